This is an optimization exercise on Yosys and OpenROAD, whose aim is small area, not a production implementation. At most, simulation tests tie the RTL to the original design; equivalence was not proved. Order is by start time. A run may have started before the one above it ended, and the first run may already hold edits. Some runs may be left out. An edit can pass the tests and still lose a function that they never use. Function not checked in run 2: the RTL went through the layout flow alone. Power and IR drop assume default switching activity.

--- design/flow/design.v ---
module immediate_gen_optimized #(
    parameter DATA_WIDTH = 32
) (
    input  wire [DATA_WIDTH-1:0] instruction,
    output wire [DATA_WIDTH-1:0] immediate
);
    wire [6:0] opcode = instruction[6:0];
    wire [31:0] i_imm, s_imm, b_imm, u_imm, j_imm;
    assign i_imm = {{20{instruction[31]}}, instruction[31:20]};
    wire [11:0] s_imm_parts = {instruction[31:25], instruction[11:7]};
    assign s_imm = {{20{instruction[31]}}, s_imm_parts};
    wire [11:0] b_imm_parts = {instruction[31], instruction[7], instruction[30:25], instruction[11:8]};
    assign b_imm = {{19{instruction[31]}}, b_imm_parts, 1'b0};
    assign u_imm = {instruction[31:12], 12'h000};
    wire [19:0] j_imm_parts = {instruction[31], instruction[19:12], instruction[20], instruction[30:21]};
    assign j_imm = {{11{instruction[31]}}, j_imm_parts, 1'b0};
    wire sel_i = (opcode[6:2] == 5'b00000) ||   
                 (opcode[6:2] == 5'b00100) ||   
                 (opcode[6:2] == 5'b11001) ||   
                 (opcode[6:2] == 5'b11100);     
    wire sel_s = (opcode[6:2] == 5'b01000);     
    wire sel_b = (opcode[6:2] == 5'b11000);     
    wire sel_u = (opcode[6:2] == 5'b01101) ||   
                 (opcode[6:2] == 5'b00101);     
    wire sel_j = (opcode[6:2] == 5'b11011);     
    wire [31:0] mux_a = sel_i ? i_imm : s_imm;   
    wire [31:0] mux_b = sel_b ? b_imm : j_imm;   
    wire [31:0] mux_c = sel_u ? u_imm : 32'h0;   
    wire sel_ab = sel_i | sel_s;
    wire sel_cd = sel_b | sel_j;
    wire [31:0] result_ab = sel_ab ? mux_a : mux_b;
    wire [31:0] result_cd = sel_cd ? mux_b : mux_c;
    assign immediate = (sel_i | sel_s | sel_b | sel_j) ? result_ab : result_cd;
endmodule 
module control_unit (
    input  wire [6:0] opcode,
    input  wire [2:0] funct3,
    input  wire [6:0] funct7,
    output reg        reg_write,
    output reg        mem_read,
    output reg        mem_write,
    output reg        branch,
    output reg        jump,
    output reg        alu_src,
    output reg [3:0]  alu_op,
    output reg [1:0]  wb_sel,
    output reg [1:0]  pc_sel
);
    localparam OP_LUI     = 7'b0110111;
    localparam OP_AUIPC   = 7'b0010111;
    localparam OP_JAL     = 7'b1101111;
    localparam OP_JALR    = 7'b1100111;
    localparam OP_BRANCH  = 7'b1100011;
    localparam OP_LOAD    = 7'b0000011;
    localparam OP_STORE   = 7'b0100011;
    localparam OP_IMM     = 7'b0010011;
    localparam OP_REG     = 7'b0110011;
    localparam OP_FENCE   = 7'b0001111;
    localparam OP_SYSTEM  = 7'b1110011;
    localparam ALU_ADD    = 4'b0000;
    localparam ALU_SUB    = 4'b0001;
    localparam ALU_AND    = 4'b0010;
    localparam ALU_OR     = 4'b0011;
    localparam ALU_XOR    = 4'b0100;
    localparam ALU_SLL    = 4'b0101;
    localparam ALU_SRL    = 4'b0110;
    localparam ALU_SRA    = 4'b0111;
    localparam ALU_SLT    = 4'b1000;
    localparam ALU_SLTU   = 4'b1001;
    localparam ALU_PASS_A = 4'b1010;
    localparam ALU_PASS_B = 4'b1011;
    localparam WB_ALU     = 2'b00;
    localparam WB_MEM     = 2'b01;
    localparam WB_PC4     = 2'b10;
    localparam WB_IMM     = 2'b11;
    localparam PC_PLUS4   = 2'b00;
    localparam PC_ALU     = 2'b01;
    localparam PC_IMM     = 2'b10;
    always @(*) begin
        reg_write = 1'b0;
        mem_read  = 1'b0;
        mem_write = 1'b0;
        branch    = 1'b0;
        jump      = 1'b0;
        alu_src   = 1'b0;
        alu_op    = ALU_ADD;
        wb_sel    = WB_ALU;
        pc_sel    = PC_PLUS4;
        case (opcode)
            OP_LUI: begin
                reg_write = 1'b1;
                alu_src   = 1'b1;
                alu_op    = ALU_PASS_B;
                wb_sel    = WB_ALU;
            end
            OP_AUIPC: begin
                reg_write = 1'b1;
                alu_src   = 1'b1;
                alu_op    = ALU_ADD;
                wb_sel    = WB_ALU;
            end
            OP_JAL: begin
                reg_write = 1'b1;
                jump      = 1'b1;
                wb_sel    = WB_PC4;
                pc_sel    = PC_IMM;
            end
            OP_JALR: begin
                reg_write = 1'b1;
                jump      = 1'b1;
                alu_src   = 1'b1;
                alu_op    = ALU_ADD;
                wb_sel    = WB_PC4;
                pc_sel    = PC_ALU;
            end
            OP_BRANCH: begin
                branch = 1'b1;
                alu_src = 1'b0;
                case (funct3)
                    3'b000: alu_op = ALU_SUB;   
                    3'b001: alu_op = ALU_SUB;   
                    3'b100: alu_op = ALU_SLT;   
                    3'b101: alu_op = ALU_SLT;   
                    3'b110: alu_op = ALU_SLTU;  
                    3'b111: alu_op = ALU_SLTU;  
                    default: alu_op = ALU_SUB;
                endcase
            end
            OP_LOAD: begin
                reg_write = 1'b1;
                mem_read  = 1'b1;
                alu_src   = 1'b1;
                alu_op    = ALU_ADD;
                wb_sel    = WB_MEM;
            end
            OP_STORE: begin
                mem_write = 1'b1;
                alu_src   = 1'b1;
                alu_op    = ALU_ADD;
            end
            OP_IMM: begin
                reg_write = 1'b1;
                alu_src   = 1'b1;
                case (funct3)
                    3'b000: alu_op = ALU_ADD;    
                    3'b010: alu_op = ALU_SLT;    
                    3'b011: alu_op = ALU_SLTU;   
                    3'b100: alu_op = ALU_XOR;    
                    3'b110: alu_op = ALU_OR;     
                    3'b111: alu_op = ALU_AND;    
                    3'b001: alu_op = ALU_SLL;    
                    3'b101: begin
                        if (funct7[5])
                            alu_op = ALU_SRA;    
                        else
                            alu_op = ALU_SRL;    
                    end
                    default: alu_op = ALU_ADD;
                endcase
                wb_sel = WB_ALU;
            end
            OP_REG: begin
                reg_write = 1'b1;
                alu_src   = 1'b0;
                case (funct3)
                    3'b000: begin
                        if (funct7[5])
                            alu_op = ALU_SUB;    
                        else
                            alu_op = ALU_ADD;    
                    end
                    3'b001: alu_op = ALU_SLL;    
                    3'b010: alu_op = ALU_SLT;    
                    3'b011: alu_op = ALU_SLTU;   
                    3'b100: alu_op = ALU_XOR;    
                    3'b101: begin
                        if (funct7[5])
                            alu_op = ALU_SRA;    
                        else
                            alu_op = ALU_SRL;    
                    end
                    3'b110: alu_op = ALU_OR;     
                    3'b111: alu_op = ALU_AND;    
                    default: alu_op = ALU_ADD;
                endcase
                wb_sel = WB_ALU;
            end
            OP_FENCE: begin
                reg_write = 1'b0;
            end
            OP_SYSTEM: begin
                case (funct3)
                    3'b000: begin
                        reg_write = 1'b0;
                    end
                    default: begin
                        reg_write = 1'b1;
                        alu_src   = 1'b1;
                        alu_op    = ALU_PASS_B;
                        wb_sel    = WB_ALU;
                    end
                endcase
            end
            default: begin
                reg_write = 1'b0;
                mem_read  = 1'b0;
                mem_write = 1'b0;
                branch    = 1'b0;
                jump      = 1'b0;
            end
        endcase
    end
endmodule 
module register_file #(
    parameter DATA_WIDTH = 32,
    parameter ADDR_WIDTH = 5
) (
    input  wire                  clk,
    input  wire                  rst_n,
    input  wire [ADDR_WIDTH-1:0] rs1_addr,
    input  wire [ADDR_WIDTH-1:0] rs2_addr,
    output wire [DATA_WIDTH-1:0] rs1_data,
    output wire [DATA_WIDTH-1:0] rs2_data,
    input  wire [ADDR_WIDTH-1:0] rd_addr,
    input  wire [DATA_WIDTH-1:0] rd_data,
    input  wire                  reg_we
);
    reg [DATA_WIDTH-1:0] registers [31:1];  
    integer i;
    always @(posedge clk or negedge rst_n) begin
        if (!rst_n) begin
            for (i = 1; i < 32; i = i + 1) begin
                registers[i] <= 32'h00000000;
            end
        end else if (reg_we && rd_addr != 5'b00000) begin
            registers[rd_addr] <= rd_data;
        end
    end
    assign rs1_data = (rs1_addr == 5'b00000) ? 32'h00000000 : registers[rs1_addr];
    assign rs2_data = (rs2_addr == 5'b00000) ? 32'h00000000 : registers[rs2_addr];
endmodule 
module alu_optimized #(
    parameter DATA_WIDTH = 32
) (
    input  wire [DATA_WIDTH-1:0] src1,
    input  wire [DATA_WIDTH-1:0] src2,
    input  wire [3:0]            alu_op,
    output wire [DATA_WIDTH-1:0] result,
    output wire                  zero,
    output wire                  fast_ready,
    output wire                  slow_ready
);
    localparam ALU_ADD    = 4'b0000;
    localparam ALU_SUB    = 4'b0001;
    localparam ALU_AND    = 4'b0010;
    localparam ALU_OR     = 4'b0011;
    localparam ALU_XOR    = 4'b0100;
    localparam ALU_SLL    = 4'b0101;
    localparam ALU_SRL    = 4'b0110;
    localparam ALU_SRA    = 4'b0111;
    localparam ALU_SLT    = 4'b1000;
    localparam ALU_SLTU   = 4'b1001;
    localparam ALU_PASS_A = 4'b1010;
    localparam ALU_PASS_B = 4'b1011;
    wire is_fast_op = (alu_op == ALU_ADD) || (alu_op == ALU_SUB) || 
                      (alu_op == ALU_PASS_A) || (alu_op == ALU_PASS_B);
    wire is_logic_op = (alu_op == ALU_AND) || (alu_op == ALU_OR) || 
                       (alu_op == ALU_XOR);
    wire is_shift_op = (alu_op == ALU_SLL) || (alu_op == ALU_SRL) || 
                       (alu_op == ALU_SRA);
    wire is_compare_op = (alu_op == ALU_SLT) || (alu_op == ALU_SLTU);
    wire [31:0] add_result;
    wire [31:0] sub_result;
    assign add_result = src1 + src2;
    assign sub_result = src1 - src2;
    wire [31:0] and_result = src1 & src2;
    wire [31:0] or_result  = src1 | src2;
    wire [31:0] xor_result = src1 ^ src2;
    wire [31:0] pass_a_result = src1;
    wire [31:0] pass_b_result = src2;
    wire [4:0] shamt = src2[4:0];
    wire signed [31:0] signed_src1 = $signed(src1);
    wire signed [31:0] signed_src2 = $signed(src2);
    wire [31:0] sll_result = src1 << shamt;
    wire [31:0] srl_result = src1 >> shamt;
    wire [31:0] sra_result = $unsigned(signed_src1 >>> shamt);
    wire slt_result  = (signed_src1 < signed_src2);
    wire sltu_result = (src1 < src2);
    wire [31:0] fast_arith_result = (alu_op[0]) ? sub_result : add_result;
    wire [31:0] fast_logic_result = (alu_op[1:0] == 2'b10) ? and_result :
                                   (alu_op[1:0] == 2'b11) ? or_result :
                                                           xor_result;
    wire [31:0] fast_pass_result = (alu_op[0]) ? pass_b_result : pass_a_result;
    wire [31:0] fast_result = (alu_op[3:2] == 2'b00) ? 
                             ((alu_op[1]) ? fast_logic_result : fast_arith_result) :
                             fast_pass_result;
    wire [31:0] shift_result = (alu_op[1:0] == 2'b01) ? sll_result :
                              (alu_op[1:0] == 2'b10) ? srl_result :
                                                      sra_result;
    wire [31:0] compare_result = {31'b0, (alu_op[0]) ? sltu_result : slt_result};
    wire [31:0] slow_result = (alu_op[3]) ? compare_result : shift_result;
    assign result = is_fast_op ? fast_result :
                   is_logic_op ? fast_logic_result :
                   slow_result;
    assign fast_ready = is_fast_op | is_logic_op;
    assign slow_ready = 1'b1;   
    assign zero = (result == 32'h00000000);
endmodule 
module branch_unit_optimized (
    input  wire [31:0] rs1_data,
    input  wire [31:0] rs2_data,
    input  wire [2:0]  funct3,
    output wire        branch_taken,
    output wire        predict_taken
);
    localparam BEQ  = 3'b000;
    localparam BNE  = 3'b001;
    localparam BLT  = 3'b100;
    localparam BGE  = 3'b101;
    localparam BLTU = 3'b110;
    localparam BGEU = 3'b111;
    wire eq_result  = (rs1_data == rs2_data);
    wire ne_result  = ~eq_result;
    wire signed [31:0] signed_rs1 = $signed(rs1_data);
    wire signed [31:0] signed_rs2 = $signed(rs2_data);
    wire slt_result = (signed_rs1 < signed_rs2);
    wire sge_result = ~slt_result;
    wire ult_result = (rs1_data < rs2_data);
    wire uge_result = ~ult_result;
    wire [5:0] comparison_results = {uge_result, ult_result, sge_result, 
                                   slt_result, ne_result, eq_result};
    reg taken_sel;
    always @(*) begin
        case (funct3)
            BEQ:     taken_sel = comparison_results[0];
            BNE:     taken_sel = comparison_results[1];
            BLT:     taken_sel = comparison_results[2];
            BGE:     taken_sel = comparison_results[3];
            BLTU:    taken_sel = comparison_results[4];
            BGEU:    taken_sel = comparison_results[5];
            default: taken_sel = 1'b0;
        endcase
    end
    assign branch_taken = taken_sel;
    assign predict_taken = 1'b1;   
endmodule 
module risc_v_cpu_optimized #(
    parameter DATA_WIDTH = 32,
    parameter ADDR_WIDTH = 32,
    parameter REG_FILE_ADDR_WIDTH = 5
) (
    input  wire                      clk,
    input  wire                      rst_n,
    output wire [ADDR_WIDTH-1:0]     imem_addr,
    output wire                      imem_req,
    input  wire [DATA_WIDTH-1:0]     imem_data,
    input  wire                      imem_ready,
    output wire [ADDR_WIDTH-1:0]     dmem_addr,
    output wire [DATA_WIDTH-1:0]     dmem_wdata,
    output wire [3:0]                dmem_wstrb,
    output wire                      dmem_req,
    output wire                      dmem_we,
    input  wire [DATA_WIDTH-1:0]     dmem_rdata,
    input  wire                      dmem_ready,
    output wire [31:0]               cycle_count,
    output wire [31:0]               instr_count,
    output wire [31:0]               stall_count,
    output wire [31:0]               branch_count,
    output wire [31:0]               branch_taken_count
);
    reg [DATA_WIDTH-1:0] if_pc, id_pc;
    reg [DATA_WIDTH-1:0] if_instruction, id_instruction;
    reg                  if_valid, id_valid;
    wire stall_if, stall_id, flush_if, flush_id;
    wire pipeline_ready;
    wire [6:0]  opcode;
    wire [4:0]  rd, rs1, rs2;
    wire [2:0]  funct3;
    wire [6:0]  funct7;
    wire [31:0] immediate;
    wire        reg_write;
    wire [1:0]  reg_write_src;
    wire        alu_src;
    wire [3:0]  alu_op;
    wire        mem_read, mem_write;
    wire [2:0]  mem_size;
    wire        branch, jump;
    wire        branch_condition;
    wire        fast_ready, slow_ready;
    wire [DATA_WIDTH-1:0] rs1_data, rs2_data, rd_data;
    wire [DATA_WIDTH-1:0] alu_src1, alu_src2, alu_result;
    wire                  alu_zero;
    wire                  branch_taken, predict_taken;
    wire [DATA_WIDTH-1:0] branch_target, jump_target;
    wire [DATA_WIDTH-1:0] next_pc;
    wire [DATA_WIDTH-1:0] mem_result;
    wire [3:0]            mem_strobe;
    reg [31:0] cycle_counter;
    reg [31:0] instr_counter; 
    reg [31:0] stall_counter;
    reg [31:0] branch_counter;
    reg [31:0] branch_taken_counter;
    assign cycle_count = cycle_counter;
    assign instr_count = instr_counter;
    assign stall_count = stall_counter;
    assign branch_count = branch_counter;
    assign branch_taken_count = branch_taken_counter;
    reg [DATA_WIDTH-1:0] pc_reg;
    wire pc_enable = pipeline_ready && imem_ready && !stall_if;
    wire [DATA_WIDTH-1:0] pc_plus_4 = pc_reg + 4;
    assign branch_target = id_pc + immediate;
    assign jump_target = (opcode == 7'b1101111) ? id_pc + immediate :   
                        (opcode == 7'b1100111) ? alu_result :            
                        pc_plus_4;
    assign next_pc = (flush_id) ? branch_target :
                    (jump && id_valid) ? jump_target :
                    pc_plus_4;
    always @(posedge clk or negedge rst_n) begin
        if (!rst_n) begin
            pc_reg <= 32'h00001000;  
        end else if (pc_enable || flush_id) begin
            pc_reg <= next_pc;
        end
    end
    assign imem_addr = pc_reg;
    assign imem_req = !stall_if && rst_n;
    always @(posedge clk or negedge rst_n) begin
        if (!rst_n) begin
            if_pc <= 32'h00001000;
            if_instruction <= 32'h00000013;  
            if_valid <= 1'b0;
        end else if (flush_if) begin
            if_pc <= 32'h00001000;
            if_instruction <= 32'h00000013;
            if_valid <= 1'b0;
        end else if (pc_enable) begin
            if_pc <= pc_reg;
            if_instruction <= imem_data;
            if_valid <= imem_ready;
        end else if (!stall_id) begin
            if_valid <= 1'b0;
        end
    end
    always @(posedge clk or negedge rst_n) begin
        if (!rst_n) begin
            id_pc <= 32'h00001000;
            id_instruction <= 32'h00000013;
            id_valid <= 1'b0;
        end else if (flush_id) begin
            id_pc <= 32'h00001000;
            id_instruction <= 32'h00000013;
            id_valid <= 1'b0;
        end else if (!stall_id) begin
            id_pc <= if_pc;
            id_instruction <= if_instruction;
            id_valid <= if_valid;
        end
    end
    assign mem_size = funct3;
    assign opcode = id_instruction[6:0];
    assign rd     = id_instruction[11:7];
    assign funct3 = id_instruction[14:12];
    assign rs1    = id_instruction[19:15];
    assign rs2    = id_instruction[24:20];
    assign funct7 = id_instruction[31:25];
    immediate_gen_optimized imm_gen (
        .instruction(id_instruction),
        .immediate(immediate)
    );
    control_unit ctrl_unit (
        .opcode(opcode),
        .funct3(funct3),
        .funct7(funct7),
        .reg_write(reg_write),
        .wb_sel(reg_write_src),
        .pc_sel(),
        .alu_src(alu_src),
        .alu_op(alu_op),
        .mem_read(mem_read),
        .mem_write(mem_write),
        .branch(branch),
        .jump(jump)
    );
    register_file reg_file (
        .clk(clk),
        .rst_n(rst_n),
        .rs1_addr(rs1),
        .rs2_addr(rs2),
        .rd_addr(rd),
        .rd_data(rd_data),
        .reg_we(reg_write && id_valid && !stall_id),
        .rs1_data(rs1_data),
        .rs2_data(rs2_data)
    );
    assign alu_src1 = (opcode == 7'b0010111) ? id_pc : rs1_data;   
    assign alu_src2 = alu_src ? immediate : rs2_data;
    alu_optimized alu (
        .src1(alu_src1),
        .src2(alu_src2),
        .alu_op(alu_op),
        .result(alu_result),
        .zero(alu_zero),
        .fast_ready(fast_ready),
        .slow_ready(slow_ready)
    );
    branch_unit_optimized branch_unit (
        .rs1_data(rs1_data),
        .rs2_data(rs2_data), 
        .funct3(funct3),
        .branch_taken(branch_taken),
        .predict_taken(predict_taken)
    );
    assign branch_condition = branch && branch_taken && id_valid;
    assign dmem_addr = alu_result;
    assign dmem_wdata = rs2_data;
    assign dmem_req = (mem_read || mem_write) && id_valid;
    assign dmem_we = mem_write;
    memory_byte_enable mem_be_gen (
        .addr(alu_result[1:0]),
        .mem_size(mem_size),
        .byte_enable(mem_strobe)
    );
    assign dmem_wstrb = mem_strobe;
    memory_load_unit mem_load (
        .addr(alu_result[1:0]),
        .mem_size(mem_size),
        .mem_data(dmem_rdata),
        .load_result(mem_result)
    );
    wire [DATA_WIDTH-1:0] pc_plus_4_wb = id_pc + 4;
    assign rd_data = (reg_write_src == 2'b00) ? alu_result :
                    (reg_write_src == 2'b01) ? mem_result :
                    (reg_write_src == 2'b10) ? pc_plus_4_wb :
                    32'h00000000;
    assign stall_if = !imem_ready || stall_id;
    assign stall_id = (mem_read || mem_write) && !dmem_ready;
    assign flush_if = branch_condition || (jump && id_valid);
    assign flush_id = branch_condition || (jump && id_valid);
    assign pipeline_ready = 1'b1;
    always @(posedge clk or negedge rst_n) begin
        if (!rst_n) begin
            cycle_counter <= 32'h0;
            instr_counter <= 32'h0;
            stall_counter <= 32'h0;
            branch_counter <= 32'h0;
            branch_taken_counter <= 32'h0;
        end else begin
            cycle_counter <= cycle_counter + 1;
            if (id_valid && !stall_id) begin
                instr_counter <= instr_counter + 1;
            end
            if (stall_if || stall_id) begin
                stall_counter <= stall_counter + 1;
            end
            if (branch && id_valid) begin
                branch_counter <= branch_counter + 1;
                if (branch_taken) begin
                    branch_taken_counter <= branch_taken_counter + 1;
                end
            end
        end
    end
endmodule
module memory_byte_enable (
    input  wire [1:0] addr,
    input  wire [2:0] mem_size,
    output reg  [3:0] byte_enable
);
    always @(*) begin
        case (mem_size)
            3'b000:  
                case (addr)
                    2'b00: byte_enable = 4'b0001;
                    2'b01: byte_enable = 4'b0010; 
                    2'b10: byte_enable = 4'b0100;
                    2'b11: byte_enable = 4'b1000;
                endcase
            3'b001:  
                case (addr[1])
                    1'b0: byte_enable = 4'b0011;
                    1'b1: byte_enable = 4'b1100;
                endcase
            3'b010:  
                byte_enable = 4'b1111;
            default:
                byte_enable = 4'b1111;
        endcase
    end
endmodule
module memory_load_unit (
    input  wire [1:0]  addr,
    input  wire [2:0]  mem_size,
    input  wire [31:0] mem_data,
    output reg  [31:0] load_result
);
    always @(*) begin
        case (mem_size)
            3'b000:  
                case (addr)
                    2'b00: load_result = {{24{mem_data[7]}}, mem_data[7:0]};
                    2'b01: load_result = {{24{mem_data[15]}}, mem_data[15:8]};
                    2'b10: load_result = {{24{mem_data[23]}}, mem_data[23:16]};
                    2'b11: load_result = {{24{mem_data[31]}}, mem_data[31:24]};
                endcase
            3'b001:  
                case (addr[1])
                    1'b0: load_result = {{16{mem_data[15]}}, mem_data[15:0]};
                    1'b1: load_result = {{16{mem_data[31]}}, mem_data[31:16]};
                endcase
            3'b010:  
                load_result = mem_data;
            3'b100:  
                case (addr)
                    2'b00: load_result = {24'h0, mem_data[7:0]};
                    2'b01: load_result = {24'h0, mem_data[15:8]};
                    2'b10: load_result = {24'h0, mem_data[23:16]};
                    2'b11: load_result = {24'h0, mem_data[31:24]};
                endcase
            3'b101:  
                case (addr[1])
                    1'b0: load_result = {16'h0, mem_data[15:0]};
                    1'b1: load_result = {16'h0, mem_data[31:16]};
                endcase
            default:
                load_result = mem_data;
        endcase
    end
endmodule 
--- design/flow/config.mk ---
export PLATFORM = sky130hd
export DESIGN_NAME = risc_v_cpu_optimized
export DESIGN_NICKNAME = risc_v_cpu_optimized
export VERILOG_FILES = /design/flow/design.v
export SDC_FILE = /design/flow/constraint.sdc
export NUM_CORES = 8
export LEC_CHECK = 0
export CAP_MARGIN = 20
export CORE_MARGIN = 2
export CORE_UTILIZATION = 40
export SETUP_SLACK_MARGIN = 0.3
export SLEW_MARGIN = 20
--- design/flow/run.sh ---
#!/bin/bash
# synth_recipe.tcl (not shown) runs the flow's synth.tcl, then flattens the netlist and writes it again
# the make line also repeats each setting of config.mk as NAME=value (left out here)
make -C /OpenROAD-flow-scripts/flow DESIGN_CONFIG=/design/flow/config.mk WORK_HOME=/design/flow/orfs CLKGATE_MAP_FILE= SYNTH_SCRIPT=/design/flow/synth_recipe.tcl finish
--- design/flow/constraint.sdc ---
create_clock -name core_clock -period 13.0 [get_ports {clk}]
set_input_delay 2.6000 -clock core_clock [delete_from_list [all_inputs] [get_ports {clk}]]
set_output_delay 2.6000 -clock core_clock [all_outputs]
set_load 0.01 [all_outputs]
==> metrics.log, run 1 <==
[metrics] result of the run: finished clean
[metrics] actual slew at the worst max-slew pin: 1.32 ns
[metrics] Most flops, register: reg_file.registers
[metrics] number of synthesis warnings: 7
[metrics] FF/Latch Area: 32,900 um^2
[metrics] Die Ht: 449 um
[metrics] cell type with the largest total area after synthesis: dfrtp_1
[metrics] wire length per cell: 39.5 um
[metrics] worst setup path category: register to output port
[metrics] #FFs+latches synth: 1,314
[metrics] pin count of the biggest net entering global routing: 161
[metrics] DRC violations left: 0
[metrics] worst hold slack across all endpoints: 0.461 ns
[metrics] area of the multi-input gates: 43,300 um^2
[metrics] number of flops mapped to enable cells by yosys: 0
[metrics] vias in the first global route: 78.3k
[metrics] routed via count: 85.1k
[metrics] initial core utilization: 40.2%
[metrics] number of post-CTS setup repair buffers: 0
[metrics] final count of hold timing violations: 0
[metrics] slowest cell on the critical path: a21oi_1
[metrics] DP Wirelength: 337,000 um
[metrics] share of flip-flops with an asynchronous set or reset: 100%
[metrics] DRC violation total after the first TritonRoute iteration: 15.0k
[metrics] final global-route overflow total: 0
[metrics] CTS Root Cell: clkbuf_16
[metrics] Highest Clock Rate: 0.0804 GHz
[metrics] Worst Setup Slack, final: 0.563 ns
[metrics] count of port buffers added during placement: 330
[metrics] CTS clk-pin slew, worst paths: 0.06 ns
[metrics] cell count after synthesis: 9,311
[metrics] post-synth cell types: 124
[metrics] routed wire length: 480,000 um
[metrics] critical path's most frequent cell: buf_4
[metrics] Mapped Area: 79,300 um^2
[metrics] biggest area contributors in the synthesized netlist: dfrtp_1 41%, nand2_1 6.2%, o21ai_0 4.8%
[metrics] leading register cell type out of synthesis: dfrtp_1
[metrics] area fraction of the dominant cell type after synthesis: 41.2%
[metrics] family of cells with the greatest summed delay on the critical path: compound AO/OA/AOI/OAI gates
[metrics] initial antenna violation count: 37
[metrics] Arr. time, crit path: 9.84 ns
[metrics] kind of start point of the critical path: register
[metrics] post-place setup slack: 2.00 ns
[metrics] number of flip-flops in the largest register: 992
[metrics] MaxCap Viol Count: 0
[metrics] antenna violation net count after detailed routing: 0
[metrics] Crit Path Max Fanout: 18
[metrics] total die area: 202,000 um^2
[metrics] LEAKAGE: 40.4 nW
[metrics] detailed-router iteration count before antenna repair: 11
[metrics] worst-case clock buffer depth: 3
[metrics] largest voltage drop on the vdd net: 130 uV
[metrics] width of the die: 449 um
[metrics] wire length of the first global-routing pass: 654,000 um
[metrics] I/O Pins: 331
[metrics] register area share after synthesis: 41.5%
[metrics] most instantiated cells after synthesis: 1,314 x nand2_1, 1,305 x dfrtp_1, 753 x o21ai_0
[metrics] number of resized instances in the post-cts repair step: 0
[metrics] # H-tree levels: 4
[metrics] period utilization: 95.7%
[metrics] required arrival time at the worst endpoint: 10.40 ns
[metrics] area of the placeable core: 197,000 um^2
[metrics] clk_skew: 0.0644 ns
[metrics] count leader, synth: nand2_1
[metrics] buffers plus inverters on the worst setup path: 4
[metrics] Sinks on Clock Net: 1,314
[metrics] unrepaired setup endpoints after global routing: no
[metrics] number of cells in the finished layout apart from fillers: 12.2k
[metrics] Layout Area Growth over Synthesis: 15.9%
[metrics] class of the tightest hold or removal check: register to register
[metrics] TritonCTS clock tree: yes
[metrics] number of rows in the core area: 163
[metrics] number of buffers added by the clock tree synthesis step: 150
[metrics] max incr delay on CP: 0.90 ns
[metrics] worst slew margin relative to its limit: 11.0%
[metrics] ratio of cells with drive above 1 in the final layout: 11.5%
[metrics] endpoint type of the worst setup path: output port
[metrics] number of cells in the design after placement: 11.9k
[metrics] max-slew violation count: 0
[metrics] gr usage total: 45.9%
[metrics] Final GP Congestion: 1.07
[metrics] Layout Nets: 9,608
[metrics] Post-CTS Hold Buffers: 0
[metrics] Filler Cell Count: 19.3k
[metrics] Post-Syn Area per Cell: 8.51 um^2
[metrics] worst-skew pair later-pin latency: 0.87 ns
[metrics] Vias/cell: 7.00
[metrics] Total Neg Setup Slack: 0 ns
[metrics] Period minus WS final: 12.44 ns
[metrics] pwr dens: 144 nW/um^2
[metrics] number of setup violations in the final report: 0
## layout by cell type, fill, tap and decap left out, types with 145 or more instances in the layout
cell	count
dfrtp_1	1297
nand2_1	1295
o21ai_0	750
a21oi_1	692
nor2_1	613
a22oi_1	409
nand3_1	399
and3_1	397
buf_4	355
clkdlybuf4s50_1	329
xnor2_1	189
nand4_1	178
ha_1	167
mux2_2	160
inv_1	158
clkbuf_16	152
mux2i_1	145
## worst reg2reg max path, cell delays in order (launching register included)
cell and delay [ns]:
dfrtp_1 0.75, nand2b_1 0.63, nor2_4 0.81, buf_4 0.45, buf_4 0.33, a22oi_1 0.13
nand4_1 0.10, nor2_1 0.07, a21oi_1 0.90, buf_4 0.32, mux2i_1 0.15, ha_1 0.53
nand3_1 0.17, or2_2 0.32, o41ai_1 0.55, o211ai_1 0.20, a21oi_1 0.27, a31o_2 0.23
a2111oi_0 0.10, nor3_1 0.34, o211ai_1 0.19, a311oi_2 0.41, o31a_1 0.26, mux2_4 0.38
or2_2 0.64, a311oi_4 0.48, buf_4 0.46, mux2_2 0.32
## layout make-up
type,instances,area share (%)
diodes,26,0.0708
clock buffers,205,4.64
clock inverters,62,1.12
inverters,166,0.681
multi-input cells,7031,47.2
flip-flops and latches,1314,35.8
well taps,2640,3.59
repair buffers,707,6.92
## logic make-up (layout without fill, tap and decap cells)
group           count (synthesis)  count (layout)  synth area share, %
compound gates               2758            2758                 22.4
mux                           321             321                 4.37
buf+inv                       966            1140                 4.96
other cells                     0              26                    0
simple gates                 3516            3516                 21.2
fa+ha+maj                     171             171                 2.72
flops                        1314            1314                 41.5
xor+xnor                      265             265                 2.93
## stage by stage
| step | power (mW) | area, um^2 | utilization, % |
|---|---|---|---|
| after detailed placement | 8.48 | 86500 | 43.8 |
| final | 13.3 | 91900 | 46.6 |
| after global routing | 13.5 | 91800 | 46.6 |
| after global placement | 8.46 | 86500 | 43.8 |
| after floorplan | 6.55 | 79300 | - |
| after CTS | 13.1 | 91800 | 46.5 |
## power breakdown
| part | internal, mW | switching [mW] | leakage, nW |
|---|---|---|---|
| logic | 1.10 | 2.68 | 19.8 |
| clock network | 2.75 | 1.90 | 2.59 |
| registers | 4.36 | 0.474 | 18.0 |
## layer usage
metal	GRT usage, %	part of all wire (%)	wire, um
met1	60.2	39	186000
met2	63.1	39	189000
met3	16.3	13	63400
met4	30.9	8.6	41400
met5	0	0.022	104
## worst paths after layout
kind / startpoint / end / slack (ns) / cells past startpoint
max in group asynchronous: rst_n / cycle_counter[6] / 7.78 / 5
hold reg to reg: instr_counter[31] / instr_counter[31] / 0.46 / 1
min in group asynchronous: rst_n / reg_file.registers[14][1] / 1.65 / 1
setup reg to reg: id_instruction[21] / reg_file.registers[14][21] / 2.43 / 27
setup / recovery: id_instruction[21] / dmem_wstrb[2] / 0.56 / 25
hold / removal: instr_counter[31] / instr_counter[31] / 0.46 / 1
==> run 2: changes to the inputs <==
==> design/flow/design.v (replaced) <==
module immediate_gen_optimized (
    input  wire [31:7] i,
    input  wire        m,
    input  wire [2:0]  k,
    output wire [31:0] imm
);
    wire fs = m & k[0];                      
    wire fb = !m & (k == 3'd5);              
    wire fu = !m & (k == 3'd2 || k == 3'd4); 
    wire fj = !m & (k == 3'd6);              
    wire s = i[31];
    assign imm[0]     = (fs | fb | fu | fj) ? (fs & i[7]) : i[20];
    assign imm[4:1]   = fu ? 4'b0 : (fs | fb) ? i[11:8] : i[24:21];
    assign imm[10:5]  = fu ? 6'b0 : i[30:25];
    assign imm[11]    = fu ? 1'b0 : fb ? i[7] : fj ? i[20] : s;
    assign imm[19:12] = (fu | fj) ? i[19:12] : {8{s}};
    assign imm[30:20] = fu ? i[30:20] : {11{s}};
    assign imm[31]    = s;
endmodule
module control_unit (
    input  wire [31:0] instr,
    output wire        m,
    output reg  [2:0]  k,
    output wire [4:0]  rd
);
    wire [6:0] op = instr[6:0];
    wire is_load  = (op == 7'b0000011);
    wire is_store = (op == 7'b0100011);
    wire is_csr   = (op == 7'b1110011) && (instr[14:12] != 3'b000);
    reg  known;
    always @(*) begin
        known = 1'b1;
        k     = 3'd0;
        case (op)
            7'b0010011: k = 3'd0;
            7'b0110011: k = 3'd1;
            7'b0110111: k = 3'd2;
            7'b0010111: k = 3'd4;
            7'b1100011: k = 3'd5;
            7'b1101111: k = 3'd6;
            7'b1100111: k = 3'd7;
            7'b0000011: k = 3'd0;
            7'b0100011: k = 3'd1;
            default: begin
                k     = is_csr ? 3'd3 : 3'd0;
                known = is_csr;
            end
        endcase
    end
    assign m  = is_load | is_store;
    assign rd = known ? instr[11:7] : 5'd0;
endmodule
module rf_aoi222 (
    input  wire a1, a2, b1, b2, c1, c2,
    output wire y
);
    assign y = ~((a1 & a2) | (b1 & b2) | (c1 & c2));
endmodule
module rf_read_port (
    input  wire [31:1]     sel,
    input  wire [32*32-1:0] q,       
    output wire [31:0]     data
);
    genvar b, g;
    generate for (b = 0; b < 32; b = b + 1) begin : bt
        wire [10:0] n;
        for (g = 0; g < 10; g = g + 1) begin : grp
            rf_aoi222 u (
                .a1(sel[3*g+1]), .a2(q[32*(3*g+1)+b]),
                .b1(sel[3*g+2]), .b2(q[32*(3*g+2)+b]),
                .c1(sel[3*g+3]), .c2(q[32*(3*g+3)+b]),
                .y(n[g])
            );
        end
        assign n[10] = ~(sel[31] & q[32*31+b]);
        assign data[b] = ~&n;
    end endgenerate
endmodule
module alu_optimized (
    input  wire [31:0] a,
    input  wire [31:0] b,
    input  wire [2:0]  f3,
    input  wire        sub,      
    input  wire        alt,      
    input  wire        passb,    
    output wire [31:0] sum,
    output wire [31:0] result,
    output wire        eq,
    output wire        lt,
    output wire        ltu
);
    assign sum = a + (b ^ {32{sub}}) + {31'b0, sub};
    wire diff_neg = sum[31];
    wire sgn_ne   = a[31] ^ b[31];
    assign lt  = sgn_ne ? a[31] : diff_neg;
    assign ltu = sgn_ne ? b[31] : diff_neg;
    wire [31:0] x = a ^ b;
    assign eq = ~|x;
    wire left = !f3[2];
    wire [31:0] ar;
    genvar g;
    generate for (g = 0; g < 32; g = g + 1) begin : rev
        assign ar[g] = left ? a[31-g] : a[g];
    end endgenerate
    wire fill = alt & a[31];
    wire [31:0] sh = $signed({fill, ar}) >>> b[4:0];
    wire [31:0] shr;
    generate for (g = 0; g < 32; g = g + 1) begin : rev2
        assign shr[g] = left ? sh[31-g] : sh[g];
    end endgenerate
    reg [31:0] r;
    always @(*) begin
        case (f3)
            3'b000: r = sum;
            3'b001: r = shr;
            3'b010: r = {31'b0, lt};
            3'b011: r = {31'b0, ltu};
            3'b100: r = x;
            3'b101: r = shr;
            3'b110: r = a | b;
            default: r = a & b;
        endcase
    end
    assign result = passb ? b : r;
endmodule
module branch_unit_optimized (
    input  wire [2:0] funct3,
    input  wire       eq,
    input  wire       lt,
    input  wire       ltu,
    output wire       taken
);
    assign taken = funct3[2] ? ((funct3[1] ? ltu : lt) ^ funct3[0])
                             : (!funct3[1] & (eq ^ funct3[0]));
endmodule
module risc_v_cpu_optimized #(
    parameter DATA_WIDTH = 32,
    parameter ADDR_WIDTH = 32,
    parameter REG_FILE_ADDR_WIDTH = 5
) (
    input  wire                      clk,
    input  wire                      rst_n,
    output wire [ADDR_WIDTH-1:0]     imem_addr,
    output wire                      imem_req,
    input  wire [DATA_WIDTH-1:0]     imem_data,
    input  wire                      imem_ready,
    output wire [ADDR_WIDTH-1:0]     dmem_addr,
    output wire [DATA_WIDTH-1:0]     dmem_wdata,
    output wire [3:0]                dmem_wstrb,
    output wire                      dmem_req,
    output wire                      dmem_we,
    input  wire [DATA_WIDTH-1:0]     dmem_rdata,
    input  wire                      dmem_ready,
    output wire [31:0]               cycle_count,
    output wire [31:0]               instr_count,
    output wire [31:0]               stall_count,
    output wire [31:0]               branch_count,
    output wire [31:0]               branch_taken_count
);
    reg [31:0] pc;
    reg        if_v, id_v;
    reg        if_m, id_m;
    reg [2:0]  if_k, id_k;
    reg [31:7] if_i, id_i;
    reg [31:0] cyc_q, ins_q, stl_q, brc_q, brt_q;
    wire       f_m;
    wire [2:0] f_k;
    wire [4:0] f_rd;
    control_unit pre (
        .instr(imem_data),
        .m(f_m),
        .k(f_k),
        .rd(f_rd)
    );
    wire [2:0] f3  = id_i[14:12];
    wire [4:0] rd  = id_i[11:7];
    wire [4:0] rs1 = id_i[19:15];
    wire [4:0] rs2 = id_i[24:20];
    wire c_store  = id_m & id_k[0];
    wire c_opimm  = !id_m & (id_k == 3'd0);
    wire c_op     = !id_m & (id_k == 3'd1);
    wire c_lui_sys= !id_m & (id_k[2:1] == 2'b01);
    wire c_auipc  = !id_m & (id_k == 3'd4);
    wire c_branch = !id_m & (id_k == 3'd5);
    wire c_jump   = !id_m & (id_k[2:1] == 2'b11);
    wire stall_id = id_m & !dmem_ready;
    wire fetch    = imem_ready & !stall_id;
    wire [31:0] imm;
    immediate_gen_optimized immgen (
        .i(id_i),
        .m(id_m),
        .k(id_k),
        .imm(imm)
    );
    wire [31:0] rs1_data, rs2_data, rd_data;
    wire        wr = id_v & !stall_id & !c_store & !c_branch & (rd != 5'd0);
    reg  [31:1]      vld;
    wire [31:1]      rf_we, sel1, sel2;
    wire [32*32-1:0] rf_q;
    assign rf_q[31:0] = 32'b0;
    genvar gr;
    generate for (gr = 1; gr < 32; gr = gr + 1) begin : R
        reg [31:0] q;
        assign rf_we[gr] = wr && (rd == gr);
        always @(posedge clk)
            if (rf_we[gr]) q <= rd_data;
        always @(posedge clk or negedge rst_n)
            if (!rst_n) vld[gr] <= 1'b0;
            else if (rf_we[gr]) vld[gr] <= 1'b1;
        assign rf_q[32*gr +: 32] = q;
        assign sel1[gr] = vld[gr] && (rs1 == gr);
        assign sel2[gr] = vld[gr] && (rs2 == gr);
    end endgenerate
    rf_read_port rp1 (.sel(sel1), .q(rf_q), .data(rs1_data));
    rf_read_port rp2 (.sel(sel2), .q(rf_q), .data(rs2_data));
    wire use_imm = id_m | c_opimm | c_lui_sys;
    wire [31:0] src2 = use_imm ? imm : rs2_data;
    wire alu_f3_on = c_op | c_opimm;
    wire [2:0] alu_f3 = alu_f3_on ? f3 : 3'b000;
    wire sub = c_branch | (alu_f3_on & (f3[2:1] == 2'b01)) |
               (c_op & (f3 == 3'b000) & id_i[30]);
    wire [31:0] sum, alu_result;
    wire eq, lt, ltu;
    alu_optimized alu (
        .a(rs1_data),
        .b(src2),
        .f3(alu_f3),
        .sub(sub),
        .alt(id_i[30]),
        .passb(c_lui_sys),
        .sum(sum),
        .result(alu_result),
        .eq(eq),
        .lt(lt),
        .ltu(ltu)
    );
    wire taken;
    branch_unit_optimized bru (
        .funct3(f3),
        .eq(eq),
        .lt(lt),
        .ltu(ltu),
        .taken(taken)
    );
    wire [29:0] id_pc_w = pc[31:2] - {if_v, !if_v};
    wire [31:0] id_pc   = {id_pc_w, pc[1:0]};
    wire [31:0] target  = id_pc + imm;
    wire [29:0] link_w  = pc[31:2] - {29'b0, if_v};
    wire [31:0] link    = {link_w, pc[1:0]};
    wire flush = id_v & (c_jump | (c_branch & taken));
    assign dmem_addr  = sum;
    assign dmem_wdata = rs2_data;
    assign dmem_req   = id_m & id_v;
    assign dmem_we    = id_k[0];
    wire [1:0] ba = sum[1:0];
    reg  [3:0] wstrb;
    always @(*) begin
        case (f3)
            3'b000:  wstrb = 4'b0001 << ba;
            3'b001:  wstrb = ba[1] ? 4'b1100 : 4'b0011;
            default: wstrb = 4'b1111;
        endcase
    end
    assign dmem_wstrb = wstrb;
    wire [15:0] half  = ba[1] ? dmem_rdata[31:16] : dmem_rdata[15:0];
    wire [7:0]  byte_ = ba[0] ? half[15:8] : half[7:0];
    wire        ld_word = f3[1];
    wire        ld_half = f3[0];
    wire        ld_fill = !f3[2] & (ld_half ? half[15] : byte_[7]);
    wire [31:0] ld_data;
    assign ld_data[7:0]   = ld_word ? dmem_rdata[7:0]  : ld_half ? half[7:0] : byte_;
    assign ld_data[15:8]  = ld_word ? dmem_rdata[15:8] : ld_half ? half[15:8] : {8{ld_fill}};
    assign ld_data[31:16] = ld_word ? dmem_rdata[31:16] : {16{ld_fill}};
    assign rd_data = id_m    ? ld_data :
                     c_jump  ? link :
                     c_auipc ? target :
                               alu_result;
    always @(posedge clk or negedge rst_n) begin
        if (!rst_n) begin
            pc <= 32'h00001000;
        end else if (flush) begin
            pc <= target;
        end else if (fetch) begin
            pc <= pc + 32'd4;
        end
    end
    always @(posedge clk or negedge rst_n) begin
        if (!rst_n) begin
            if_v <= 1'b0;
            if_m <= 1'b0;
            id_v <= 1'b0;
            id_m <= 1'b0;
        end else if (!stall_id) begin
            if_v <= fetch & !flush;
            if_m <= flush ? 1'b0 : fetch ? f_m : if_m;
            id_v <= if_v & !flush;
            id_m <= if_m & !flush;
        end
    end
    always @(posedge clk) begin
        if (!stall_id) begin
            if_k <= f_k;
            if_i <= {imem_data[31:12], f_rd};
            id_k <= if_k;
            id_i <= if_i;
        end
    end
    assign imem_addr = pc;
    assign imem_req  = fetch & rst_n;
    always @(posedge clk or negedge rst_n) begin
        if (!rst_n) begin
            cyc_q <= 32'h0;
            ins_q <= 32'h0;
            stl_q <= 32'h0;
            brc_q <= 32'h0;
            brt_q <= 32'h0;
        end else begin
            cyc_q <= cyc_q + 32'd1;
            ins_q <= ins_q + {31'b0, id_v & !stall_id};
            stl_q <= stl_q + {31'b0, !imem_ready | stall_id};
            brc_q <= brc_q + {31'b0, id_v & c_branch};
            brt_q <= brt_q + {31'b0, id_v & c_branch & taken};
        end
    end
    assign cycle_count        = cyc_q;
    assign instr_count        = ins_q;
    assign stall_count        = stl_q;
    assign branch_count       = brc_q;
    assign branch_taken_count = brt_q;
endmodule
--- a/design/flow/config.mk
+++ b/design/flow/config.mk
@@ -12 +12,2 @@
 export SLEW_MARGIN = 20
+export SYNTH_HIERARCHICAL = 1
==> metrics.log, run 2 <==
[metrics] result of the run: finished clean
[metrics] ratio of cells with drive above 1 in the final layout: 11.9% (+0.40 points)
[metrics] largest voltage drop on the vdd net: 145 uV (+11%)
[metrics] DRC violations left: 0 (unchanged)
[metrics] clk_skew: 0.0423 ns (-0.0221 ns)
[metrics] unrepaired setup endpoints after global routing: no
[metrics] area of the placeable core: 156,000 um^2 (-21%)
[metrics] routed via count: 52.4k (-38%)
[metrics] MaxCap Viol Count: 0 (unchanged)
[metrics] worst slew margin relative to its limit: 19.6% (+8.6 points)
[metrics] number of setup violations in the final report: 0 (unchanged)
[metrics] Post-CTS Hold Buffers: 0 (unchanged)
[metrics] Die Ht: 401 um (-11%)
[metrics] Final GP Congestion: 1.05 (-1.7%)
[metrics] class of the tightest hold or removal check: register to register
[metrics] wire length of the first global-routing pass: 373,000 um (-43%)
[metrics] number of flip-flops in the largest register: 992 (unchanged)
[metrics] commonest non-fill, non-tap cell in the layout: edfxtp_1
[metrics] required arrival time at the worst endpoint: 10.40 ns (about the same)
[metrics] Design Area, Final: 74,300 um^2 (-19%)
[metrics] switching power: 4.11 mW (-19%)
[metrics] max-slew violation count: 0 (unchanged)
[metrics] routed wire length: 269,000 um (-44%)
[metrics] Crit Path Max Fanout: 36 (+18)
[metrics] number of rows in the core area: 145 (-11%)
[metrics] period utilization: 79.8% (-16 points)
[metrics] clock share of power: 31.7% (-3.3 points)
[metrics] Highest Clock Rate: 0.0964 GHz (+20%)
[metrics] wire length per cell: 36.2 um (-8.4%)
[metrics] Post-Syn Area per Cell: 13.1 um^2 (+54%)
[metrics] Layout Nets: 5,495 (-43%)
[metrics] combinational share of power: 26.5% (-2.0 points)
[metrics] pwr dens: 164 nW/um^2 (+13%)
[metrics] Sinks on Clock Net: 1,275 (-3.0%)
[metrics] DRC violation total after the first TritonRoute iteration: 12.0k (-20%)
[metrics] number of synthesis warnings: 9 (+2)
[metrics] internal portion of total power: 8.05 mW (-1.9%)
[metrics] Sw Share: 33.8% (-4.3 points)
[metrics] Filler Cell Count: 13.8k (-28%)
[metrics] Reg power frac: 41.8% (+5.3 points)
[metrics] width of the die: 401 um (-11%)
[metrics] worst-case clock buffer depth: 3 (unchanged)
[metrics] DP Wirelength: 180,000 um (-47%)
[metrics] pin count of the biggest net entering global routing: 132 (-18%)
[metrics] Most flops, register: R.q
[metrics] instance area at placement: 69,900 um^2 (-19%)
[metrics] CTS clk-pin slew, worst paths: 0.06 ns (about the same)
[metrics] worst hold slack across all endpoints: 0.417 ns (-0.0434 ns)
[metrics] Total Neg Setup Slack: 0 ns (unchanged)
[metrics] number of resized instances in the post-cts repair step: 0 (unchanged)
[metrics] number of buffers added by the clock tree synthesis step: 137 (-8.7%)
[metrics] vias in the first global route: 48.6k (-38%)
[metrics] cell count after synthesis: 4,812 (-48%)
[metrics] number of post-CTS setup repair buffers: 0 (unchanged)
[metrics] initial core utilization: 40.4% (+0.16 points)
[metrics] detailed-router iteration count before antenna repair: 15 (+4)
[metrics] endpoint type of the worst setup path: output port
[metrics] final count of hold timing violations: 0 (unchanged)
[metrics] Vias/cell: 7.04 (+0.48%)
[metrics] # H-tree levels: 4 (unchanged)
[metrics] Arr. time, crit path: 7.77 ns (-2.07 ns)
[metrics] CTS Root Cell: clkbuf_16
[metrics] TritonCTS clock tree: yes
[metrics] antenna violation net count after detailed routing: 0 (unchanged)
[metrics] I/O Pins: 331 (unchanged)
[metrics] total die area: 161,000 um^2 (-20%)
[metrics] Period minus WS final: 10.37 ns (-2.06 ns)
[metrics] worst setup path category: register to output port
[metrics] kind of start point of the critical path: register
[metrics] worst-skew pair later-pin latency: 0.80 ns (-0.07 ns)
[metrics] final global-route overflow total: 0 (unchanged)
[metrics] gr usage total: 32.2% (-14 points)
[metrics] Layout Area Growth over Synthesis: 17.7%
[metrics] most frequent cells in the layout: 1,048 x edfxtp_1, 641 x a222oi_1, 332 x nand2_1
[metrics] LEAKAGE: 26.9 nW (-33%)
[metrics] Mapped Area: 63,100 um^2 (-20%)
[metrics] count of port buffers added during placement: 330 (unchanged)
[metrics] initial antenna violation count: 14 (-62%)
[metrics] actual slew at the worst max-slew pin: 1.20 ns (-0.116 ns)
run 2: power by group through the flow:
| stage | registers (mW) | clock network (mW) | logic (mW) |
|---|---|---|---|
| CTS | 5.07 | 3.89 | 3.11 |
| finish | 5.08 | 3.86 | 3.23 |
| global placement | 5.15 | 0 | 3.09 |
| global route | 5.09 | 4.06 | 3.35 |
| detailed placement | 5.16 | 0 | 3.09 |
| floorplan | 5.06 | 0 | 1.69 |
run 2: worst paths after layout:
path                            startpoint            end  slack (ns)  cells after the start
worst max-delay path              id_i[20]  dmem_addr[31]        2.63                     18
min in group asynchronous            rst_n      cyc_q[26]        1.72                      1
worst min-delay path              if_i[25]       id_i[25]        0.42                      0
max in group asynchronous            rst_n           id_m        9.35                      3
worst min register to register    if_i[25]       id_i[25]        0.42                      0
worst max register to register    id_i[20]      brt_q[30]        3.79                     28
run 2: area by class of cell:
type	instances	area [um^2]	share of cell area (%)
flip-flops and latches	1275	37200	50.0
multi-input cells	3252	25200	33.9
repair buffers	493	4560	6.14
clock buffers	172	3640	4.90
well taps	2058	2570	3.46
clock inverters	74	726	0.976
inverters	125	469	0.631
diodes	2	5.00	0.00673
run 2: through the flow:
step           setup slack [ns]  std cells  power, mW  utilization (%)
3_5_place_dp               3.77       7203       8.25             44.7
4_1_cts                    2.91       7449       12.1             47.5
5_1_grt                    2.58       7449       12.5             47.5
6_report                   2.63       7451       12.2             47.5
3_3_place_gp               3.89       7202       8.24             44.7
2_1_floorplan              5.09       4812       6.76                -
run 2: layer usage:
| metal | global-route usage (%) | wire, um | vias up |
|---|---|---|---|
| li1 | - | - | 21330 |
| met1 | 43.7 | 102000 | 26041 |
| met2 | 46.1 | 112000 | 4391 |
| met3 | 11.8 | 41300 | 655 |
| met4 | 13.7 | 13700 | 8 |
| met5 | 0 | 86 | - |
run 2: worst max-delay path: stages (launching register included):
cell	delay, ns
edfxtp_1	0.56
nor2b_1	0.39
nor2b_1	0.39
and3_2	0.95
a222oi_1	0.27
nand4_1	0.20
a2111o_1	0.19
mux2_2	0.76
xor2_1	0.15
ha_1	0.41
nand4_1	0.11
o221ai_1	0.44
o2111a_1	0.30
o21ai_1	0.11
a211oi_1	0.59
nor2_1	0.12
xnor2_1	0.38
inv_1	0.09
clkdlybuf4s50_1	0.50
==> run 3: changes to the inputs <==
--- a/design/flow/design.v
+++ b/design/flow/design.v
@@ -52,8 +52,2 @@
 endmodule
-module rf_aoi222 (
-    input  wire a1, a2, b1, b2, c1, c2,
-    output wire y
-);
-    assign y = ~((a1 & a2) | (b1 & b2) | (c1 & c2));
-endmodule
 module rf_read_port (
@@ -67,3 +61,3 @@
         for (g = 0; g < 10; g = g + 1) begin : grp
-            rf_aoi222 u (
+            c_a222oi u (
                 .a1(sel[3*g+1]), .a2(q[32*(3*g+1)+b]),
@@ -74,4 +68,91 @@
         end
-        assign n[10] = ~(sel[31] & q[32*31+b]);
-        assign data[b] = ~&n;
+        c_nand2 u31 (.a(sel[31]), .b(q[32*31+b]), .y(n[10]));
+        wire h0, h1, h2;
+        c_nand4 o0 (.a(n[0]), .b(n[1]), .c(n[2]), .d(n[3]), .y(h0));
+        c_nand4 o1 (.a(n[4]), .b(n[5]), .c(n[6]), .d(n[7]), .y(h1));
+        c_nand3 o2 (.a(n[8]), .b(n[9]), .c(n[10]), .y(h2));
+        c_or3   o3 (.a(h0), .b(h1), .c(h2), .y(data[b]));
+    end endgenerate
+endmodule
+module c_xor2  (input wire a, b, output wire y); assign y = a ^ b;  endmodule
+module c_xnor2 (input wire a, b, output wire y); assign y = ~(a ^ b); endmodule
+module c_and2  (input wire a, b, output wire y); assign y = a & b;  endmodule
+module c_or2   (input wire a, b, output wire y); assign y = a | b;  endmodule
+module c_nand2 (input wire a, b, output wire y); assign y = ~(a & b); endmodule
+module c_a21o  (input wire a1, a2, b1, output wire y); assign y = (a1 & a2) | b1; endmodule
+module c_a21oi (input wire a1, a2, b1, output wire y); assign y = ~((a1 & a2) | b1); endmodule
+module c_a22oi (input wire a1, a2, b1, b2, output wire y); assign y = ~((a1 & a2) | (b1 & b2)); endmodule
+module c_a222oi (input wire a1, a2, b1, b2, c1, c2, output wire y);
+    assign y = ~((a1 & a2) | (b1 & b2) | (c1 & c2));
+endmodule
+module c_and4  (input wire a, b, c, d, output wire y); assign y = a & b & c & d; endmodule
+module c_nand3 (input wire a, b, c, output wire y); assign y = ~(a & b & c); endmodule
+module c_nand4 (input wire a, b, c, d, output wire y); assign y = ~(a & b & c & d); endmodule
+module c_or3   (input wire a, b, c, output wire y); assign y = a | b | c; endmodule
+module c_mux2i (input wire a0, a1, s, output wire y); assign y = ~(s ? a1 : a0); endmodule
+module c_ha (input wire a, b, output wire s, co); assign s = a ^ b; assign co = a & b; endmodule
+module add_ripple #(parameter N = 32) (
+    input  wire [N-1:0] x,
+    input  wire [N-1:0] y,
+    input  wire         cin,
+    output wire [N-1:0] s,
+    output wire [N-1:0] p,
+    output wire [N-1:0] g
+);
+    wire [N:0] c;
+    assign c[0] = cin;
+    genvar i;
+    generate for (i = 0; i < N; i = i + 1) begin : b
+        c_xor2 up (.a(x[i]), .b(y[i]), .y(p[i]));
+        c_and2 ug (.a(x[i]), .b(y[i]), .y(g[i]));
+        c_a21o uc (.a1(p[i]), .a2(c[i]), .b1(g[i]), .y(c[i+1]));
+        c_xor2 us (.a(p[i]), .b(c[i]), .y(s[i]));
+    end endgenerate
+endmodule
+module add_cla32 (
+    input  wire [31:0] x,
+    input  wire [31:0] y,
+    input  wire        cin,
+    output wire [31:0] s,
+    output wire [31:0] p,
+    output wire [31:0] g
+);
+    wire [32:0] c;
+    wire [8:0]  bc;           
+    assign bc[0] = cin;
+    genvar i, k;
+    generate for (i = 0; i < 32; i = i + 1) begin : pg
+        c_xor2 up (.a(x[i]), .b(y[i]), .y(p[i]));
+        c_and2 ug (.a(x[i]), .b(y[i]), .y(g[i]));
+        c_xor2 us (.a(p[i]), .b(c[i]), .y(s[i]));
+    end endgenerate
+    generate for (k = 0; k < 8; k = k + 1) begin : blk
+        assign c[4*k] = bc[k];
+        c_a21o c1 (.a1(p[4*k]),   .a2(c[4*k]),   .b1(g[4*k]),   .y(c[4*k+1]));
+        c_a21o c2 (.a1(p[4*k+1]), .a2(c[4*k+1]), .b1(g[4*k+1]), .y(c[4*k+2]));
+        c_a21o c3 (.a1(p[4*k+2]), .a2(c[4*k+2]), .b1(g[4*k+2]), .y(c[4*k+3]));
+        if (k < 7) begin : la
+            wire bp, t1, t2, bg;
+            c_and4 ubp (.a(p[4*k]), .b(p[4*k+1]), .c(p[4*k+2]), .d(p[4*k+3]), .y(bp));
+            c_a21o ut1 (.a1(p[4*k+1]), .a2(g[4*k]),   .b1(g[4*k+1]), .y(t1));
+            c_a21o ut2 (.a1(p[4*k+2]), .a2(t1),       .b1(g[4*k+2]), .y(t2));
+            c_a21o ubg (.a1(p[4*k+3]), .a2(t2),       .b1(g[4*k+3]), .y(bg));
+            c_a21o ubc (.a1(bp),       .a2(bc[k]),    .b1(bg),       .y(bc[k+1]));
+        end
+    end endgenerate
+endmodule
+module inc_ripple #(parameter N = 32) (
+    input  wire [N-1:0] q,
+    input  wire         inc,
+    output wire [N-1:0] s
+);
+    wire [N:0] c;
+    assign c[0] = inc;
+    genvar i;
+    generate for (i = 0; i < N; i = i + 1) begin : b
+        if (i == N - 1) begin : top
+            c_xor2 ux (.a(q[i]), .b(c[i]), .y(s[i]));
+        end else begin : h
+            c_ha u (.a(q[i]), .b(c[i]), .s(s[i]), .co(c[i+1]));
+        end
     end endgenerate
@@ -80,10 +161,13 @@
     input  wire [31:0] a,
-    input  wire [31:0] b,
-    input  wire [2:0]  f3,
-    input  wire        sub,      
-    input  wire        alt,      
-    input  wire        passb,    
+    input  wire [31:0] rs2,
+    input  wire [31:0] imm,
+    input  wire        use_imm,
+    input  wire        sub,
+    input  wire        left,      
+    input  wire        fill,      
     output wire [31:0] sum,
-    output wire [31:0] result,
-    output wire        eq,
+    output wire [31:0] p,         
+    output wire [31:0] g,         
+    output wire [31:0] shr,       
+    output wire        eq,        
     output wire        lt,
@@ -91,35 +175,31 @@
 );
-    assign sum = a + (b ^ {32{sub}}) + {31'b0, sub};
-    wire diff_neg = sum[31];
-    wire sgn_ne   = a[31] ^ b[31];
-    assign lt  = sgn_ne ? a[31] : diff_neg;
-    assign ltu = sgn_ne ? b[31] : diff_neg;
-    wire [31:0] x = a ^ b;
-    assign eq = ~|x;
-    wire left = !f3[2];
-    wire [31:0] ar;
-    genvar g;
-    generate for (g = 0; g < 32; g = g + 1) begin : rev
-        assign ar[g] = left ? a[31-g] : a[g];
-    end endgenerate
-    wire fill = alt & a[31];
-    wire [31:0] sh = $signed({fill, ar}) >>> b[4:0];
-    wire [31:0] shr;
-    generate for (g = 0; g < 32; g = g + 1) begin : rev2
-        assign shr[g] = left ? sh[31-g] : sh[g];
+    wire [31:0] bn, bp;
+    genvar i;
+    generate for (i = 0; i < 32; i = i + 1) begin : src
+        c_mux2i um (.a0(rs2[i]), .a1(imm[i]), .s(use_imm), .y(bn[i]));
+        c_xnor2 ux (.a(bn[i]), .b(sub), .y(bp[i]));
     end endgenerate
-    reg [31:0] r;
-    always @(*) begin
-        case (f3)
-            3'b000: r = sum;
-            3'b001: r = shr;
-            3'b010: r = {31'b0, lt};
-            3'b011: r = {31'b0, ltu};
-            3'b100: r = x;
-            3'b101: r = shr;
-            3'b110: r = a | b;
-            default: r = a & b;
-        endcase
-    end
-    assign result = passb ? b : r;
+    add_cla32 add (.x(a), .y(bp), .cin(sub), .s(sum), .p(p), .g(g));
+    assign eq  = &p;
+    wire sgn_ne = ~p[31];
+    assign lt  = sgn_ne ? a[31]  : sum[31];
+    assign ltu = sgn_ne ? ~a[31] : sum[31];
+    wire [31:0] x0n;      
+    generate for (i = 0; i < 32; i = i + 1) begin : rv
+        c_mux2i u (.a0(a[i]), .a1(a[31-i]), .s(left), .y(x0n[i]));
+    end endgenerate
+    wire [31:0] st [0:5];
+    assign st[0] = x0n;
+    genvar k;
+    generate for (k = 0; k < 5; k = k + 1) begin : stg
+        wire fk = (k % 2 == 0) ? ~fill : fill;    
+        for (i = 0; i < 32; i = i + 1) begin : m
+            if (i + (1 << k) < 32) begin : in
+                c_mux2i u (.a0(st[k][i + (1 << k)]), .a1(st[k][i]), .s(bn[k]), .y(st[k+1][i]));
+            end else begin : fl
+                c_mux2i u (.a0(fk), .a1(st[k][i]), .s(bn[k]), .y(st[k+1][i]));
+            end
+        end
+    end endgenerate
+    assign shr = st[5];
 endmodule
@@ -159,3 +239,4 @@
 );
-    reg [31:0] pc;
+    genvar gi;
+    reg [31:0] lnk;           
     reg        if_v, id_v;
@@ -165,2 +246,3 @@
     reg [31:0] cyc_q, ins_q, stl_q, brc_q, brt_q;
+    reg        brt_p;         
     wire       f_m;
@@ -168,8 +250,3 @@
     wire [4:0] f_rd;
-    control_unit pre (
-        .instr(imem_data),
-        .m(f_m),
-        .k(f_k),
-        .rd(f_rd)
-    );
+    control_unit pre (.instr(imem_data), .m(f_m), .k(f_k), .rd(f_rd));
     wire [2:0] f3  = id_i[14:12];
@@ -178,2 +255,3 @@
     wire [4:0] rs2 = id_i[24:20];
+    wire c_load   = id_m & !id_k[0];
     wire c_store  = id_m & id_k[0];
@@ -185,2 +263,3 @@
     wire c_jump   = !id_m & (id_k[2:1] == 2'b11);
+    wire c_alu    = c_op | c_opimm;
     wire stall_id = id_m & !dmem_ready;
@@ -188,10 +267,5 @@
     wire [31:0] imm;
-    immediate_gen_optimized immgen (
-        .i(id_i),
-        .m(id_m),
-        .k(id_k),
-        .imm(imm)
-    );
-    wire [31:0] rs1_data, rs2_data, rd_data;
-    wire        wr = id_v & !stall_id & !c_store & !c_branch & (rd != 5'd0);
+    immediate_gen_optimized immgen (.i(id_i), .m(id_m), .k(id_k), .imm(imm));
+    wire [31:0]      rs1_data, rs2_data, rd_data;
+    wire             wr = id_v & !stall_id & !c_store & !c_branch & (rd != 5'd0);
     reg  [31:1]      vld;
@@ -199,15 +273,15 @@
     wire [32*32-1:0] rf_q;
+    wire             rd1_en = !c_lui_sys;      
     assign rf_q[31:0] = 32'b0;
-    genvar gr;
-    generate for (gr = 1; gr < 32; gr = gr + 1) begin : R
+    generate for (gi = 1; gi < 32; gi = gi + 1) begin : R
         reg [31:0] q;
-        assign rf_we[gr] = wr && (rd == gr);
+        assign rf_we[gi] = wr && (rd == gi);
         always @(posedge clk)
-            if (rf_we[gr]) q <= rd_data;
+            if (rf_we[gi]) q <= rd_data;
         always @(posedge clk or negedge rst_n)
-            if (!rst_n) vld[gr] <= 1'b0;
-            else if (rf_we[gr]) vld[gr] <= 1'b1;
-        assign rf_q[32*gr +: 32] = q;
-        assign sel1[gr] = vld[gr] && (rs1 == gr);
-        assign sel2[gr] = vld[gr] && (rs2 == gr);
+            if (!rst_n) vld[gi] <= 1'b0;
+            else if (rf_we[gi]) vld[gi] <= 1'b1;
+        assign rf_q[32*gi +: 32] = q;
+        assign sel1[gi] = vld[gi] && rd1_en && (rs1 == gi);
+        assign sel2[gi] = vld[gi] && (rs2 == gi);
     end endgenerate
@@ -216,36 +290,36 @@
     wire use_imm = id_m | c_opimm | c_lui_sys;
-    wire [31:0] src2 = use_imm ? imm : rs2_data;
-    wire alu_f3_on = c_op | c_opimm;
-    wire [2:0] alu_f3 = alu_f3_on ? f3 : 3'b000;
-    wire sub = c_branch | (alu_f3_on & (f3[2:1] == 2'b01)) |
+    wire sub = c_branch | (c_alu & (f3[2:1] == 2'b01)) |
                (c_op & (f3 == 3'b000) & id_i[30]);
-    wire [31:0] sum, alu_result;
+    wire [31:0] sum, p, g, shr;
     wire eq, lt, ltu;
     alu_optimized alu (
-        .a(rs1_data),
-        .b(src2),
-        .f3(alu_f3),
-        .sub(sub),
-        .alt(id_i[30]),
-        .passb(c_lui_sys),
-        .sum(sum),
-        .result(alu_result),
-        .eq(eq),
-        .lt(lt),
-        .ltu(ltu)
+        .a(rs1_data), .rs2(rs2_data), .imm(imm),
+        .use_imm(use_imm), .sub(sub),
+        .left(!f3[2]), .fill(f3[2] & id_i[30] & rs1_data[31]),
+        .sum(sum), .p(p), .g(g), .shr(shr),
+        .eq(eq), .lt(lt), .ltu(ltu)
     );
     wire taken;
-    branch_unit_optimized bru (
-        .funct3(f3),
-        .eq(eq),
-        .lt(lt),
-        .ltu(ltu),
-        .taken(taken)
-    );
-    wire [29:0] id_pc_w = pc[31:2] - {if_v, !if_v};
-    wire [31:0] id_pc   = {id_pc_w, pc[1:0]};
-    wire [31:0] target  = id_pc + imm;
-    wire [29:0] link_w  = pc[31:2] - {29'b0, if_v};
-    wire [31:0] link    = {link_w, pc[1:0]};
+    branch_unit_optimized bru (.funct3(f3), .eq(eq), .lt(lt), .ltu(ltu), .taken(taken));
     wire flush = id_v & (c_jump | (c_branch & taken));
+    wire [31:0] pc;
+    assign pc[1:0] = lnk[1:0];
+    inc_ripple #(30) pcinc (.q(lnk[31:2]), .inc(if_v), .s(pc[31:2]));
+    wire [31:0] tx;       
+    wire [32:0] ty;
+    assign ty[0] = 1'b0;
+    generate for (gi = 0; gi < 32; gi = gi + 1) begin : csa
+        if (gi < 2) begin : lo
+            c_xor2 ux (.a(lnk[gi]), .b(imm[gi]), .y(tx[gi]));
+            c_and2 uy (.a(lnk[gi]), .b(imm[gi]), .y(ty[gi+1]));
+        end else begin : hi
+            c_xnor2 ux (.a(lnk[gi]), .b(imm[gi]), .y(tx[gi]));
+            c_or2   uy (.a(lnk[gi]), .b(imm[gi]), .y(ty[gi+1]));
+        end
+    end endgenerate
+    wire [31:0] target;
+    wire [31:1] tp_unused, tg_unused;
+    assign target[0] = tx[0];
+    add_ripple #(31) tadd (.x(tx[31:1]), .y(ty[31:1]), .cin(1'b0),
+                           .s(target[31:1]), .p(tp_unused), .g(tg_unused));
     assign dmem_addr  = sum;
@@ -264,22 +338,61 @@
     assign dmem_wstrb = wstrb;
-    wire [15:0] half  = ba[1] ? dmem_rdata[31:16] : dmem_rdata[15:0];
-    wire [7:0]  byte_ = ba[0] ? half[15:8] : half[7:0];
-    wire        ld_word = f3[1];
-    wire        ld_half = f3[0];
-    wire        ld_fill = !f3[2] & (ld_half ? half[15] : byte_[7]);
-    wire [31:0] ld_data;
-    assign ld_data[7:0]   = ld_word ? dmem_rdata[7:0]  : ld_half ? half[7:0] : byte_;
-    assign ld_data[15:8]  = ld_word ? dmem_rdata[15:8] : ld_half ? half[15:8] : {8{ld_fill}};
-    assign ld_data[31:16] = ld_word ? dmem_rdata[31:16] : {16{ld_fill}};
-    assign rd_data = id_m    ? ld_data :
-                     c_jump  ? link :
-                     c_auipc ? target :
-                               alu_result;
+    wire ld_word = f3[1];
+    wire ld_half = !f3[1] & f3[0];
+    wire ld_byte = !f3[1] & !f3[0];
+    wire e_l0 = c_load & (ld_word | (ld_half & !ba[1]) | (ld_byte & (ba == 2'd0)));
+    wire e_l1 = c_load & ld_byte & (ba == 2'd1);
+    wire e_l2 = c_load & ((ld_half & ba[1]) | (ld_byte & (ba == 2'd2)));
+    wire e_l3 = c_load & ld_byte & (ba == 2'd3);
+    wire e_h0 = c_load & (ld_word | (ld_half & !ba[1]));
+    wire e_h1 = c_load & ld_half & ba[1];
+    wire e_w  = c_load & ld_word;
+    wire sbit = ld_half ? (ba[1] ? dmem_rdata[31] : dmem_rdata[15])
+                        : (ba[1] ? (ba[0] ? dmem_rdata[31] : dmem_rdata[23])
+                                 : (ba[0] ? dmem_rdata[15] : dmem_rdata[7]));
+    wire e_fhi  = c_load & !ld_word & !f3[2];              
+    wire e_fmid = e_fhi & ld_byte;                          
+    wire e_sum  = (c_alu & (f3 == 3'b000)) | c_lui_sys;
+    wire e_shr  = c_alu & (f3[1:0] == 2'b01) & f3[2];
+    wire e_shl  = c_alu & (f3[1:0] == 2'b01) & !f3[2];
+    wire e_xo   = c_alu & f3[2] & !f3[0];                  
+    wire e_ao   = c_alu & f3[2] & f3[1];                   
+    wire e_slt  = c_alu & (f3[2:1] == 2'b01);
+    wire slt_v  = f3[0] ? ltu : lt;
+    generate for (gi = 0; gi < 32; gi = gi + 1) begin : wb
+        wire n0, n1, n2;
+        wire lx;
+        c_a222oi u0 (.a1(e_sum), .a2(sum[gi]), .b1(e_shr), .b2(shr[gi]),
+                     .c1(e_shl), .c2(shr[31-gi]), .y(n0));
+        c_a222oi u1 (.a1(c_jump), .a2(lnk[gi]), .b1(c_auipc), .b2(target[gi]),
+                     .c1(e_xo), .c2(p[gi]), .y(n1));
+        if (gi < 8) begin : b0
+            wire n3, n4;
+            c_a222oi u2 (.a1(e_ao), .a2(g[gi]), .b1(e_l0), .b2(dmem_rdata[gi]),
+                         .c1(e_l1), .c2(dmem_rdata[gi+8]), .y(n2));
+            if (gi == 0) begin : s
+                c_a222oi u3 (.a1(e_l2), .a2(dmem_rdata[gi+16]), .b1(e_l3), .b2(dmem_rdata[gi+24]),
+                             .c1(e_slt), .c2(slt_v), .y(n3));
+            end else begin : ns
+                c_a22oi  u3 (.a1(e_l2), .a2(dmem_rdata[gi+16]), .b1(e_l3), .b2(dmem_rdata[gi+24]), .y(n3));
+            end
+            c_nand4 uo (.a(n0), .b(n1), .c(n2), .d(n3), .y(rd_data[gi]));
+        end else if (gi < 16) begin : b1
+            wire n3;
+            c_a222oi u2 (.a1(e_ao), .a2(g[gi]), .b1(e_h0), .b2(dmem_rdata[gi]),
+                         .c1(e_h1), .c2(dmem_rdata[gi+16]), .y(n2));
+            c_nand2  u3 (.a(e_fmid), .b(sbit), .y(n3));
+            c_nand4 uo (.a(n0), .b(n1), .c(n2), .d(n3), .y(rd_data[gi]));
+        end else begin : b2
+            c_a222oi u2 (.a1(e_ao), .a2(g[gi]), .b1(e_w), .b2(dmem_rdata[gi]),
+                         .c1(e_fhi), .c2(sbit), .y(n2));
+            c_nand3 uo (.a(n0), .b(n1), .c(n2), .y(rd_data[gi]));
+        end
+    end endgenerate
     always @(posedge clk or negedge rst_n) begin
         if (!rst_n) begin
-            pc <= 32'h00001000;
+            lnk <= 32'h00001000;
         end else if (flush) begin
-            pc <= target;
-        end else if (fetch) begin
-            pc <= pc + 32'd4;
+            lnk <= target;
+        end else if (!stall_id) begin
+            lnk <= pc;
         end
@@ -309,2 +422,8 @@
     assign imem_req  = fetch & rst_n;
+    wire [31:0] cyc_n, ins_n, stl_n, brc_n, brt_n;
+    inc_ripple #(32) ic0 (.q(cyc_q), .inc(1'b1),                      .s(cyc_n));
+    inc_ripple #(32) ic1 (.q(ins_q), .inc(id_v & !stall_id),          .s(ins_n));
+    inc_ripple #(32) ic2 (.q(stl_q), .inc(!imem_ready | stall_id),    .s(stl_n));
+    inc_ripple #(32) ic3 (.q(brc_q), .inc(id_v & c_branch),           .s(brc_n));
+    inc_ripple #(32) ic4 (.q(brt_q), .inc(brt_p),                     .s(brt_n));
     always @(posedge clk or negedge rst_n) begin
@@ -316,8 +435,10 @@
             brt_q <= 32'h0;
+            brt_p <= 1'b0;
         end else begin
-            cyc_q <= cyc_q + 32'd1;
-            ins_q <= ins_q + {31'b0, id_v & !stall_id};
-            stl_q <= stl_q + {31'b0, !imem_ready | stall_id};
-            brc_q <= brc_q + {31'b0, id_v & c_branch};
-            brt_q <= brt_q + {31'b0, id_v & c_branch & taken};
+            cyc_q <= cyc_n;
+            ins_q <= ins_n;
+            stl_q <= stl_n;
+            brc_q <= brc_n;
+            brt_q <= brt_n;
+            brt_p <= id_v & c_branch & taken;
         end
@@ -328,3 +449,3 @@
     assign branch_count       = brc_q;
-    assign branch_taken_count = brt_q;
+    assign branch_taken_count = brt_n;
 endmodule
==> design/flow/flow/run.sh (new file) <==
#!/bin/bash
# Standard layout (standard.sh: the standard synthesis and ORFS flow)
# with two changes: input/output ports are buffered with buf_1 instead of
# the resizer's default pick, and the clock tree uses clkbuf_8 buffers with
# explicit sink clusters and no dummy loads.
set -euo pipefail
export BUFFER_PORTS_ARGS="-buffer_cell sky130_fd_sc_hd__buf_1"
export CTS_ARGS="-sink_clustering_enable -repair_clock_nets -dont_use_dummy_load -buf_list sky130_fd_sc_hd__clkbuf_8 -sink_clustering_size 18 -sink_clustering_max_diameter 50"
bash standard.sh > standard.log 2>&1
==> design/flow/standard.sh (new file) <==
#!/bin/bash
# synth_recipe.tcl (not shown) runs the flow's synth.tcl, then flattens the netlist and writes it again
# the make line also repeats each setting of config.mk as NAME=value (left out here)
make -C /OpenROAD-flow-scripts/flow DESIGN_CONFIG=/design/flow/config.mk WORK_HOME=/design/flow/orfs CLKGATE_MAP_FILE= SYNTH_SCRIPT=/design/flow/synth_recipe.tcl "${@:-finish}"
--- a/design/flow/config.mk
+++ b/design/flow/config.mk
@@ -9,4 +9,4 @@
 export CORE_MARGIN = 2
-export CORE_UTILIZATION = 40
-export SETUP_SLACK_MARGIN = 0.3
+export CORE_UTILIZATION = 60
+export SETUP_SLACK_MARGIN = 0.2
 export SLEW_MARGIN = 20
removed: design/flow/run.sh
==> metrics.log, run 3 <==
[metrics] most frequent cells in the layout: 1,048 x edfxtp_1, 738 x a222oi_1, 329 x buf_1
[metrics] Highest Clock Rate: 0.0916 GHz (-4.9%)
[metrics] vias in the first global route: 42.2k (-13%)
[metrics] gr usage total: 43.2% (+11 points)
[metrics] cell depth of the worst flop-to-flop path: 38 (+36%)
[metrics] Total Neg Setup Slack: 0 ns (unchanged)
[metrics] antenna violation net count after detailed routing: 0 (unchanged)
[metrics] Layout Area Growth over Synthesis: 9.76%
[metrics] MaxCap Viol Count: 0 (unchanged)
[metrics] worst-case clock buffer depth: 3 (unchanged)
[metrics] endpoint type of the worst setup path: output port
[metrics] number of resized instances in the post-cts repair step: 0 (unchanged)
[metrics] DP Wirelength: 139,000 um (-23%)
[metrics] number of setup violations in the final report: 0 (unchanged)
[metrics] # H-tree levels: 3 (-1)
[metrics] width of the die: 313 um (-22%)
[metrics] Die Ht: 313 um (-22%)
[metrics] Post-CTS Hold Buffers: 0 (unchanged)
[metrics] DRC violations left: 0 (unchanged)
[metrics] register-to-register path setup slack: 3.42 ns (-0.37 ns)
[metrics] beginning of the worst register-to-register path: id_k[1]
[metrics] commonest non-fill, non-tap cell in the layout: edfxtp_1
[metrics] number of rows in the core area: 113 (-22%)
[metrics] number of flip-flops in the largest register: 992 (unchanged)
[metrics] initial core utilization: 60.5% (+20 points)
[metrics] Final GP Congestion: 0.986 (-6.2%)
[metrics] Period minus WS final: 10.91 ns (+0.539 ns)
[metrics] Final Util: 66.4% (+19 points)
[metrics] largest voltage drop on the vdd net: 137 uV (-5.2%)
[metrics] CTS Root Cell: clkbuf_8
[metrics] Arr. time, crit path: 8.31 ns (+0.54 ns)
[metrics] wire length of the first global-routing pass: 302,000 um (-19%)
[metrics] unrepaired setup endpoints after global routing: no
[metrics] result of the run: finished clean
[metrics] Post-Syn Area per Cell: 15.8 um^2 (+20%)
[metrics] final count of hold timing violations: 0 (unchanged)
[metrics] Vias/cell: 8.08 (+15%)
[metrics] worst-skew pair later-pin latency: 0.87 ns (+0.07 ns)
[metrics] number of synthesis warnings: 9 (unchanged)
[metrics] worst setup path category: register to output port
[metrics] Crit Path Max Fanout: 33 (-8.3%)
[metrics] clk_skew: 0.142 ns (+0.0999 ns)
[metrics] TritonCTS clock tree: yes
[metrics] CTS clk-pin slew, worst paths: 0.09 ns (+0.03 ns)
[metrics] FF-to-FF End: R[17].q[31]
[metrics] wire length per cell: 39.9 um (+10%)
[metrics] number of buffers added by the clock tree synthesis step: 108 (-21%)
[metrics] total die area: 98,100 um^2 (-39%)
[metrics] LEAKAGE: 24.3 nW (-9.9%)
[metrics] max-slew violation count: 0 (unchanged)
[metrics] cell count after synthesis: 3,634 (-24%)
[metrics] pin count of the biggest net entering global routing: 81 (-39%)
[metrics] ratio of cells with drive above 1 in the final layout: 9.11% (-2.8 points)
[metrics] I/O Pins: 331 (unchanged)
[metrics] launch point of the worst path: id_i[22]
[metrics] period utilization: 83.9% (+4.1 points)
[metrics] Filler Cell Count: 6,703 (-52%)
[metrics] class of the tightest hold or removal check: register to register
[metrics] routed wire length: 218,000 um (-19%)
[metrics] count of port buffers added during placement: 330 (unchanged)
[metrics] initial antenna violation count: 19 (+5)
[metrics] kind of start point of the critical path: register
[metrics] Mapped Area: 57,400 um^2 (-9.1%)
[metrics] detailed-router iteration count before antenna repair: 15 (unchanged)
[metrics] final global-route overflow total: 0 (unchanged)
[metrics] Layout Nets: 4,445 (-19%)
[metrics] number of post-CTS setup repair buffers: 0 (unchanged)
[metrics] Most flops, register: R.q
[metrics] Sinks on Clock Net: 1,276 (+0.078%)
[metrics] area of the placeable core: 94,900 um^2 (-39%)
[metrics] actual slew at the worst max-slew pin: 1.13 ns (-0.0747 ns)
[metrics] routed via count: 44.2k (-16%)
[metrics] DRC violation total after the first TritonRoute iteration: 10.8k (-10%)
[metrics] crit path capture: dmem_addr[31]
[metrics] pwr dens: 147 nW/um^2 (-10%)
[metrics] required arrival time at the worst endpoint: 10.40 ns (about the same)
[metrics] worst slew margin relative to its limit: 24.6% (+5.0 points)
## run 3: how the worst min path moves through the flow
stage               startpoint  endpoint  slack (ns)  depth (start not counted)
floorplan             if_i[10]  id_i[10]        0.40                          0
global placement      if_i[31]  id_i[31]        0.41                          0
detailed placement    if_i[16]  id_i[16]        0.41                          0
CTS                   if_i[18]  id_i[18]        0.41                          0
global route          if_i[18]  id_i[18]        0.42                          0
finish                if_i[18]  id_i[18]        0.41                          0
## run 3: critical path: stages, from the launching register on
cell and delay [ns]:
edfxtp_1 0.56, nor2b_1 0.51, nor2b_1 0.41, and3_1 0.85
buf_4 0.56, a222oi_1 0.13, nand4_1 0.17, or3_1 0.27
mux2i_4 0.09, buf_4 0.31, xnor2_1 0.29, xor2_1 0.43
and4_1 0.26, a21o_1 0.17, a21o_1 0.25, a21o_1 0.23
a21o_1 0.20, a21o_1 0.19, a21o_1 0.31, a21o_1 0.22
a21o_1 0.17, a21o_1 0.16, a21o_1 0.13, xor2_1 0.26
buf_1 0.30
## run 3: metrics by stage
stage / worst slack, ns / cells / power [mW] / hold WS (ns) / area, um^2
final: 2.09 / 5468 / 9.24 / 0.414 / 63000
after global routing: 1.96 / 5461 / 9.48 / 0.416 / 62900
after CTS: 2.29 / 5456 / 9.15 / 0.410 / 62900
after detailed placement: 2.60 / 5348 / 7.25 / 0.406 / 61400
after global placement: 2.72 / 5348 / 7.17 / 0.410 / 61400
after floorplan: 0.337 / 3635 / 6.30 / 0.400 / 57400
## run 3: cell type report
cell class	count	area, um^2	area share [%]
Inverter	12	45.0	0.0716
Multi-Input combinational cell	2312	20200	32.1
Clock buffer	108	1490	2.36
Antenna cell	12	30.0	0.0477
Timing Repair Buffer	483	2390	3.80
Sequential cell	1276	37200	59.1
Tap cell	1265	1580	2.51
## run 3: where the power goes
| group | leakage (nW) | total (mW) | switching [mW] | internal, mW |
|---|---|---|---|---|
| registers | 12.8 | 4.98 | 0.112 | 4.87 |
| logic | 10.7 | 2.29 | 1.65 | 0.635 |
| clock network | 0.777 | 1.98 | 1.24 | 0.734 |
## run 3: routing by layer
metal	up-vias	GRT usage [%]	wire, um
met2	4350	62.1	92100
met4	14	30.2	18800
met1	21566	55.7	72200
met5	-	0.145	103
li1	17397	-	-
met3	881	14.1	34700
==> run 4: changes to the inputs <==
--- a/design/flow/design.v
+++ b/design/flow/design.v
@@ -195,2 +195,3 @@
         wire fk = (k % 2 == 0) ? ~fill : fill;    
+        wire sfk = ~bn[k] & fk;                   
         for (i = 0; i < 32; i = i + 1) begin : m
@@ -199,3 +200,3 @@
             end else begin : fl
-                c_mux2i u (.a0(fk), .a1(st[k][i]), .s(bn[k]), .y(st[k+1][i]));
+                c_a21oi u (.a1(bn[k]), .a2(st[k][i]), .b1(sfk), .y(st[k+1][i]));
             end
==> design/flow/flow/run.sh (replaced) <==
#!/bin/bash
# Standard layout (standard.sh: the standard synthesis and ORFS flow)
# with these changes:
#  - input/output ports are buffered with buf_1 instead of the resizer's
#    default pick;
#  - the clock tree uses clkbuf_4 buffers with explicit sink clusters and
#    no dummy loads;
#  - after global routing, gates on paths with positive slack are
#    downsized (ORFS RECOVER_POWER).
set -euo pipefail
export BUFFER_PORTS_ARGS="-buffer_cell sky130_fd_sc_hd__buf_1"
export CTS_ARGS="-sink_clustering_enable -repair_clock_nets -dont_use_dummy_load -buf_list sky130_fd_sc_hd__clkbuf_4 -sink_clustering_size 10 -sink_clustering_max_diameter 35"
export RECOVER_POWER=100
bash standard.sh > standard.log 2>&1
==> metrics.log, run 4 <==
[metrics] count of port buffers added during placement: 330 (unchanged)
[metrics] Vias/cell: 8.00 (-1.0%)
[metrics] Arr. time, crit path: 8.99 ns (+0.68 ns)
[metrics] CTS Root Cell: clkbuf_4
[metrics] DR top layer: met5
[metrics] I/O Pins: 331 (unchanged)
[metrics] Mapped Area: 57,300 um^2 (about the same)
[metrics] class of the tightest hold or removal check: register to register
[metrics] initial antenna violation count: 17 (-2)
[metrics] initial core utilization: 60.4% (about the same)
[metrics] failed layout checks: max-capacitance violations, max-slew violations
[metrics] width of the die: 313 um (about the same)
[metrics] number of post-CTS setup repair buffers: 0 (unchanged)
[metrics] number of synthesis warnings: 9 (unchanged)
[metrics] Post-Syn Area per Cell: 15.8 um^2 (-0.14%)
[metrics] final count of hold timing violations: 0 (unchanged)
[metrics] detailed-router iteration count before antenna repair: 14 (-1)
[metrics] DP Wirelength: 137,000 um (-1.0%)
[metrics] Final Util: 65.9% (-0.49 points)
[metrics] worst slew margin relative to its limit: -366% (-390 points)
[metrics] vias in the first global route: 43.0k (+2.0%)
[metrics] wire length of the first global-routing pass: 300,000 um (-0.49%)
[metrics] switching power: 3.01 mW (+0.29%)
[metrics] number of buffers added by the clock tree synthesis step: 179 (+66%)
[metrics] number of resized instances in the post-cts repair step: 0 (unchanged)
[metrics] Period minus WS final: 11.59 ns (+0.683 ns)
[metrics] actual slew at the worst max-slew pin: 6.99 ns (+5.86 ns)
[metrics] Total Neg Setup Slack: 0 ns (unchanged)
[metrics] number of rows in the core area: 113 (unchanged)
[metrics] routed via count: 44.5k (+0.61%)
[metrics] worst hold slack across all endpoints: 0.389 ns (-0.0246 ns)
[metrics] combinational share of power: 24.6% (about the same)
[metrics] WL met2: 91,800 um (-0.35%)
[metrics] unrepaired setup endpoints after global routing: no
[metrics] antenna violation net count after detailed routing: 0 (unchanged)
[metrics] sum of routed wire segments on met1: 70,100 um (-2.9%)
[metrics] endpoint type of the worst setup path: output port
[metrics] worst setup path category: register to output port
[metrics] MaxCap Viol Count: 65 (+65)
[metrics] Post-CTS Hold Buffers: 0 (unchanged)
[metrics] power consumption: 9.17 mW (-0.83%)
[metrics] largest voltage drop on the vdd net: 96.5 uV (-30%)
[metrics] routed wire length: 216,000 um (-1.1%)
[metrics] cell count after synthesis: 3,638 (+0.11%)
[metrics] pwr dens: 147 nW/um^2 (about the same)
[metrics] DRC violations left: 0 (unchanged)
[metrics] beginning of the worst register-to-register path: id_k[1]
[metrics] gr usage total: 43.0% (-0.17 points)
[metrics] kind of start point of the critical path: register
[metrics] WL met3: 34,200 um (-1.6%)
[metrics] Filler Cell Count: 6,851 (+2.2%)
[metrics] Crit Path Max Fanout: 20 (-39%)
[metrics] result of the run: failed layout checks
[metrics] Reg power frac: 54.8% (+0.9 points)
[metrics] Hold Crit Start: if_k[2]
[metrics] period utilization: 89.2% (+5.3 points)
[metrics] most frequent cells in the layout: 1,048 x edfxtp_1, 738 x a222oi_1, 325 x buf_1
[metrics] required arrival time at the worst endpoint: 10.40 ns (about the same)
[metrics] number of setup violations in the final report: 0 (unchanged)
[metrics] Final GP Congestion: 0.984 (-0.14%)
[metrics] Layout Area Growth over Synthesis: 8.99%
[metrics] Sinks on Clock Net: 1,276 (unchanged)
[metrics] LEAKAGE: 23.9 nW (-1.7%)
[metrics] clock share of power: 20.5% (-0.9 points)
[metrics] number of flip-flops in the largest register: 992 (unchanged)
[metrics] Layout Nets: 4,524 (+1.8%)
[metrics] total die area: 98,100 um^2 (about the same)
[metrics] wire length per cell: 38.8 um (-2.7%)
[metrics] TritonCTS clock tree: yes
[metrics] final global-route overflow total: 0 (unchanged)
[metrics] CTS clk-pin slew, worst paths: 0.10 ns (about the same)
[metrics] ratio of cells with drive above 1 in the final layout: 9.25% (+0.14 points)
[metrics] clk_skew: 0.214 ns (+0.0714 ns)
[metrics] Highest Clock Rate: 0.0862 GHz (-5.9%)
[metrics] commonest non-fill, non-tap cell in the layout: edfxtp_1
[metrics] worst-case clock buffer depth: 3 (unchanged)
[metrics] area of the placeable core: 94,900 um^2 (unchanged)
[metrics] DRC violation total after the first TritonRoute iteration: 9,800 (-9.0%)
[metrics] internal portion of total power: 6.15 mW (-1.4%)
[metrics] worst-skew pair later-pin latency: 1.23 ns (+0.36 ns)
[metrics] Most flops, register: R.q
[metrics] # H-tree levels: 4 (+1)
[metrics] Die Ht: 313 um (about the same)
[metrics] max-slew violation count: 2,207 (+2,207)
[metrics] Sw Share: 32.9% (+0.37 points)
[metrics] launch point of the worst path: id_k[1]
[metrics] pin count of the biggest net entering global routing: 148 (+83%)
## run 4: worst paths after layout
path / cells after the start / end / slack [ns]
setup / recovery: 18 / dmem_addr[31] / 1.41
hold / removal: 0 / id_k[2] / 0.39
setup reg to reg: 26 / lnk[0] / 2.23
hold reg to reg: 0 / id_k[2] / 0.39
max in group asynchronous: 2 / vld[20] / 2.94
min in group asynchronous: 1 / brc_q[18] / 2.07
## run 4: per-stage QoR
step                setup WS, ns  cell area, um^2  cells
finish                      1.41            62500   5558
global route                1.05            62500   5546
CTS                         2.20            62800   5535
detailed placement          3.21            61400   5356
global placement            3.37            61400   5355
floorplan                  0.298            57300   3639
## run 4: metal layers
metal  vias up  track usage [%]
li1      17668                -
met1     21392             54.0
met2      4493             63.3
met3       915             13.8
met4         8             30.6
met5         -             1.11
## run 4: worst max-delay path, cell delays in order (launching register included)
cell and delay (ns):
edfxtp_1 0.83, nor3b_1 1.00, nor4b_1 0.29, and3_1 0.55, clkbuf_1 0.59, a222oi_1 0.57, nand4_1 0.56, or3_1 0.69
xor2_1 0.61, and4_1 0.28, a21o_1 0.23, a21o_1 0.22, a21o_1 0.26, a21o_1 0.19, a21o_1 0.16, a21o_1 0.15
a21o_1 0.13, xor2_1 0.32, buf_1 0.26
## run 4: area by class of cell
| cell class | instances | area (um^2) | share of cell area, % |
|---|---|---|---|
| sequential | 1276 | 37200 | 59.5 |
| clock buffer | 179 | 1340 | 2.15 |
| antenna | 23 | 57.6 | 0.0921 |
| multi-input combinational | 2317 | 20100 | 32.2 |
| timing repair buffer | 487 | 2150 | 3.43 |
| inverter | 11 | 41.3 | 0.0661 |
| tap | 1265 | 1580 | 2.53 |
## run 4: power groups by stage
stage / combinational [mW] / clock (mW) / sequential (mW)
finish: 2.26 / 1.88 / 5.03
global placement: 2.15 / 0 / 5.08
global route: 2.35 / 2.06 / 5.04
CTS: 2.22 / 1.90 / 4.99
floorplan: 1.27 / 0 / 5.07
detailed placement: 2.21 / 0 / 5.08
==> run 5: changes to the inputs <==
--- a/design/flow/design.v
+++ b/design/flow/design.v
@@ -6,14 +6,33 @@
 );
-    wire fs = m & k[0];                      
-    wire fb = !m & (k == 3'd5);              
-    wire fu = !m & (k == 3'd2 || k == 3'd4); 
-    wire fj = !m & (k == 3'd6);              
-    wire s = i[31];
-    assign imm[0]     = (fs | fb | fu | fj) ? (fs & i[7]) : i[20];
-    assign imm[4:1]   = fu ? 4'b0 : (fs | fb) ? i[11:8] : i[24:21];
-    assign imm[10:5]  = fu ? 6'b0 : i[30:25];
-    assign imm[11]    = fu ? 1'b0 : fb ? i[7] : fj ? i[20] : s;
-    assign imm[19:12] = (fu | fj) ? i[19:12] : {8{s}};
-    assign imm[30:20] = fu ? i[30:20] : {11{s}};
-    assign imm[31]    = s;
+    wire fS  = m & k[0];                                
+    wire fB  = !m & (k == 3'd5);                        
+    wire fU  = !m & (k == 3'd2 || k == 3'd4);           
+    wire fJ  = !m & (k == 3'd6);                        
+    wire fI  = !(fS | fB | fU | fJ);                    
+    wire fIS = fI | fS;
+    wire fIJ = fI | fJ;
+    wire fSB = fS | fB;
+    wire fUJ = fU | fJ;
+    wire s   = i[31];
+    wire s_nU  = s & !fU;                               
+    wire s_nUJ = s & !fUJ;                              
+    wire nU    = !fU;
+    genvar b;
+    c_a22o u0 (.a1(fI), .a2(i[20]), .b1(fS), .b2(i[7]), .y(imm[0]));
+    generate for (b = 1; b < 5; b = b + 1) begin : lo
+        c_a22o u (.a1(fIJ), .a2(i[b+20]), .b1(fSB), .b2(i[b+7]), .y(imm[b]));
+    end endgenerate
+    generate for (b = 5; b < 11; b = b + 1) begin : md
+        c_and2 u (.a(nU), .b(i[b+20]), .y(imm[b]));
+    end endgenerate
+    wire n11;
+    c_a222oi u11 (.a1(fIS), .a2(s), .b1(fB), .b2(i[7]), .c1(fJ), .c2(i[20]), .y(n11));
+    c_inv    u11i (.a(n11), .y(imm[11]));
+    generate for (b = 12; b < 20; b = b + 1) begin : hi
+        c_a21o u (.a1(fUJ), .a2(i[b]), .b1(s_nUJ), .y(imm[b]));
+    end endgenerate
+    generate for (b = 20; b < 31; b = b + 1) begin : up
+        c_a21o u (.a1(fU), .a2(i[b]), .b1(s_nU), .y(imm[b]));
+    end endgenerate
+    assign imm[31] = s;
 endmodule
@@ -76,2 +95,3 @@
 endmodule
+module c_inv   (input wire a, output wire y); assign y = ~a; endmodule
 module c_xor2  (input wire a, b, output wire y); assign y = a ^ b;  endmodule
@@ -82,2 +102,3 @@
 module c_a21o  (input wire a1, a2, b1, output wire y); assign y = (a1 & a2) | b1; endmodule
+module c_a22o  (input wire a1, a2, b1, b2, output wire y); assign y = (a1 & a2) | (b1 & b2); endmodule
 module c_a21oi (input wire a1, a2, b1, output wire y); assign y = ~((a1 & a2) | b1); endmodule
@@ -88,2 +109,3 @@
 module c_and4  (input wire a, b, c, d, output wire y); assign y = a & b & c & d; endmodule
+module c_and3  (input wire a, b, c, output wire y); assign y = a & b & c; endmodule
 module c_nand3 (input wire a, b, c, output wire y); assign y = ~(a & b & c); endmodule
@@ -270,3 +292,3 @@
     wire [31:0]      rs1_data, rs2_data, rd_data;
-    wire             wr = id_v & !stall_id & !c_store & !c_branch & (rd != 5'd0);
+    wire             wr = id_v & !stall_id & !c_store & !c_branch;    
     reg  [31:1]      vld;
@@ -276,5 +298,19 @@
     assign rf_q[31:0] = 32'b0;
+    wire [3:0] a1l, a2l, wl;
+    wire [7:0] a1h, a2h, wh;
+    generate for (gi = 0; gi < 4; gi = gi + 1) begin : pdl
+        assign a1l[gi] = rd1_en && (rs1[1:0] == gi);
+        assign a2l[gi] = (rs2[1:0] == gi);
+        assign wl[gi]  = wr && (rd[1:0] == gi);
+    end endgenerate
+    generate for (gi = 0; gi < 8; gi = gi + 1) begin : pdh
+        assign a1h[gi] = (rs1[4:2] == gi);
+        assign a2h[gi] = (rs2[4:2] == gi);
+        assign wh[gi]  = (rd[4:2] == gi);
+    end endgenerate
     generate for (gi = 1; gi < 32; gi = gi + 1) begin : R
         reg [31:0] q;
-        assign rf_we[gi] = wr && (rd == gi);
+        wire vld_n;
+        c_and2 uw (.a(wl[gi % 4]), .b(wh[gi / 4]), .y(rf_we[gi]));
+        c_or2  uv (.a(vld[gi]), .b(rf_we[gi]), .y(vld_n));
         always @(posedge clk)
@@ -283,6 +319,6 @@
             if (!rst_n) vld[gi] <= 1'b0;
-            else if (rf_we[gi]) vld[gi] <= 1'b1;
+            else vld[gi] <= vld_n;
         assign rf_q[32*gi +: 32] = q;
-        assign sel1[gi] = vld[gi] && rd1_en && (rs1 == gi);
-        assign sel2[gi] = vld[gi] && (rs2 == gi);
+        c_and3 u1 (.a(vld[gi]), .b(a1l[gi % 4]), .c(a1h[gi / 4]), .y(sel1[gi]));
+        c_and3 u2 (.a(vld[gi]), .b(a2l[gi % 4]), .c(a2h[gi / 4]), .y(sel2[gi]));
     end endgenerate
@@ -391,2 +427,10 @@
     end endgenerate
+    wire        lnk_go = !flush & !stall_id;
+    wire [31:0] lnk_n;
+    generate for (gi = 0; gi < 32; gi = gi + 1) begin : ln
+        wire y;
+        c_a222oi um (.a1(flush), .a2(target[gi]), .b1(stall_id), .b2(lnk[gi]),
+                     .c1(lnk_go), .c2(pc[gi]), .y(y));
+        c_inv    ui (.a(y), .y(lnk_n[gi]));
+    end endgenerate
     always @(posedge clk or negedge rst_n) begin
@@ -394,6 +438,4 @@
             lnk <= 32'h00001000;
-        end else if (flush) begin
-            lnk <= target;
-        end else if (!stall_id) begin
-            lnk <= pc;
+        end else begin
+            lnk <= lnk_n;
         end
--- a/design/flow/flow/run.sh
+++ b/design/flow/flow/run.sh
@@ -6,5 +6,3 @@
 #  - the clock tree uses clkbuf_4 buffers with explicit sink clusters and
-#    no dummy loads;
-#  - after global routing, gates on paths with positive slack are
-#    downsized (ORFS RECOVER_POWER).
+#    no dummy loads.
 set -euo pipefail
@@ -12,3 +10,2 @@
 export CTS_ARGS="-sink_clustering_enable -repair_clock_nets -dont_use_dummy_load -buf_list sky130_fd_sc_hd__clkbuf_4 -sink_clustering_size 10 -sink_clustering_max_diameter 35"
-export RECOVER_POWER=100
 bash standard.sh > standard.log 2>&1
==> metrics.log, run 5 <==
[metrics] number of synthesis warnings: 9 (unchanged)
[metrics] Sinks on Clock Net: 1,276 (unchanged)
[metrics] vias in the first global route: 41.9k (-2.6%)
[metrics] DP Wirelength: 143,000 um (+4.1%)
[metrics] switching power: 3.09 mW (+2.5%)
[metrics] beginning of the worst register-to-register path: id_m
[metrics] max-slew violation count: 0 (-100%)
[metrics] number of setup violations in the final report: 0 (unchanged)
[metrics] clk_skew: 0.207 ns (-0.00636 ns)
[metrics] Crit Path Max Fanout: 34 (+70%)
[metrics] gr usage total: 43.5% (+0.47 points)
[metrics] internal portion of total power: 6.13 mW (-0.36%)
[metrics] slowest cell on the critical path: and3_1
[metrics] Arr. time, crit path: 8.57 ns (-0.42 ns)
[metrics] routed via count: 44.3k (-0.34%)
[metrics] number of rows in the core area: 112 (-0.88%)
[metrics] number of post-CTS setup repair buffers: 0 (unchanged)
[metrics] CP Depth: 26 (+8)
[metrics] final global-route overflow total: 0 (unchanged)
[metrics] Layout Nets: 4,484 (-0.88%)
[metrics] cell depth of the worst flop-to-flop path: 37 (+42%)
[metrics] actual slew at the worst max-slew pin: 1.16 ns (-5.83 ns)
[metrics] Layout Area Growth over Synthesis: 9.49%
[metrics] ratio of cells with drive above 1 in the final layout: 10.1% (+0.82 points)
[metrics] most frequent cells in the layout: 1,048 x edfxtp_1, 770 x a222oi_1, 329 x buf_1
[metrics] period utilization: 85.9% (-3.2 points)
[metrics] endpoint type of the worst setup path: output port
[metrics] MaxCap Viol Count: 0 (-100%)
[metrics] # H-tree levels: 4 (unchanged)
[metrics] Filler Cell Count: 6,707 (-2.1%)
[metrics] number of buffers added by the clock tree synthesis step: 180 (+0.56%)
[metrics] Sw Share: 33.5% (+0.64 points)
[metrics] wire length per cell: 39.4 um (+1.7%)
[metrics] routed wire length: 217,000 um (+0.70%)
[metrics] wire length of the first global-routing pass: 302,000 um (+0.51%)
[metrics] Vias/cell: 8.05 (+0.63%)
[metrics] unrepaired setup endpoints after global routing: no
[metrics] Final GP Congestion: 1.00 (+1.8%)
[metrics] commonest non-fill, non-tap cell in the layout: edfxtp_1
[metrics] Die Ht: 312 um (-0.45%)
[metrics] result of the run: finished clean
[metrics] worst-case clock buffer depth: 3 (unchanged)
[metrics] CTS Root Cell: clkbuf_4
[metrics] critical path's most frequent cell: a21o_1
[metrics] width of the die: 312 um (-0.45%)
[metrics] clock share of power: 20.7% (+0.2 points)
[metrics] worst setup path category: register to output port
[metrics] TritonCTS clock tree: yes
[metrics] initial core utilization: 60.7% (+0.25 points)
[metrics] Post-CTS Hold Buffers: 0 (unchanged)
[metrics] largest voltage drop on the vdd net: 117 uV (+22%)
[metrics] Total Neg Setup Slack: 0 ns (unchanged)
[metrics] total die area: 97,200 um^2 (-0.90%)
[metrics] initial antenna violation count: 18 (+1)
[metrics] number of flip-flops in the largest register: 992 (unchanged)
[metrics] number of resized instances in the post-cts repair step: 0 (unchanged)
[metrics] launch point of the worst path: id_i[23]
[metrics] antenna violation net count after detailed routing: 0 (unchanged)
[metrics] cell count after synthesis: 3,590 (-1.3%)
[metrics] Reg power frac: 54.2% (-0.6 points)
[metrics] detailed-router iteration count before antenna repair: 15 (+1)
[metrics] DRC violations left: 0 (unchanged)
[metrics] max incr delay on CP: 0.56 ns (-0.44 ns)
[metrics] CTS clk-pin slew, worst paths: 0.10 ns (about the same)
[metrics] Post-Syn Area per Cell: 15.8 um^2 (+0.41%)
[metrics] combinational share of power: 25.2% (+0.6 points)
[metrics] Most flops, register: R.q
[metrics] worst slew margin relative to its limit: 22.8% (+390 points)
[metrics] DRC violation total after the first TritonRoute iteration: 12.0k (+23%)
[metrics] kind of start point of the critical path: register
[metrics] worst-skew pair later-pin latency: 1.21 ns (-0.02 ns)
[metrics] Period minus WS final: 11.17 ns (-0.421 ns)
[metrics] class of the tightest hold or removal check: register to register
[metrics] Mapped Area: 56,800 um^2 (-0.92%)
[metrics] count of port buffers added during placement: 330 (unchanged)
[metrics] pwr dens: 148 nW/um^2 (+1.1%)
[metrics] Highest Clock Rate: 0.0895 GHz (+3.8%)
[metrics] area of the placeable core: 93,600 um^2 (-1.3%)
[metrics] Hold Path Cell Cnt: 0 (unchanged)
[metrics] Hold Crit Start: if_k[2]
[metrics] I/O Pins: 331 (unchanged)
[metrics] family of cells with the greatest summed delay on the critical path: compound AO/OA/AOI/OAI gates
[metrics] pin count of the biggest net entering global routing: 88 (-41%)
[metrics] instance area at placement: 60,800 um^2 (-1.1%)
[metrics] Design Area, Final: 62,200 um^2 (-0.46%)
[metrics] buffers plus inverters on the worst setup path: 3 (+1)
[metrics] LEAKAGE: 24.3 nW (+2.0%)
[metrics] required arrival time at the worst endpoint: 10.40 ns (about the same)
[metrics] final count of hold timing violations: 0 (unchanged)
==> run 5: final timing paths <==
check / slack [ns] / end
worst max-delay path: 1.83 / dmem_addr[31]
worst min-delay path: 0.39 / id_k[2]
worst max register to register: 3.07 / R[28].q[30]
worst min register to register: 0.39 / id_k[2]
max in group asynchronous: 9.57 / ins_q[1]
min in group asynchronous: 1.46 / lnk[9]
==> run 5: power by group through the flow <==
| stage | registers, mW | clock network, mW | logic [mW] |
|---|---|---|---|
| 6_report | 4.99 | 1.91 | 2.32 |
| 2_1_floorplan | 5.06 | 0 | 1.25 |
| 4_1_cts | 4.99 | 1.91 | 2.23 |
| 3_3_place_gp | 5.07 | 0 | 2.16 |
| 3_5_place_dp | 5.08 | 0 | 2.22 |
| 5_1_grt | 5.01 | 2.07 | 2.39 |
==> run 5: routing by layer <==
| layer | track usage [%] | routed length [um] |
|---|---|---|
| met1 | 57.5 | 72500 |
| met2 | 63.3 | 91900 |
| met4 | 26.1 | 16600 |
| met5 | 0 | 95 |
| met3 | 13.7 | 36000 |
==> run 5: cell type report <==
cell class | instances | area, um^2 | area share [%]
Antenna cell | 20 | 50.0 | 0.0805
Clock buffer | 180 | 1350 | 2.17
Inverter | 44 | 165 | 0.266
Multi-Input combinational cell | 2262 | 19600 | 31.5
Sequential cell | 1276 | 37200 | 59.8
Tap cell | 1254 | 1570 | 2.52
Timing Repair Buffer | 468 | 2290 | 3.68
==> run 5: per-stage QoR <==
stage | hold WS (ns) | setup WS [ns] | std cells | power, mW | utilization (%)
global placement | 0.407 | 3.26 | 5302 | 7.24 | 64.9
detailed placement | 0.405 | 3.27 | 5304 | 7.29 | 64.9
finish | 0.386 | 1.83 | 5504 | 9.22 | 66.4
CTS | 0.384 | 2.01 | 5484 | 9.13 | 66.4
floorplan | 0.400 | 2.64 | 3591 | 6.30 | -
global route | 0.390 | 1.67 | 5495 | 9.47 | 66.4
==> run 5: worst register-to-register path: cells and delay by family, from the launching register on <==
kind            cells  cell delay, ns
flops               1            0.84
xor+xnor            2            0.33
simple gates        2            0.89
buf+inv             1            0.21
compound gates     32            7.10
==> run 6: changes to the inputs <==
--- a/design/flow/flow/run.sh
+++ b/design/flow/flow/run.sh
@@ -9,3 +9,3 @@
 export BUFFER_PORTS_ARGS="-buffer_cell sky130_fd_sc_hd__buf_1"
-export CTS_ARGS="-sink_clustering_enable -repair_clock_nets -dont_use_dummy_load -buf_list sky130_fd_sc_hd__clkbuf_4 -sink_clustering_size 10 -sink_clustering_max_diameter 35"
+export CTS_ARGS="-sink_clustering_enable -repair_clock_nets -dont_use_dummy_load -buf_list sky130_fd_sc_hd__clkbuf_4 -sink_clustering_size 10 -sink_clustering_max_diameter 45"
 bash standard.sh > standard.log 2>&1
==> metrics.log, run 6 <==
[metrics] CTS clk-pin slew, worst paths: 0.11 ns (about the same)
[metrics] antenna violation net count after detailed routing: 0 (unchanged)
[metrics] initial antenna violation count: 16 (-2)
[metrics] Post-Syn Area per Cell: 15.8 um^2 (unchanged)
[metrics] result of the run: finished clean
[metrics] DRC violation total after the first TritonRoute iteration: 12.2k (+1.3%)
[metrics] WL met2: 92,000 um (about the same)
[metrics] cell depth of the worst flop-to-flop path: 36 (-2.7%)
[metrics] Final Util: 66.3% (-0.17 points)
[metrics] register-to-register path setup slack: 3.17 ns (+0.10 ns)
[metrics] Mapped Area: 56,800 um^2 (unchanged)
[metrics] Die Ht: 312 um (unchanged)
[metrics] routed wire length: 217,000 um (-0.20%)
[metrics] number of flip-flops in the largest register: 992 (unchanged)
[metrics] TritonCTS clock tree: yes
[metrics] unrepaired setup endpoints after global routing: no
[metrics] ratio of cells with drive above 1 in the final layout: 9.58% (-0.49 points)
[metrics] Highest Clock Rate: 0.0889 GHz (-0.72%)
[metrics] DR top layer: met5
[metrics] beginning of the worst register-to-register path: id_m
[metrics] most frequent cells in the layout: 1,048 x edfxtp_1, 770 x a222oi_1, 329 x buf_1
[metrics] number of buffers added by the clock tree synthesis step: 157 (-13%)
[metrics] worst-case clock buffer depth: 3 (unchanged)
[metrics] detailed-router iteration count before antenna repair: 20 (+5)
[metrics] DP Wirelength: 143,000 um (unchanged)
[metrics] WL met3: 35,200 um (-2.4%)
[metrics] pwr dens: 147 nW/um^2 (-0.73%)
[metrics] power consumption: 9.13 mW (-0.99%)
[metrics] wire length per cell: 39.5 um (+0.15%)
[metrics] I/O Pins: 331 (unchanged)
[metrics] Post-CTS Hold Buffers: 0 (unchanged)
[metrics] Endpoint, Worst Hold: id_k[2]
[metrics] sum of routed wire segments on met1: 72,800 um (+0.37%)
[metrics] number of rows in the core area: 112 (unchanged)
[metrics] area of the placeable core: 93,600 um^2 (unchanged)
[metrics] number of synthesis warnings: 9 (unchanged)
[metrics] vias in the first global route: 41.7k (-0.48%)
[metrics] Crit Path Max Fanout: 34 (unchanged)
[metrics] LEAKAGE: 24.2 nW (-0.43%)
[metrics] Final GP Congestion: 1.00 (unchanged)
[metrics] FF-to-FF End: R[31].q[30]
[metrics] total die area: 97,200 um^2 (unchanged)
[metrics] wire length of the first global-routing pass: 301,000 um (-0.20%)
[metrics] worst setup path category: register to output port
[metrics] MaxCap Viol Count: 0 (unchanged)
[metrics] period utilization: 86.6% (+0.63 points)
[metrics] Arr. time, crit path: 8.65 ns (+0.08 ns)
[metrics] Most flops, register: R.q
[metrics] Hold Path Cell Cnt: 0 (unchanged)
[metrics] Layout Area Growth over Synthesis: 9.20%
[metrics] worst slew margin relative to its limit: 22.0% (-0.74 points)
[metrics] DRC violations left: 0 (unchanged)
[metrics] actual slew at the worst max-slew pin: 1.17 ns (+0.0111 ns)
[metrics] worst-skew pair later-pin latency: 1.20 ns (about the same)
[metrics] required arrival time at the worst endpoint: 10.40 ns (about the same)
[metrics] number of resized instances in the post-cts repair step: 0 (unchanged)
[metrics] # H-tree levels: 4 (unchanged)
[metrics] endpoint type of the worst setup path: output port
[metrics] commonest non-fill, non-tap cell in the layout: edfxtp_1
[metrics] gr usage total: 43.4% (-0.10 points)
[metrics] kind of start point of the critical path: register
[metrics] Period minus WS final: 11.25 ns (+0.0813 ns)
[metrics] final global-route overflow total: 0 (unchanged)
[metrics] number of setup violations in the final report: 0 (unchanged)
[metrics] routed via count: 44.4k (+0.24%)
[metrics] initial core utilization: 60.7% (unchanged)
[metrics] width of the die: 312 um (unchanged)
[metrics] Layout Nets: 4,461 (-0.51%)
[metrics] Sinks on Clock Net: 1,276 (unchanged)
[metrics] Vias/cell: 8.10 (+0.59%)
[metrics] max-slew violation count: 0 (unchanged)
[metrics] Total Neg Setup Slack: 0 ns (unchanged)
[metrics] cell count after synthesis: 3,590 (unchanged)
[metrics] largest voltage drop on the vdd net: 95.2 uV (-19%)
[metrics] class of the tightest hold or removal check: register to register
[metrics] final count of hold timing violations: 0 (unchanged)
[metrics] count of port buffers added during placement: 330 (unchanged)
[metrics] clk_skew: 0.184 ns (-0.0232 ns)
[metrics] CTS Root Cell: clkbuf_4
[metrics] number of post-CTS setup repair buffers: 0 (unchanged)
[metrics] pin count of the biggest net entering global routing: 88 (unchanged)
[metrics] Hold Crit Start: if_k[2]
## run 6: where the power goes
part	total (mW)	internal, mW	leakage (nW)	switching, mW
sequential	5.00	4.86	12.8	0.132
clock	1.81	0.554	0.722	1.25
combinational	2.33	0.635	10.7	1.69
## run 6: worst max-delay path by stage
stage                          to  slack, ns  cells past startpoint     start
global route        dmem_addr[31]       1.69                     26  id_i[23]
global placement      R[14].q[31]       3.26                     38      id_m
detailed placement  dmem_addr[31]       3.27                     26  id_i[23]
CTS                 dmem_addr[31]       2.00                     26  id_i[23]
finish              dmem_addr[31]       1.75                     26  id_i[23]
floorplan           dmem_addr[31]       2.64                     20  id_i[12]
## run 6: routing by layer
metal | global-route usage (%) | vias up
met5 | 0.346 | -
met3 | 12.8 | 824
li1 | - | 17440
met1 | 57.8 | 21556
met4 | 25.8 | 12
met2 | 63.4 | 4598
## run 6: stage by stage
step | hold slack (ns) | instances | setup WS, ns | area [um^2]
after floorplan | 0.400 | 3591 | 2.64 | 56800
final | 0.414 | 5485 | 1.75 | 62000
after global placement | 0.407 | 5302 | 3.26 | 60800
after global routing | 0.418 | 5477 | 1.69 | 62000
after CTS | 0.407 | 5461 | 2.00 | 62000
after detailed placement | 0.405 | 5304 | 3.27 | 60800
## run 6: layout make-up
type	instances	area (um^2)
Timing Repair Buffer	468	2290
Inverter	44	165
Tap cell	1254	1570
Clock buffer	157	1180
Multi-Input combinational cell	2262	19600
Fill cell	6728	31600
Antenna cell	24	60.1
Sequential cell	1276	37200
## run 6: critical path: stages, from the launching register on
cell      delay, ns
edfxtp_1       0.54
nand2_1        0.13
nor2_1         0.14
and3_1         0.57
buf_4          0.40
a222oi_1       0.53
nand4_1        0.37
or3_1          0.53
mux2i_4        0.16
buf_4          0.49
xnor2_1        0.18
xor2_1         0.27
a21o_1         0.22
a21o_1         0.15
a21o_1         0.15
a21o_1         0.22
a21o_1         0.23
a21o_1         0.23
a21o_1         0.21
a21o_1         0.20
a21o_1         0.23
a21o_1         0.21
a21o_1         0.20
a21o_1         0.19
a21o_1         0.17
xor2_1         0.29
buf_1          0.23
==> run 7: changes to the inputs <==
--- a/design/flow/design.v
+++ b/design/flow/design.v
@@ -165,2 +165,40 @@
 endmodule
+module add_ripple_nc #(parameter N = 32) (
+    input  wire [N-1:0] x,
+    input  wire [N-1:0] y,
+    output wire [N-1:0] s
+);
+    wire [N:0] c;
+    genvar i;
+    generate for (i = 0; i < N; i = i + 1) begin : b
+        wire p, g;
+        c_xor2 up (.a(x[i]), .b(y[i]), .y(p));
+        if (i == 0) begin : f
+            assign s[i] = p;
+            c_and2 ug (.a(x[i]), .b(y[i]), .y(c[i+1]));
+        end else begin : r
+            if (i < N - 1) begin : cc
+                c_and2 ug (.a(x[i]), .b(y[i]), .y(g));
+                c_a21o uc (.a1(p), .a2(c[i]), .b1(g), .y(c[i+1]));
+            end
+            c_xor2 us (.a(p), .b(c[i]), .y(s[i]));
+        end
+    end endgenerate
+endmodule
+module inc1_ripple #(parameter N = 32) (
+    input  wire [N-1:0] q,
+    output wire [N-1:0] s
+);
+    wire [N:0] c;
+    genvar i;
+    c_inv u0 (.a(q[0]), .y(s[0]));
+    assign c[1] = q[0];
+    generate for (i = 1; i < N; i = i + 1) begin : b
+        if (i == N - 1) begin : top
+            c_xor2 ux (.a(q[i]), .b(c[i]), .y(s[i]));
+        end else begin : h
+            c_ha u (.a(q[i]), .b(c[i]), .s(s[i]), .co(c[i+1]));
+        end
+    end endgenerate
+endmodule
 module inc_ripple #(parameter N = 32) (
@@ -357,6 +395,4 @@
     wire [31:0] target;
-    wire [31:1] tp_unused, tg_unused;
     assign target[0] = tx[0];
-    add_ripple #(31) tadd (.x(tx[31:1]), .y(ty[31:1]), .cin(1'b0),
-                           .s(target[31:1]), .p(tp_unused), .g(tg_unused));
+    add_ripple_nc #(31) tadd (.x(tx[31:1]), .y(ty[31:1]), .s(target[31:1]));
     assign dmem_addr  = sum;
@@ -399,3 +435,2 @@
         wire n0, n1, n2;
-        wire lx;
         c_a222oi u0 (.a1(e_sum), .a2(sum[gi]), .b1(e_shr), .b2(shr[gi]),
@@ -405,3 +440,3 @@
         if (gi < 8) begin : b0
-            wire n3, n4;
+            wire n3;
             c_a222oi u2 (.a1(e_ao), .a2(g[gi]), .b1(e_l0), .b2(dmem_rdata[gi]),
@@ -466,3 +501,3 @@
     wire [31:0] cyc_n, ins_n, stl_n, brc_n, brt_n;
-    inc_ripple #(32) ic0 (.q(cyc_q), .inc(1'b1),                      .s(cyc_n));
+    inc1_ripple #(32) ic0 (.q(cyc_q), .s(cyc_n));
     inc_ripple #(32) ic1 (.q(ins_q), .inc(id_v & !stall_id),          .s(ins_n));
==> metrics.log, run 7 <==
[metrics] class of the tightest hold or removal check: register to register
[metrics] DRC violation total after the first TritonRoute iteration: 11.3k (-7.3%)
[metrics] width of the die: 312 um (about the same)
[metrics] Layout Area Growth over Synthesis: 9.26% (about the same)
[metrics] initial core utilization: 60.7% (about the same)
[metrics] wire length of the first global-routing pass: 306,000 um (+1.8%)
[metrics] gr usage total: 44.4% (+1.0 points)
[metrics] number of resized instances in the post-cts repair step: 0 (unchanged)
[metrics] Hold Crit Start: if_i[19]
[metrics] final count of hold timing violations: 0 (unchanged)
[metrics] Crit Path Max Fanout: 34 (unchanged)
[metrics] count of port buffers added during placement: 330 (unchanged)
[metrics] routed via count: 44.5k (+0.099%)
[metrics] worst-case clock buffer depth: 3 (unchanged)
[metrics] Post-Syn Area per Cell: 15.8 um^2 (about the same)
[metrics] DRC violations left: 0 (unchanged)
[metrics] pwr dens: 146 nW/um^2 (-1.1%)
[metrics] Sinks on Clock Net: 1,276 (unchanged)
[metrics] wire length per cell: 40.1 um (+1.6%)
[metrics] Vias/cell: 8.11 (+0.15%)
[metrics] worst setup path category: register to output port
[metrics] TritonCTS clock tree: yes
[metrics] vias in the first global route: 42.7k (+2.4%)
[metrics] endpoint type of the worst setup path: output port
[metrics] initial antenna violation count: 16 (unchanged)
[metrics] final global-route overflow total: 0 (unchanged)
[metrics] I/O Pins: 331 (unchanged)
[metrics] launch point of the worst path: id_i[24]
[metrics] detailed-router iteration count before antenna repair: 14 (-30%)
[metrics] CTS clk-pin slew, worst paths: 0.10 ns (about the same)
[metrics] LEAKAGE: 24.3 nW (about the same)
[metrics] Mapped Area: 56,800 um^2 (about the same)
[metrics] area of the placeable core: 93,600 um^2 (unchanged)
[metrics] DP Wirelength: 143,000 um (-0.11%)
[metrics] Total Neg Setup Slack: 0 ns (unchanged)
[metrics] antenna violation net count after detailed routing: 0 (unchanged)
[metrics] largest voltage drop on the vdd net: 97.0 uV (+1.9%)
[metrics] Highest Clock Rate: 0.0912 GHz (+2.6%)
[metrics] period utilization: 84.4% (-2.2 points)
[metrics] clk_skew: 0.164 ns (-0.0199 ns)
[metrics] result of the run: finished clean
[metrics] Post-CTS Hold Buffers: 0 (unchanged)
[metrics] actual slew at the worst max-slew pin: 1.19 ns (+0.0189 ns)
[metrics] most frequent cells in the layout: 1,048 x edfxtp_1, 770 x a222oi_1, 329 x buf_1
[metrics] cell count after synthesis: 3,587 (-0.084%)
[metrics] worst hold slack across all endpoints: 0.387 ns (-0.0274 ns)
[metrics] CTS Root Cell: clkbuf_4
[metrics] commonest non-fill, non-tap cell in the layout: edfxtp_1
[metrics] number of post-CTS setup repair buffers: 0 (unchanged)
[metrics] Most flops, register: R.q
[metrics] unrepaired setup endpoints after global routing: no
[metrics] pin count of the biggest net entering global routing: 84 (-4.5%)
[metrics] number of rows in the core area: 112 (unchanged)
[metrics] worst-skew pair later-pin latency: 1.18 ns (-0.02 ns)
[metrics] MaxCap Viol Count: 0 (unchanged)
[metrics] total die area: 97,100 um^2 (about the same)
[metrics] beginning of the worst register-to-register path: id_i[24]
[metrics] Arr. time, crit path: 8.37 ns (-0.28 ns)
[metrics] number of flip-flops in the largest register: 992 (unchanged)
[metrics] routed wire length: 220,000 um (+1.6%)
[metrics] Period minus WS final: 10.97 ns (-0.284 ns)
[metrics] Layout Nets: 4,465 (+0.090%)
[metrics] worst slew margin relative to its limit: 20.8% (-1.3 points)
[metrics] number of setup violations in the final report: 0 (unchanged)
[metrics] # H-tree levels: 4 (unchanged)
[metrics] required arrival time at the worst endpoint: 10.40 ns (about the same)
[metrics] Die Ht: 312 um (about the same)
[metrics] ratio of cells with drive above 1 in the final layout: 9.83% (+0.25 points)
[metrics] number of buffers added by the clock tree synthesis step: 157 (unchanged)
[metrics] number of synthesis warnings: 9 (unchanged)
[metrics] kind of start point of the critical path: register
[metrics] max-slew violation count: 0 (unchanged)
[metrics] Final GP Congestion: 1.04 (+3.7%)
[metrics] Filler Cell Count: 6,822 (+1.4%)
==> run 7: cell types whose count changed in the layout (fill, tap and decap cells not counted), moves of 2 or more <==
cell / delta
buf_6: -2
diode_2: -8
buf_4: +12
and2_2: +2
and2_4: -2
conb_1: -3
==> run 7: stage by stage <==
step           setup slack [ns]  instances  instance area, um^2  power, mW  util [%]
2_1_floorplan              2.64       3587                56800       6.27         -
4_1_cts                    2.14       5466                62000       8.94      66.2
3_5_place_dp               3.07       5309                60800       7.21      65.0
6_report                   2.03       5482                62000       9.03      66.3
5_1_grt                    1.82       5472                62000       9.28      66.3
3_3_place_gp               3.18       5309                60800       7.14      65.0
==> run 7: area by class of cell <==
type | instances | area (um^2) | share of cell area, %
flip-flops and latches | 1276 | 37200 | 59.9
multi-input cells | 2256 | 19600 | 31.5
repair buffers | 478 | 2360 | 3.80
well taps | 1254 | 1570 | 2.53
clock buffers | 157 | 1180 | 1.90
inverters | 45 | 169 | 0.272
diodes | 16 | 40.0 | 0.0645
==> run 7: worst paths after layout <==
kind	end	slack, ns	cells past startpoint
worst max register to register	lnk[31]	3.14	37
min in group asynchronous	if_v	1.46	1
worst min register to register	id_i[19]	0.39	0
worst max-delay path	dmem_addr[31]	2.03	26
max in group asynchronous	lnk[14]	9.43	3
worst min-delay path	id_i[19]	0.39	0
==> run 7: critical path, cell delays in order, from the launching register on <==
cell and delay, ns:
edfxtp_1 0.54, nand2_1 0.11, nor2_1 0.10, and3_1 0.56
buf_4 0.43, a222oi_1 0.38, nand4_1 0.30, or3_1 0.50
mux2i_4 0.15, buf_4 0.52, xnor2_1 0.18, and2_1 0.22
a21o_1 0.17, a21o_1 0.14, a21o_1 0.14, a21o_1 0.23
a21o_1 0.23, a21o_1 0.21, a21o_1 0.21, a21o_1 0.22
a21o_1 0.22, a21o_1 0.20, a21o_1 0.24, a21o_1 0.21
a21o_1 0.18, xor2_1 0.40, buf_1 0.26
==> run 7: layer usage <==
layer  routed length (um)  track usage, %  vias to the layer above
met4                18100            28.8                       12
met1                72200            57.4                    21556
li1                     -               -                    17462
met3                36400            14.3                      916
met2                93300            64.8                     4528
met5                   88               0                        -
==> run 7: report_power, final <==
| group | leakage (nW) | internal [mW] | switching (mW) |
|---|---|---|---|
| Clock | 0.722 | 0.554 | 1.25 |
| Combinational | 10.8 | 0.621 | 1.64 |
| Sequential | 12.8 | 4.85 | 0.118 |
| Total | 24.3 | 6.03 | 3.00 |

-- separate check: timing with driven ports --
How much do the figures lean on ideal ports? The routed layouts below were timed once more, with nothing changed but the port constraints. Step 1: set_driving_cell puts a clkbuf_16 on clk and a buf_2 on each other input, an assumption about the parent block. Step 2 moves the port delays by t, midway between the first and last clock arrival at a register: inputs arrive t later, outputs are due t later. That takes back most of the time a late clock gives input paths. Slacks: no drivers / after step 1 / after step 2; pairs: no drivers / after step 1.
run	t (ns)	setup slack, ns	worst setup path at the end	latest minus earliest clock arrival (ns)	worst data-port slew with drivers (ns)
run 1	0.926	0.563 / 0.469 / 1.395	register to output	0.064 / 0.064	0.15
run 2	0.869	2.627 / 2.539 / 3.408	register to output	0.043 / 0.043	0.13
run 3	0.866	2.089 / 2.018 / 2.525	input to register	0.142 / 0.142	0.06
run 4	1.194	1.406 / 1.331 / 1.784	input, reset recovery	0.214 / 0.214	0.06
run 5	1.175	1.827 / 1.761 / 2.936	register to output	0.207 / 0.207	0.08
run 6	1.177	1.746 / 1.679 / 2.856	register to output	0.184 / 0.184	0.08
run 7	1.164	2.030 / 1.965 / 3.125	input to register	0.164 / 0.164	0.07
The worst setup slack also covers recovery checks on asynchronous resets.
